From an optimization exercise on the open Yosys and OpenROAD flow, aimed at small area and a short achievable clock period; shortcuts taken in it are not production practice. Only simulation tests tie the RTL to the original design; equivalence was not proved. The runs stand in the order in which they began. Some may have run side by side, so a run need not build on the results above it, and the first need not be the original design. The series may have gaps, and a smaller design here may also do less where the tests do not look. No activity file was given, so power comes from the tool's default toggle rates.

## design/flow/run.sh

```bash
#!/bin/bash
# synth_recipe.tcl (not shown) runs the flow's synth.tcl, then flattens the netlist and writes it again
# the make line also repeats each setting of config.mk as NAME=value (left out here)
make -C /OpenROAD-flow-scripts/flow DESIGN_CONFIG=/design/flow/config.mk WORK_HOME=/design/flow/orfs CLKGATE_MAP_FILE= SYNTH_SCRIPT=/design/flow/synth_recipe.tcl finish
```

## design/flow/config.mk

```make
export PLATFORM = sky130hd
export DESIGN_NAME = riscv32_core
export DESIGN_NICKNAME = riscv32_core
export VERILOG_FILES = /design/flow/design.v
export SDC_FILE = /design/flow/constraint.sdc
export NUM_CORES = 4
export LEC_CHECK = 0
export CAP_MARGIN = 20
export CORE_MARGIN = 2
export CORE_UTILIZATION = 30
export PLACE_DENSITY = 0.4
export SLEW_MARGIN = 20
```

## design/flow/constraint.sdc

```tcl
create_clock -name core_clock -period 12.0 [get_ports {clk}]
set_input_delay 2.4000 -clock core_clock [delete_from_list [all_inputs] [get_ports {clk}]]
set_output_delay 2.4000 -clock core_clock [all_outputs]
set_load 0.01 [all_outputs]
```

## design/flow/design.v

```verilog
`timescale 1ns / 1ps
module riscv32_core (
    input  wire clk,
    input  wire reset,
    input  wire [31:0] instr_in,
    output wire [31:0] pc_dbg,
    output wire [31:0] instr_dbg,
    output wire [31:0] x1_dbg,
    output wire [31:0] x2_dbg,
    output wire [31:0] x3_dbg,
    output wire [31:0] x4_dbg
);
    reg [31:0] pc;
    always @(posedge clk or posedge reset) begin
        if (reset)
            pc <= 32'd0;
        else
            pc <= pc + 32'd4;
    end
    assign pc_dbg = pc;
    wire [31:0] instr;
    assign instr = instr_in;
    assign instr_dbg = instr;
    wire [6:0] opcode = instr[6:0];
    wire [4:0] rd     = instr[11:7];
    wire [4:0] rs1    = instr[19:15];
    wire [4:0] rs2    = instr[24:20];
    wire [6:0] funct7 = instr[31:25];
    wire [31:0] imm_i = {{20{instr[31]}}, instr[31:20]};
    reg [31:0] regfile [0:31];
    integer i;
    always @(posedge clk or posedge reset) begin
        if (reset) begin
            for (i = 0; i < 32; i = i + 1)
                regfile[i] <= 32'd0;
        end else begin
            case (opcode)
                7'b0010011: begin  
                    if (rd != 0)
                        regfile[rd] <= regfile[rs1] + imm_i;
                end
                7'b0110011: begin  
                    if (rd != 0) begin
                        if (funct7 == 7'b0100000)
                            regfile[rd] <= regfile[rs1] - regfile[rs2];
                        else
                            regfile[rd] <= regfile[rs1] + regfile[rs2];
                    end
                end
            endcase
        end
    end
    assign x1_dbg = regfile[1];
    assign x2_dbg = regfile[2];
    assign x3_dbg = regfile[3];
    assign x4_dbg = regfile[4];
endmodule
```

==> results.txt, run 1 <==
met3 GRT Util: 10.8%
Finished Cell Area: 64500 um^2
die area: 184000 um^2
Clock Tree Root: clkbuf_16
Fmax: 0.0935 GHz
Synth Flop Type: dfrtp_1
fin crit share: 89.1%
XOR/XNOR Fraction of Synth Area: 1.47%
PwrDens: 136 nW/um^2
Least-Margin Pin Slew: 1270 ps
hold buffers post-CTS: 0
main combinational cell family by area after synthesis: compound AO/OA/AOI/OAI gates
Hold Path Origin: regfile[0][21]$_DFFE_PP0P_
Vias per Instance: 6.40
Syn Std Cell Area: 54200 um^2
met2 usage in global routing: 52.7%
critical path launch point type: input pin
TritonRoute pass-1 iters: 6
Die Height: 429 um
Nets: 6111
GRT busiest layer: met2
Setup WS post-layout: 1310 ps
GR Util met1: 50.2%
WHS Endpoint: regfile[0][21]$_DFFE_PP0P_
FF-to-FF End: regfile[15][28]$_DFFE_PP0P_
clock skew: 39.4 ps
Hold Path Class: register to register
Mapped Cells: 6023
CTS tree: done
Synth Area in Compound Gates: 25.4%
simple logic cell fraction of the synthesized area: 14.9%
Arr. time, crit path: 11360 ps
Hold Path Stages: 0
R2R Path Start: regfile[1][2]$_DFFE_PP0P_
Post-CTS Repair Setup Buffers: 0
adder and majority gate portion of the synthesized area: 1.03%
Core Util, Final: 35.8%
clock buffer depth: 3
EDFF count, synth: 0
grt ovf: 0
Yosys cell types: 90
share of cells above drive strength 1: 13.1%
wire length per cell: 41.2 um
HPWL Detailed: 231000 um
cts bufs inserted: 137
core area: 180000 um^2
Max Cap Violations: 0
register area share after synthesis: 48.6%
Routed Antenna Nets: 0
r2r setup slk: 4390 ps
I/O pins: 226
asr flop ratio synth: 100%
final count of pins violating max slew: 0
RSZ-0062 raised after global routing: no
mux cell area share after synthesis: 3.61%
Vias: 54600
Skew-Pair Late Insertion Delay: 850 ps
Synth Warn #: 2
Area growth syn-to-layout: 18.9%
DRC: 0
Cell Count, Final, Fillers Out: 8533
clock-pin slew on the worst setup and hold paths: 60 ps
placed insts: 8264
starting DRC count in detailed routing: 9441
Total Routed Length: 351000 um
Hold Violations, Final: 0
worst path required time: 12670 ps
post-CTS sizing: 0
H-tree levels: 4
largest net degree at the start of global routing: 128
final-report setup violation count: 0
Worst R2R Path Depth: 23
Peak supply drop: 153 uV
Post-Place Worst Slack: 798 ps
fin crit period: 10690 ps
Placer Congestion: 1.01
syn_area_per_cell: 9.00 um^2
starting utilization of the core area: 30.1%
kind of critical path: input pin to register
Row Count: 156
first-pass GRT wire length: 469000 um
antenna violations before repair: 39
slew margin rel.: 15.2%
CP endpoint kind: register
DP Area: 59800 um^2
CP Max Fanout: 31
Total GRT Usage: 37.2%
Die Width: 429 um
port bufs: 217
outcome: no timing/DRC/antenna violations
clk sink count: 1054
vias in the first global route: 50800
Synth Register Bits: 1054
Pleak: 28.0 nW
Total Neg Setup Slack: 0 ps
area by class of cell:
type                            count  area (um^2)
Tap cell                         2370         2970
Clock inverter                     51          623
Inverter                           37          143
Clock buffer                      193         3970
Timing Repair Buffer              481         4250
Fill cell                       18400       116000
Antenna cell                       25         62.6
Multi-Input combinational cell   4322        26100
Sequential cell                  1054        26400
state kept, by name, summed over array words and instances (netlist names):
name and cells:
pc 30, regfile 1024
report_power, final:
group	internal (mW)	switching (mW)	total [mW]
combinational	0.186	0.615	0.801
sequential	3.61	0.0712	3.68
clock	2.55	1.77	4.31
metrics by stage:
step	hold WS [ps]	power (mW)
2_1_floorplan	429	4.10
3_3_place_gp	365	4.51
3_5_place_dp	366	4.51
4_1_cts	377	8.80
5_1_grt	381	8.99
6_report	373	8.79
worst max-delay path by stage:
stage,start,to,slack (ps),cells after the start
finish,instr_in[21],regfile[15][28]$_DFFE_PP0P_,1310,27
global route,instr_in[21],regfile[8][31]$_DFFE_PP0P_,1190,28
CTS,instr_in[21],regfile[21][31]$_DFFE_PP0P_,1690,28
detailed placement,instr_in[21],regfile[21][31]$_DFFE_PP0P_,800,28
global placement,instr_in[21],regfile[21][28]$_DFFE_PP0P_,930,27
floorplan,reset,pc[10]$_DFF_PP0_,-4930,1
layout by cell type, fill, tap and decap left out, drive strengths merged, types with 78 or more instances in the layout:
master         count
buf              266
a22oi            694
nor2             149
clkbuf           194
nand4             78
o21ai           1008
dfrtp           1054
mux2             133
a21oi            142
clkdlybuf4s50    214
nand2           1286
cells in the mapped netlist (12+ instances only):
master	n	share of area, %
mux2i_1	41	0.76
nand2_1	1286	8.9
and3_1	17	0.20
nand2b_1	18	0.21
nor2b_1	21	0.24
or3b_2	12	0.19
a32o_1	13	0.24
a22oi_1	693	9.6
nor4_1	50	0.58
mux2_2	131	2.7
ha_1	43	0.99
dfrtp_1	1054	49
nor3_1	58	0.54
xnor2_1	60	0.97
nand3b_1	20	0.28
a21oi_1	142	1.3
clkbuf_1	522	3.6
nand4_1	78	0.90
a22o_1	45	0.73
and4b_1	13	0.24
a2111oi_0	13	0.21
o21ai_0	977	9.0
a32oi_1	32	0.52
nand3_1	70	0.65
o21ai_2	30	0.48
xor2_1	29	0.47
o22ai_1	30	0.35
buf_2	25	0.23
nor2_1	149	1.0
a221oi_1	42	0.68
o211ai_1	22	0.30
a21o_1	21	0.29
buf_4	43	0.60
inv_1	36	0.25
worst max-delay path: stages:
cell	delay, ps
clkdlybuf4s50_1	720
ha_2	470
or4b_1	540
o221a_2	240
a221oi_1	530
nand3_1	210
buf_4	320
or4_1	450
a211oi_1	980
nand2_1	280
nor2_1	220
nor2_1	70
xnor2_1	170
o21ai_0	100
ha_1	420
and3_1	270
nand3_1	100
a211o_1	330
a211oi_1	620
o21a_1	260
o21ai_0	150
a21oi_1	540
o21ai_0	130
nor2b_1	180
xor2_2	140
buf_4	320
o21ai_0	150
metal layers:
layer | part of all wire (%) | vias up
met1 | 41 | 27400
met4 | 6.8 | 39
met5 | 0.085 | -
met3 | 11 | 1200
li1 | - | 21800
met2 | 41 | 4176
cells by family after synthesis:
kind of cell	count (synthesis)
adder cells (fa/ha/maj)	44
XOR/XNOR	90
buffers and inverters	648
AO/OA/AOI/OAI	2158
multiplexers	176
AND/OR/NAND/NOR	1852
flip-flops	1054
other	1
==> run 2, diff against run 1 <==
==> design/flow/design.v (replaced) <==
`timescale 1ns / 1ps
module riscv32_core (
    input  wire clk,
    input  wire reset,
    input  wire [31:0] instr_in,
    output wire [31:0] pc_dbg,
    output wire [31:0] instr_dbg,
    output wire [31:0] x1_dbg,
    output wire [31:0] x2_dbg,
    output wire [31:0] x3_dbg,
    output wire [31:0] x4_dbg
);
    reg [31:2] pc;
    always @(posedge clk or posedge reset) begin
        if (reset)
            pc <= 30'd0;
        else
            pc <= pc + 30'd1;
    end
    assign pc_dbg = {pc, 2'b00};
    wire [31:0] instr = instr_in;
    assign instr_dbg = instr;
    wire [6:0] opcode = instr[6:0];
    wire [4:0] rd     = instr[11:7];
    wire [4:0] rs1    = instr[19:15];
    wire [4:0] rs2    = instr[24:20];
    wire [6:0] funct7 = instr[31:25];
    wire is_opimm = (opcode == 7'b0010011);
    wire is_op    = (opcode == 7'b0110011);
    wire sub      = is_op & (funct7 == 7'b0100000);
    wire wen      = is_opimm | is_op;
    reg [31:1] xv;
    wire [31:0] xs [0:31];
    assign xs[0] = 32'd0;
    function [31:0] rdport(input [4:0] r);
        integer k;
        reg [31:0] acc;
        begin
            acc = 32'd0;
            for (k = 1; k < 32; k = k + 1)
                acc = acc | ({32{(r == k) & xv[k]}} & xs[k]);
            rdport = acc;
        end
    endfunction
    wire [31:0] imm_i = {{20{instr[31]}}, instr[31:20]};
    wire [31:0] ra = rdport(rs1);
    wire [31:0] rb = is_opimm ? imm_i : (rdport(rs2) ^ {32{sub}});
    wire [31:0] result = add32(ra, rb, sub);
    function [31:0] add32(input [31:0] a, input [31:0] b, input cin);
        reg [31:0] g, p, gg, pp, gn, pn;
        integer lvl, i, j;
        begin
            g = a & b;
            p = a ^ b;
            g[0] = g[0] | (p[0] & cin);
            gg = g;
            pp = p;
            for (lvl = 0; lvl < 5; lvl = lvl + 1) begin
                gn = gg;
                pn = pp;
                for (i = 0; i < 32; i = i + 1) begin
                    if (i & (1 << lvl)) begin
                        j = ((i >> lvl) << lvl) - 1;
                        gn[i] = gg[i] | (pp[i] & gg[j]);
                        pn[i] = pp[i] & pp[j];
                    end
                end
                gg = gn;
                pp = pn;
            end
            add32 = p ^ {gg[30:0], cin};
        end
    endfunction
    wire [31:0] we = wen ? (32'd1 << rd) : 32'd0;
    always @(posedge clk or posedge reset) begin
        if (reset)
            xv <= 31'd0;
        else
            xv <= xv | we[31:1];
    end
    genvar g;
    generate
        for (g = 1; g < 32; g = g + 1) begin : gx
            reg [31:0] r;
            always @(posedge clk)
                if (we[g])
                    r <= result;
            assign xs[g] = r;
        end
    endgenerate
    assign x1_dbg = xs[1] & {32{xv[1]}};
    assign x2_dbg = xs[2] & {32{xv[2]}};
    assign x3_dbg = xs[3] & {32{xv[3]}};
    assign x4_dbg = xs[4] & {32{xv[4]}};
endmodule
--- a/design/flow/config.mk
+++ b/design/flow/config.mk
@@ -8,5 +8,5 @@
 export CAP_MARGIN = 20
 export CORE_MARGIN = 2
-export CORE_UTILIZATION = 30
-export PLACE_DENSITY = 0.4
+export CORE_UTILIZATION = 50
+export PLACE_DENSITY = 0.65
 export SLEW_MARGIN = 20
==> results.txt, run 2 <==
outcome: no timing/DRC/antenna violations
first-pass GRT wire length: 310000 um
top-area cell type share of the netlist area: 64.1%
Arr. time, crit path: 9520 ps
Vias per Instance: 8.32
cts bufs inserted: 106
core area: 91800 um^2
starting DRC count in detailed routing: 10000
Filler cells: 7163
RSZ-0062 raised after global routing: no
slew margin rel.: 16.6%
Row Count: 111
final-report setup violation count: 0
most frequent cells in the layout: edfxtp_1, a22oi_1, clkdlybuf4s50_1, a22o_1, a221oi_1
Skew-Pair Late Insertion Delay: 710 ps
wire length per cell: 49.0 um
Die Height: 309 um
register area share after synthesis: 67.4%
Clk pwr share: 45.2%
Largest Register: gx.r
syn_area_per_cell: 14.4 um^2
switching component of the power: 1.57 mW
fin crit share: 76.6%
Post-CTS Repair Setup Buffers: 0
Hold Path Origin: pc[31]$_DFF_PP0_
Synth Warn #: 1
Syn Std Cell Area: 46400 um^2
Pwr Total: 7.57 mW
Vias: 39500
Total GRT Usage: 48.1%
critical path launch point type: input pin
Total Routed Length: 233000 um
clock buffer depth: 3
clock skew: 21.7 ps
vias in the first global route: 36800
clock-pin slew on the worst setup and hold paths: 70 ps
Max Cap Violations: 0
Least-Margin Pin Slew: 1250 ps
grt ovf: 0
CTS tree: done
port bufs: 217
TritonRoute pass-1 iters: 17
Peak supply drop: 117 uV
DRC: 0
EDFF count, synth: 992
Finished Cell Area: 54000 um^2
area leader, netlist: edfxtp_1
Synth Flop Type: edfxtp_1
Area growth syn-to-layout: 16.3%
sequential power share: 52.9%
hold buffers post-CTS: 0
starting utilization of the core area: 50.6%
number of flip-flops in the largest register: 992
post-CTS sizing: 0
H-tree levels: 3
I/O pins: 226
Synth Register Bits: 1053
CP Max Fanout: 31
R2R Path Start: xv[1]$_DFF_PP0_
Routed Antenna Nets: 0
Mapped Cells: 3230
clk sink count: 1053
Top Registers: gx.r x992, xv x31, pc x30
worst path required time: 12330 ps
Hold Path Class: register to register
Pleak: 18.9 nW
Die Width: 309 um
count leader, synth: edfxtp_1
Crit. Startpoint: instr_in[22]
HPWL Detailed: 128000 um
largest net degree at the start of global routing: 62
Total Neg Setup Slack: 0 ps
Internal: 6.00 mW
asr flop ratio synth: 5.79%
Clock Tree Root: clkbuf_16
PwrDens: 140 nW/um^2
commonest non-fill, non-tap cell in the layout: edfxtp_1
DP Area: 50400 um^2
Hold Violations, Final: 0
Yosys cell types: 67
top post-synthesis cells by count: edfxtp_1, a22oi_1, a221oi_1
antenna violations before repair: 14
share of cells above drive strength 1: 13.7%
Placer Congestion: 1.04
Logic pwr share: 1.9%
kind of critical path: input pin to register
CP endpoint kind: register
Synth area leaders: edfxtp_1, a22oi_1, a221oi_1, a22o_1, dfrtp_1
fin crit period: 9190 ps
Nets: 3480
final count of pins violating max slew: 0
Sw Share: 20.8%
Fmax: 0.109 GHz
die area: 95300 um^2
## run 2: cell types whose count changed after synthesis, sizes merged, moves of 57 or more
cell	delta
edfxtp	+992
a21oi	-129
nand2	-1251
a22oi	-220
a221oi	+169
dfrtp	-993
a222oi	+57
a22o	+163
o21ai	-971
mux2	-131
nand3	+85
nor2	-86
clkbuf	-338
and2	+124
## run 2: worst paths after layout
check / cells past startpoint / slack (ps) / end
setup / recovery: 18 / 2810 / gx[7].r[31]$_DFFE_PP_
hold reg to reg: 1 / 460 / pc[31]$_DFF_PP0_
max in group asynchronous: 3 / 9220 / xv[3]$_DFF_PP0_
min in group asynchronous: 3 / 2230 / pc[12]$_DFF_PP0_
setup reg to reg: 15 / 5000 / gx[7].r[31]$_DFFE_PP_
hold / removal: 1 / 460 / pc[31]$_DFF_PP0_
## run 2: logic make-up (layout without fill, tap and decap cells)
family	after synthesis	count (layout)	share of synthesized area, %
AND/OR/NAND/NOR	710	710	8.93
flip-flops	1053	1053	67.4
buffers and inverters	312	580	2.98
XOR/XNOR	73	73	1.38
multiplexers	4	4	0.0916
other	1	12	0.00807
AO/OA/AOI/OAI	1041	1041	18.1
adder cells (fa/ha/maj)	36	36	1.07
## run 2: power groups by stage
stage	clock network (mW)	logic, mW	registers [mW]
CTS	3.41	0.140	4.00
floorplan	0	0.0696	4.08
finish	3.42	0.145	4.00
detailed placement	0	0.140	4.08
global placement	0	0.137	4.08
global route	3.54	0.152	4.00
## run 2: critical path, stage by stage
cell             delay, ps
clkdlybuf4s50_1        780
nor2b_1                580
and3_2                 970
a221oi_1               220
nand4_1                200
nor3_1                  80
xnor2_1                130
o21ai_0                180
fa_2                   490
fa_2                   410
a211oi_1               290
o21ai_0                180
nand3_1                160
nand2_1                260
a22oi_1                530
a311oi_2               230
a311oi_1               950
xnor2_4                420
## run 2: final cells by class
cell class	count	area (um^2)	share of cell area, %
Sequential cell	1053	31300	58.0
Multi-Input combinational cell	1866	14200	26.2
Timing Repair Buffer	367	3370	6.24
Clock buffer	133	2870	5.31
Tap cell	1243	1560	2.88
Clock inverter	64	643	1.19
Inverter	16	60.1	0.111
Antenna cell	10	25.0	0.0463
## run 2: routing by layer
| layer | wire, um | vias up | global-route usage (%) |
|---|---|---|---|
| li1 | - | 13900 | - |
| met5 | 178 | - | 0.202 |
| met3 | 43800 | 1500 | 22.4 |
| met4 | 20100 | 12 | 28.4 |
| met2 | 92700 | 5083 | 67.0 |
| met1 | 76200 | 19100 | 61.4 |
## run 2: through the flow
stage | utilization, % | hold WS [ps] | cells | setup WS (ps)
floorplan | - | 446 | 3231 | 3480
global placement | 54.9 | 453 | 4542 | 2400
detailed placement | 54.9 | 457 | 4543 | 2490
CTS | 58.8 | 468 | 4740 | 3190
global route | 58.8 | 494 | 4742 | 2800
finish | 58.9 | 465 | 4752 | 2810
==> run 3, diff against run 2 <==
--- a/design/flow/design.v
+++ b/design/flow/design.v
@@ -28,23 +28,10 @@
     wire is_opimm = (opcode == 7'b0010011);
     wire is_op    = (opcode == 7'b0110011);
-    wire sub      = is_op & (funct7 == 7'b0100000);
-    wire wen      = is_opimm | is_op;
-    reg [31:1] xv;
-    wire [31:0] xs [0:31];
-    assign xs[0] = 32'd0;
-    function [31:0] rdport(input [4:0] r);
-        integer k;
-        reg [31:0] acc;
-        begin
-            acc = 32'd0;
-            for (k = 1; k < 32; k = k + 1)
-                acc = acc | ({32{(r == k) & xv[k]}} & xs[k]);
-            rdport = acc;
-        end
-    endfunction
-    wire [31:0] imm_i = {{20{instr[31]}}, instr[31:20]};
-    wire [31:0] ra = rdport(rs1);
-    wire [31:0] rb = is_opimm ? imm_i : (rdport(rs2) ^ {32{sub}});
-    wire [31:0] result = add32(ra, rb, sub);
+    wire wen      = (is_opimm | is_op) & (rd != 5'd0);
+    reg        p_v;         
+    reg [4:0]  p_rd;
+    reg [31:0] p_a;         
+    reg [31:0] p_b;         
+    reg        p_sub;
     function [31:0] add32(input [31:0] a, input [31:0] b, input cin);
         reg [31:0] g, p, gg, pp, gn, pn;
@@ -72,11 +59,16 @@
         end
     endfunction
-    wire [31:0] we = wen ? (32'd1 << rd) : 32'd0;
+    wire [31:0] p_sum = add32(p_a, p_b, p_sub);
+    wire [31:0] p_hot = p_v ? (32'd1 << p_rd) : 32'd0;
+    reg [31:1] xv;
     always @(posedge clk or posedge reset) begin
         if (reset)
             xv <= 31'd0;
         else
-            xv <= xv | we[31:1];
+            xv <= xv | p_hot[31:1];
     end
+    wire [31:0] rd_ok = {xv & ~p_hot[31:1], 1'b0};
+    wire [31:0] xs [0:31];
+    assign xs[0] = 32'd0;
     genvar g;
     generate
@@ -84,12 +76,37 @@
             reg [31:0] r;
             always @(posedge clk)
-                if (we[g])
-                    r <= result;
+                r <= ({32{p_hot[g]}} & p_sum) | ({32{~p_hot[g]}} & r);
             assign xs[g] = r;
         end
     endgenerate
-    assign x1_dbg = xs[1] & {32{xv[1]}};
-    assign x2_dbg = xs[2] & {32{xv[2]}};
-    assign x3_dbg = xs[3] & {32{xv[3]}};
-    assign x4_dbg = xs[4] & {32{xv[4]}};
+    function [31:0] rdport(input [4:0] r);
+        integer k;
+        reg [31:0] acc;
+        begin
+            acc = p_hot[r] ? p_sum : 32'd0;
+            for (k = 1; k < 32; k = k + 1)
+                acc = acc | ({32{(r == k) & rd_ok[k]}} & xs[k]);
+            rdport = acc;
+        end
+    endfunction
+    wire [31:0] imm_i = {{20{instr[31]}}, instr[31:20]};
+    wire [31:0] ra = rdport(rs1);
+    wire        sub = is_op & (funct7 == 7'b0100000);
+    wire [31:0] rb = is_opimm ? imm_i : (rdport(rs2) ^ {32{sub}});
+    always @(posedge clk or posedge reset) begin
+        if (reset)
+            p_v <= 1'b0;
+        else
+            p_v <= wen;
+    end
+    always @(posedge clk) begin
+        p_rd  <= rd;
+        p_a   <= ra;
+        p_b   <= rb;
+        p_sub <= sub;
+    end
+    assign x1_dbg = p_hot[1] ? p_sum : (xs[1] & {32{xv[1]}});
+    assign x2_dbg = p_hot[2] ? p_sum : (xs[2] & {32{xv[2]}});
+    assign x3_dbg = p_hot[3] ? p_sum : (xs[3] & {32{xv[3]}});
+    assign x4_dbg = p_hot[4] ? p_sum : (xs[4] & {32{xv[4]}});
 endmodule
==> results.txt, run 3 <==
outcome: no timing/DRC/antenna violations
placed insts: 5018
Clk pwr share: 44.9%
antenna violations before repair: 29
final-report setup violation count: 0
Vias: 44200
Routed Antenna Nets: 0
Least-Margin Pin Slew: 1180 ps
PwrDens: 142 nW/um^2
core area: 98700 um^2
asr flop ratio synth: 5.52%
Sw Share: 21.9%
Post-CTS Repair Setup Buffers: 0
Max Cap Violations: 0
Area growth syn-to-layout: 16.3%
clock-pin slew on the worst setup and hold paths: 70 ps
clock buffer depth: 3
Placer Congestion: 0.997
fin crit share: 66.6%
clk sink count: 1124
Synth Flop Type: edfxtp_1
Skew-Pair Late Insertion Delay: 730 ps
Filler cells: 7695
largest net degree at the start of global routing: 67
Die Width: 320 um
kind of critical path: register to primary output
grt ovf: 0
CP Max Fanout: 6
syn_area_per_cell: 13.6 um^2
Row Count: 115
HPWL Detailed: 136000 um
Logic pwr share: 3.2%
Crit. Startpoint: p_a[0]$_DFF_P_
port bufs: 217
Peak supply drop: 104 uV
RSZ-0062 raised after global routing: no
Die Height: 320 um
Arr. time, crit path: 5590 ps
register area share after synthesis: 65.6%
starting DRC count in detailed routing: 10400
DRC: 0
die area: 102000 um^2
cts bufs inserted: 111
Synth Warn #: 1
Clock Tree Root: clkbuf_16
Total Routed Length: 246000 um
CTS tree: done
EDFF count, synth: 992
Hold Violations, Final: 0
area leader, netlist: edfxtp_1
clock skew: 36.0 ps
share of cells above drive strength 1: 12.1%
commonest non-fill, non-tap cell in the layout: edfxtp_1
I/O pins: 226
Pleak: 18.9 nW
post-CTS sizing: 0
Syn Std Cell Area: 49900 um^2
Cell Count, Final, Fillers Out: 5249
wire length per cell: 46.8 um
H-tree levels: 3
count leader, synth: edfxtp_1
top post-synthesis cells by count: edfxtp_1, a22oi_1, a221oi_1
fin crit period: 7990 ps
starting utilization of the core area: 50.6%
worst path required time: 9600 ps
Hold Path Class: register to register
switching component of the power: 1.81 mW
Hold Path Origin: pc[18]$_DFF_PP0_
Internal: 6.45 mW
Nets: 3914
Synth Register Bits: 1124
CP endpoint kind: primary output
final count of pins violating max slew: 0
slew margin rel.: 20.8%
Total Neg Setup Slack: 0 ps
vias in the first global route: 40700
R2R Path Start: p_rd[3]$_DFF_P_
critical path launch point type: register
Mapped Cells: 3661
sequential power share: 51.9%
top-area cell type share of the netlist area: 59.7%
TritonRoute pass-1 iters: 10
Synth area leaders: edfxtp_1, a22oi_1, a221oi_1, a22o_1, dfrtp_1
first-pass GRT wire length: 332000 um
Yosys cell types: 81
most frequent cells in the layout: edfxtp_1, a22oi_1, a221oi_1, a22o_1
Fmax: 0.125 GHz
hold buffers post-CTS: 0
Vias per Instance: 8.42
Total GRT Usage: 47.1%
==> run 3: cell families (layout without fill, tap and decap cells) <==
group / after synthesis / in the layout / share of synthesized area [%]
other cells: 1 / 22 / 0.00751
fa+ha+maj: 36 / 36 / 0.993
compound gates: 1320 / 1320 / 20.9
buf+inv: 396 / 676 / 3.42
xor+xnor: 65 / 65 / 1.14
flops: 1124 / 1124 / 65.6
mux: 8 / 8 / 0.241
simple gates: 711 / 711 / 7.73
==> run 3: worst max-delay path: stages (launching register included) <==
cell and delay [ps]:
dfxtp_1 340, fa_1 200, inv_1 60, fa_1 400, nand2b_1 180, a21oi_1 500, o21ai_0 270, o21ai_0 470
a21oi_1 160, fa_1 430, xor2_1 180, buf_4 160, o21ai_0 820, clkdlybuf4s50_1 710
==> run 3: final timing paths <==
kind	endpoint	slack, ps	depth (start not counted)
worst max-delay path	x3_dbg[17]	4010	13
worst min-delay path	pc[18]$_DFF_PP0_	490	1
worst max register to register	p_a[14]$_DFF_P_	6750	11
worst min register to register	pc[18]$_DFF_PP0_	490	1
max in group asynchronous	xv[2]$_DFF_PP0_	9040	3
min in group asynchronous	pc[31]$_DFF_PP0_	2290	3
==> run 3: power groups by stage <==
stage / combinational (mW) / clock (mW) / sequential [mW]
2_1_floorplan: 0.134 / 0 / 4.37
3_3_place_gp: 0.248 / 0 / 4.38
3_5_place_dp: 0.251 / 0 / 4.38
4_1_cts: 0.251 / 3.67 / 4.29
5_1_grt: 0.273 / 3.84 / 4.29
6_report: 0.264 / 3.71 / 4.29
==> run 3: layer usage <==
| layer | wire length (um) | global-route usage (%) |
|---|---|---|
| met5 | 498 | 1.84 |
| met3 | 47300 | 23.8 |
| met1 | 77100 | 56.7 |
| met4 | 25600 | 35.7 |
| met2 | 95400 | 64.0 |
==> run 3: metrics by stage <==
stage | hold WS [ps] | utilization, % | total power [mW] | instance area (um^2) | setup WS, ps
detailed placement | 465 | 54.9 | 4.63 | 54200 | 5120
CTS | 496 | 58.8 | 8.21 | 58000 | 4360
global route | 520 | 58.8 | 8.40 | 58000 | 4000
floorplan | 446 | - | 4.50 | 49900 | 6530
finish | 491 | 58.8 | 8.26 | 58000 | 4010
global placement | 458 | 54.9 | 4.62 | 54200 | 5180
==> run 3: final cells by class <==
class / count / area [um^2] / area share, %
sequential: 1124 / 32700 / 56.4
multi-input combinational: 2142 / 16100 / 27.7
timing repair buffer: 379 / 3390 / 5.84
clock buffer: 138 / 2990 / 5.15
tap: 1287 / 1610 / 2.77
clock inverter: 73 / 847 / 1.46
inverter: 86 / 327 / 0.563
antenna: 20 / 50.0 / 0.0862
==> run 4, diff against run 3 <==
--- a/design/flow/design.v
+++ b/design/flow/design.v
@@ -28,36 +28,13 @@
     wire is_opimm = (opcode == 7'b0010011);
     wire is_op    = (opcode == 7'b0110011);
+    wire sub      = is_op & (funct7 == 7'b0100000);
     wire wen      = (is_opimm | is_op) & (rd != 5'd0);
     reg        p_v;         
     reg [4:0]  p_rd;
-    reg [31:0] p_a;         
-    reg [31:0] p_b;         
-    reg        p_sub;
-    function [31:0] add32(input [31:0] a, input [31:0] b, input cin);
-        reg [31:0] g, p, gg, pp, gn, pn;
-        integer lvl, i, j;
-        begin
-            g = a & b;
-            p = a ^ b;
-            g[0] = g[0] | (p[0] & cin);
-            gg = g;
-            pp = p;
-            for (lvl = 0; lvl < 5; lvl = lvl + 1) begin
-                gn = gg;
-                pn = pp;
-                for (i = 0; i < 32; i = i + 1) begin
-                    if (i & (1 << lvl)) begin
-                        j = ((i >> lvl) << lvl) - 1;
-                        gn[i] = gg[i] | (pp[i] & gg[j]);
-                        pn[i] = pp[i] & pp[j];
-                    end
-                end
-                gg = gn;
-                pp = pn;
-            end
-            add32 = p ^ {gg[30:0], cin};
-        end
-    endfunction
-    wire [31:0] p_sum = add32(p_a, p_b, p_sub);
+    reg [15:0] p_lo;        
+    reg        p_c16;       
+    reg [15:0] p_h0;        
+    reg [15:0] p_h1;        
+    wire [31:0] p_sum = {p_c16 ? p_h1 : p_h0, p_lo};
     wire [31:0] p_hot = p_v ? (32'd1 << p_rd) : 32'd0;
     reg [31:1] xv;
@@ -76,5 +53,6 @@
             reg [31:0] r;
             always @(posedge clk)
-                r <= ({32{p_hot[g]}} & p_sum) | ({32{~p_hot[g]}} & r);
+                if (p_hot[g])
+                    r <= p_sum;
             assign xs[g] = r;
         end
@@ -91,7 +69,9 @@
     endfunction
     wire [31:0] imm_i = {{20{instr[31]}}, instr[31:20]};
-    wire [31:0] ra = rdport(rs1);
-    wire        sub = is_op & (funct7 == 7'b0100000);
-    wire [31:0] rb = is_opimm ? imm_i : (rdport(rs2) ^ {32{sub}});
+    wire [31:0] a = rdport(rs1);
+    wire [31:0] b = is_opimm ? imm_i : (rdport(rs2) ^ {32{sub}});
+    wire [16:0] lo = {1'b0, a[15:0]} + {1'b0, b[15:0]} + {16'd0, sub};
+    wire [15:0] h0 = a[31:16] + b[31:16];
+    wire [15:0] h1 = a[31:16] + b[31:16] + 16'd1;
     always @(posedge clk or posedge reset) begin
         if (reset)
@@ -102,7 +82,8 @@
     always @(posedge clk) begin
         p_rd  <= rd;
-        p_a   <= ra;
-        p_b   <= rb;
-        p_sub <= sub;
+        p_lo  <= lo[15:0];
+        p_c16 <= lo[16];
+        p_h0  <= h0;
+        p_h1  <= h1;
     end
     assign x1_dbg = p_hot[1] ? p_sum : (xs[1] & {32{xv[1]}});
==> design/flow/flow/run.sh (new file) <==
#!/bin/bash
# Layout flow: the standard ORFS flow (standard.sh), unchanged, with two
# optimisation settings passed through the environment:
#  - port buffers use sky130_fd_sc_hd__buf_2 instead of the default delay
#    buffer (every input and output port still gets its own buffer);
#  - timing repair aims for extra setup slack, so that the design is sized
#    for a shorter achieved period (the SDC and clock period are unchanged).
# make's full output goes to standard.log; ORFS's per-step logs stay under
# orfs/logs/.
set -euo pipefail
export BUFFER_PORTS_ARGS="-buffer_cell sky130_fd_sc_hd__buf_2"
export SETUP_SLACK_MARGIN=6.5
bash standard.sh > standard.log 2>&1
==> design/flow/standard.sh (new file) <==
#!/bin/bash
# synth_recipe.tcl (not shown) runs the flow's synth.tcl, then flattens the netlist and writes it again
# the make line also repeats each setting of config.mk as NAME=value (left out here)
make -C /OpenROAD-flow-scripts/flow DESIGN_CONFIG=/design/flow/config.mk WORK_HOME=/design/flow/orfs CLKGATE_MAP_FILE= SYNTH_SCRIPT=/design/flow/synth_recipe.tcl "${@:-finish}"
removed: design/flow/run.sh
==> results.txt, run 4 <==
starting DRC count in detailed routing: 12300
Yosys cell types: 76
RSZ-0062 raised after global routing: yes
fin crit share: 54.5%
slew margin rel.: 6.51%
Area growth syn-to-layout: 26.2%
CP endpoint kind: register
first-pass GRT wire length: 349000 um
asr flop ratio synth: 5.60%
core area: 98400 um^2
CP Max Fanout: 9
Synth Register Bits: 1108
PwrDens: 132 nW/um^2
Total GRT Usage: 50.1%
Row Count: 115
TritonRoute pass-1 iters: 22
number of flip-flops in the largest register: 992
cell family with most CP delay: compound AO/OA/AOI/OAI gates
commonest non-fill, non-tap cell in the layout: edfxtp_1
Largest Register: gx.r
clock buffer depth: 3
antenna violations before repair: 20
clk sink count: 1108
DRC: 0
Clock Tree Root: clkbuf_16
area of the multi-input gates: 17700 um^2
wire length per cell: 47.8 um
Cell Count, Final, Fillers Out: 5566
Nets: 4223
Arr. time, crit path: 7180 ps
Synth Flop Type: edfxtp_1
Syn Std Cell Area: 49600 um^2
H-tree levels: 3
clock-pin slew on the worst setup and hold paths: 60 ps
Filler cells: 7141
Clk pwr share: 45.8%
slowest cell delay on critical path: 480 ps
Vias: 47000
area leader, netlist: edfxtp_1
final-report setup violation count: 0
Vias per Instance: 8.44
Synth Warn #: 1
starting utilization of the core area: 50.4%
register area share after synthesis: 65.3%
Max Cap Violations: 0
grt ovf: 0
Pleak: 22.0 nW
kind of critical path: input pin to register
port bufs: 217
Sw Share: 22.1%
Mapped Cells: 3693
vias in the first global route: 42100
HPWL Detailed: 133000 um
Total Neg Setup Slack: 0 ps
Die Width: 319 um
EDFF count, synth: 992
Peak supply drop: 120 uV
register area: 32400 um^2
most frequent cells in the layout: edfxtp_1, a22oi_1, buf_4, buf_2, a22o_1
Top Registers: gx.r x992, xv x31, pc x30
sequential power share: 51.1%
Logic pwr share: 3.1%
slowest CP cell: o41a_1
CTS tree: done
final count of pins violating max slew: 0
switching component of the power: 1.82 mW
cts bufs inserted: 115
worst path required time: 12640 ps
fin crit period: 6530 ps
Internal: 6.42 mW
placed insts: 5069
count leader, synth: edfxtp_1
worst-path cell chain: buf_16, or3b_4, buf_4, a2111oi_4, buf_6, buf_12, a22oi_1, nand3_1, a2111oi_4, xnor2_1, o21ai_1, fa_2, fa_2, a21o_1, a21oi_4, o21ai_4, a211oi_4, o31ai_4, o41a_1, a311oi_2, o21ai_1
top post-synthesis cells by count: edfxtp_1, a22oi_1, clkbuf_1
Skew-Pair Late Insertion Delay: 760 ps
Least-Margin Pin Slew: 1400 ps
largest net degree at the start of global routing: 63
share of cells above drive strength 1: 26.6%
Min Hold Slack: 468 ps
Core Util, Final: 63.6%
syn_area_per_cell: 13.4 um^2
outcome: no timing/DRC/antenna violations
clock skew: 45.6 ps
top-area cell type share of the netlist area: 60.0%
Total Routed Length: 266000 um
Hold Violations, Final: 0
critical path launch point type: input pin
Placer Congestion: 0.998
I/O pins: 226
Hold Path Class: register to register
Fmax: 0.153 GHz
Synth area leaders: edfxtp_1, a22oi_1, a221oi_1, a22o_1, dfrtp_1
Routed Antenna Nets: 0
die area: 102000 um^2
Die Height: 319 um
worst path bufs/invs: 4
-- run 4: cell count changes after synthesis, sizes merged, moves of 28 or more --
cell and delta:
nand2 +100, o21ai -76, clkbuf +59, a22oi +56, buf -47, a221oi -32
xnor2 +32, a2111oi +31, a22o -28
-- run 4: layout make-up --
cell class	instances	share of cell area (%)
Inverter	69	0.496
Clock buffer	135	4.88
Antenna cell	24	0.0959
Tap cell	1287	2.57
Timing Repair Buffer	665	10.5
Sequential cell	1108	51.8
Clock inverter	83	1.42
Multi-Input combinational cell	2195	28.2
-- run 4: what timing repair did --
item | in CTS | in global routing
hold buffers | 0 | 0
setup endpoints to repair | 165 | 54
setup buffers | 175 | 51
pin swaps | 86 | 61
gates cloned | 24 | 5
resized for setup | 382 | 87
-- run 4: final timing paths --
kind	slack, ps	from	endpoint	cells past startpoint
worst max-delay path	5470	instr_in[22]	p_c16$_DFF_P_	21
worst min-delay path	470	pc[31]$_DFF_PP0_	pc[31]$_DFF_PP0_	1
worst max register to register	5600	p_rd[0]$_DFF_P_	p_c16$_DFF_P_	20
worst min register to register	470	pc[31]$_DFF_PP0_	pc[31]$_DFF_PP0_	1
max in group asynchronous	9440	reset	xv[3]$_DFF_PP0_	3
min in group asynchronous	1940	reset	pc[28]$_DFF_PP0_	3
-- run 4: routing by layer --
metal  up-vias  wire [um]  track usage, %
met2      6170      98700            65.8
met1     22200      83700            61.2
li1      16400          -               -
met5         -        713            3.31
met3      2204      55300            29.5
met4        18      27800            33.5
-- run 4: worst reg2reg max path, delay by kind of cell (launching register included) --
kind | cells | cell delay [ps]
adders and majority gates | 2 | 770
and+or+nand+nor | 6 | 1780
buffers and inverters | 3 | 1120
DFF | 1 | 430
AOI/OAI and AO/OA | 9 | 2220
-- run 4: metrics by stage --
| stage | instance area, um^2 | power, mW | setup WS [ps] |
|---|---|---|---|
| 2_1_floorplan | 51000 | 4.41 | 5390 |
| 3_3_place_gp | 53800 | 4.49 | 3630 |
| 3_5_place_dp | 53800 | 4.49 | 3580 |
| 4_1_cts | 61600 | 8.18 | 5620 |
| 5_1_grt | 62600 | 8.36 | 5460 |
| 6_report | 62600 | 8.24 | 5470 |
-- run 4: cell families after synthesis --
group | synth area share (%)
flops | 65.3
fa+ha+maj | 0.928
compound gates | 19.9
other cells | 0.00756
buf+inv | 3.30
simple gates | 8.29
xor+xnor | 1.86
mux | 0.368
-- run 4: power groups by stage --
stage               Combinational [mW]  Clock, mW  Sequential [mW]
floorplan                        0.115          0             4.30
global placement                 0.196          0             4.29
detailed placement               0.198          0             4.29
CTS                              0.234       3.73             4.21
global route                     0.262       3.89             4.21
finish                           0.256       3.78             4.21
==> run 5, diff against run 4 <==
--- a/design/flow/design.v
+++ b/design/flow/design.v
@@ -32,9 +32,40 @@
     reg        p_v;         
     reg [4:0]  p_rd;
-    reg [15:0] p_lo;        
-    reg        p_c16;       
-    reg [15:0] p_h0;        
-    reg [15:0] p_h1;        
-    wire [31:0] p_sum = {p_c16 ? p_h1 : p_h0, p_lo};
+    reg [31:0] p_s0;        
+    reg [31:0] p_s1;        
+    reg [7:0]  p_bg;        
+    reg [7:0]  p_bp;        
+    reg        p_inv;       
+    function [7:0] blkcarry(input [7:0] g, input [7:0] p);
+        reg [7:0] gg, pp, gn, pn;
+        integer lvl, i, j;
+        begin
+            gg = g;
+            pp = p;
+            for (lvl = 0; lvl < 3; lvl = lvl + 1) begin
+                gn = gg;
+                pn = pp;
+                for (i = 0; i < 8; i = i + 1) begin
+                    if (i & (1 << lvl)) begin
+                        j = ((i >> lvl) << lvl) - 1;
+                        gn[i] = gg[i] | (pp[i] & gg[j]);
+                        pn[i] = pp[i] & pp[j];
+                    end
+                end
+                gg = gn;
+                pp = pn;
+            end
+            blkcarry = {gg[6:0], 1'b0};
+        end
+    endfunction
+    wire [7:0]  p_bc = blkcarry(p_bg, p_bp);
+    wire [31:0] p_sel;
+    genvar q;
+    generate
+        for (q = 0; q < 8; q = q + 1) begin : gsel
+            assign p_sel[4*q+3:4*q] = p_bc[q] ? p_s1[4*q+3:4*q] : p_s0[4*q+3:4*q];
+        end
+    endgenerate
+    wire [31:0] p_sum = p_sel ^ {32{p_inv}};
     wire [31:0] p_hot = p_v ? (32'd1 << p_rd) : 32'd0;
     reg [31:1] xv;
@@ -69,9 +100,30 @@
     endfunction
     wire [31:0] imm_i = {{20{instr[31]}}, instr[31:20]};
-    wire [31:0] a = rdport(rs1);
-    wire [31:0] b = is_opimm ? imm_i : (rdport(rs2) ^ {32{sub}});
-    wire [16:0] lo = {1'b0, a[15:0]} + {1'b0, b[15:0]} + {16'd0, sub};
-    wire [15:0] h0 = a[31:16] + b[31:16];
-    wire [15:0] h1 = a[31:16] + b[31:16] + 16'd1;
+    wire [31:0] a = rdport(rs1) ^ {32{sub}};
+    wire [31:0] b = is_opimm ? imm_i : rdport(rs2);
+    wire [31:0] gen = a & b;
+    wire [31:0] prp = a ^ b;
+    function [79:0] blocks(input [31:0] g, input [31:0] p);
+        reg [31:0] s0, s1;
+        reg [7:0]  bg, bp;
+        reg        c0, c1;
+        integer n, m;
+        begin
+            for (n = 0; n < 8; n = n + 1) begin
+                c0 = 1'b0;
+                c1 = 1'b1;
+                for (m = 0; m < 4; m = m + 1) begin
+                    s0[4*n+m] = p[4*n+m] ^ c0;
+                    s1[4*n+m] = p[4*n+m] ^ c1;
+                    c0 = g[4*n+m] | (p[4*n+m] & c0);
+                    c1 = g[4*n+m] | (p[4*n+m] & c1);
+                end
+                bg[n] = c0;
+                bp[n] = &p[4*n +: 4];
+            end
+            blocks = {bp, bg, s1, s0};
+        end
+    endfunction
+    wire [79:0] blk = blocks(gen, prp);
     always @(posedge clk or posedge reset) begin
         if (reset)
@@ -82,8 +134,9 @@
     always @(posedge clk) begin
         p_rd  <= rd;
-        p_lo  <= lo[15:0];
-        p_c16 <= lo[16];
-        p_h0  <= h0;
-        p_h1  <= h1;
+        p_s0  <= blk[31:0];
+        p_s1  <= blk[63:32];
+        p_bg  <= blk[71:64];
+        p_bp  <= blk[79:72];
+        p_inv <= sub;
     end
     assign x1_dbg = p_hot[1] ? p_sum : (xs[1] & {32{xv[1]}});
--- a/design/flow/config.mk
+++ b/design/flow/config.mk
@@ -8,5 +8,5 @@
 export CAP_MARGIN = 20
 export CORE_MARGIN = 2
-export CORE_UTILIZATION = 50
-export PLACE_DENSITY = 0.65
+export CORE_UTILIZATION = 40
+export PLACE_DENSITY = 0.55
 export SLEW_MARGIN = 20
==> results.txt, run 5 <==
outcome: no timing/DRC/antenna violations
vias in the first global route: 41300
Syn Std Cell Area: 51300 um^2
Filler cells: 11100
clock buffer depth: 3
commonest non-fill, non-tap cell in the layout: edfxtp_1
Total GRT Usage: 39.4%
CP endpoint kind: register
Largest Register: gx.r
worst path required time: 12660 ps
wire length per cell: 46.2 um
RSZ-0062 raised after global routing: yes
core area: 128000 um^2
clock skew: 36.5 ps
fin crit period: 5560 ps
Crit. Startpoint: instr_in[23]
first-pass GRT wire length: 353000 um
register area share after synthesis: 64.1%
Die Width: 362 um
port bufs: 217
Top Registers: gx.r x992, p_s0 x32, xv x31
die area: 131000 um^2
Max Cap Violations: 0
most frequent cells in the layout: edfxtp_1, a22oi_1, buf_2, a221oi_1, nand3_1
HPWL Detailed: 143000 um
Hold Path Origin: pc[31]$_DFF_PP0_
kind of critical path: input pin to register
final count of pins violating max slew: 0
Total Neg Setup Slack: 0 ps
Pleak: 20.9 nW
clock-pin slew on the worst setup and hold paths: 60 ps
cts bufs inserted: 117
Synth Flop Type: edfxtp_1
Nets: 4157
Clock Tree Root: clkbuf_16
R2R Path Start: p_rd[3]$_DFF_P_
CP Max Fanout: 23
Die Height: 362 um
placed insts: 5494
Cell Count, Final, Fillers Out: 5834
I/O pins: 226
fin crit share: 46.3%
starting utilization of the core area: 40.3%
starting DRC count in detailed routing: 10900
syn_area_per_cell: 13.6 um^2
EDFF count, synth: 992
CTS tree: done
Vias per Instance: 7.76
final-report setup violation count: 0
slew margin rel.: 19.9%
Yosys cell types: 91
Hold Path Stages: 1
DRC: 0
largest net degree at the start of global routing: 63
Mapped Cells: 3769
area leader, netlist: edfxtp_1
Hold Violations, Final: 0
Peak supply drop: 119 uV
top post-synthesis cells by count: edfxtp_1, a22oi_1, a221oi_1
area of the multi-input gates: 18000 um^2
Routed Antenna Nets: 0
Pwr Total: 8.46 mW
antenna violations before repair: 15
top-area cell type share of the netlist area: 58.0%
Synth Warn #: 1
Area growth syn-to-layout: 19.5%
Least-Margin Pin Slew: 1200 ps
register area: 32900 um^2
H-tree levels: 3
PwrDens: 138 nW/um^2
Arr. time, crit path: 6220 ps
count leader, synth: edfxtp_1
Vias: 45300
Worst R2R Path Depth: 11
Fmax: 0.180 GHz
Row Count: 131
share of cells above drive strength 1: 22.3%
TritonRoute pass-1 iters: 15
Skew-Pair Late Insertion Delay: 770 ps
asr flop ratio synth: 5.47%
grt ovf: 0
clk sink count: 1133
Placer Congestion: 0.994
Synth area leaders: edfxtp_1, a22oi_1, a221oi_1, dfxtp_1, dfrtp_1
r2r setup slk: 6540 ps
critical path launch point type: input pin
number of flip-flops in the largest register: 992
Hold Path Class: register to register
Total Routed Length: 270000 um
Synth Register Bits: 1133
## run 5: changes by cell type after synthesis, moves of 26 or more
cell       previous run  this run
a2111oi_0            55         9
nor4_1               46        14
a21oi_1              18        49
a22o_1              207       176
fa_1                  3        37
buf_2                14        83
nand2_1             193       148
and3_1               14        50
xor2_1               20        46
clkbuf_1            239       160
nand4_1             144       118
## run 5: cell type report
type	instances	area share (%)
sequential	1133	53.7
multi-input combinational	2220	29.4
timing repair buffer	489	6.52
clock buffer	146	5.03
tap	1662	3.39
clock inverter	76	1.39
inverter	90	0.557
antenna	17	0.0693
timing repair inverter	1	0.00816
## run 5: critical path, stage by stage
cell	delay (ps)
buf_8	170
nor3b_1	430
o2111a_2	610
buf_6	500
a22o_1	230
a221oi_1	50
and3_1	200
nand4_1	140
o32a_1	180
ha_2	240
fa_2	230
fa_2	210
inv_2	40
fa_1	530
inv_1	40
## run 5: final timing paths
kind | end
hold reg to reg | pc[31]$_DFF_PP0_
setup reg to reg | p_s0[19]$_DFF_P_
max in group asynchronous | p_v$_DFF_PP0_
hold / removal | pc[31]$_DFF_PP0_
min in group asynchronous | xv[21]$_DFF_PP0_
setup / recovery | p_s0[3]$_DFF_P_
## run 5: per-layer routing
metal	GRT usage (%)	routed length, um	up-vias	part of all wire, %
li1	-	-	16100	-
met1	50.8	92900	22200	34
met2	53.7	105000	5503	39
met3	18.0	48600	1476	18
met4	24.1	22800	19	8.5
met5	0.481	224	-	0.083
## run 5: timing repair
action                                 in CTS  in global routing
hold buffers                                0                  0
setup endpoints to repair                 168                 54
setup buffers                              41                 53
pin swaps                                   8                  9
endpoints found under the hold margin       0                  0
cloned                                      3                  4
resized for setup                         205                 88
## run 5: through the flow
step / worst slack (ps) / utilization (%) / area, um^2 / hold WS, ps
floorplan: 6480 / - / 52100 / 456
global placement: 4830 / 43.3 / 55200 / 460
detailed placement: 4760 / 43.3 / 55300 / 458
CTS: 6500 / 47.4 / 60400 / 470
global route: 6470 / 48.1 / 61300 / 479
finish: 6440 / 48.1 / 61400 / 465
## run 5: kinds of logic (layout without fill, tap and decap cells)
| logic type | after synthesis | in the layout | share of synthesized area [%] |
|---|---|---|---|
| xor+xnor | 114 | 114 | 2.00 |
| fa+ha+maj | 71 | 71 | 2.27 |
| simple gates | 727 | 728 | 7.62 |
| flops | 1133 | 1133 | 64.1 |
| mux | 28 | 28 | 0.570 |
| compound gates | 1277 | 1277 | 19.8 |
| other cells | 1 | 19 | 0.00731 |
| buf+inv | 418 | 802 | 3.62 |
## run 5: where the power goes
| part | switching [mW] | internal (mW) |
|---|---|---|
| combinational | 0.247 | 0.0839 |
| clock | 1.66 | 2.14 |
| sequential | 0.0141 | 4.33 |
| total | 1.92 | 6.55 |
==> run 6, diff against run 5 <==
--- a/design/flow/design.v
+++ b/design/flow/design.v
@@ -33,5 +33,4 @@
     reg [4:0]  p_rd;
     reg [31:0] p_s0;        
-    reg [31:0] p_s1;        
     reg [7:0]  p_bg;        
     reg [7:0]  p_bp;        
@@ -64,5 +63,6 @@
     generate
         for (q = 0; q < 8; q = q + 1) begin : gsel
-            assign p_sel[4*q+3:4*q] = p_bc[q] ? p_s1[4*q+3:4*q] : p_s0[4*q+3:4*q];
+            assign p_sel[4*q+3:4*q] = p_s0[4*q+3:4*q] ^ ({4{p_bc[q]}} &
+                {&p_s0[4*q+2:4*q], &p_s0[4*q+1:4*q], p_s0[4*q], 1'b1});
         end
     endgenerate
@@ -104,26 +104,24 @@
     wire [31:0] gen = a & b;
     wire [31:0] prp = a ^ b;
-    function [79:0] blocks(input [31:0] g, input [31:0] p);
-        reg [31:0] s0, s1;
+    function [47:0] blocks(input [31:0] g, input [31:0] p);
+        reg [31:0] s0;
         reg [7:0]  bg, bp;
-        reg        c0, c1;
-        integer n, m;
+        integer n;
         begin
             for (n = 0; n < 8; n = n + 1) begin
-                c0 = 1'b0;
-                c1 = 1'b1;
-                for (m = 0; m < 4; m = m + 1) begin
-                    s0[4*n+m] = p[4*n+m] ^ c0;
-                    s1[4*n+m] = p[4*n+m] ^ c1;
-                    c0 = g[4*n+m] | (p[4*n+m] & c0);
-                    c1 = g[4*n+m] | (p[4*n+m] & c1);
-                end
-                bg[n] = c0;
+                s0[4*n]   = p[4*n];
+                s0[4*n+1] = p[4*n+1] ^ g[4*n];
+                s0[4*n+2] = p[4*n+2] ^ (g[4*n+1] | (p[4*n+1] & g[4*n]));
+                s0[4*n+3] = p[4*n+3] ^ (g[4*n+2] | (p[4*n+2] & g[4*n+1])
+                                       | (p[4*n+2] & p[4*n+1] & g[4*n]));
+                bg[n] = g[4*n+3] | (p[4*n+3] & g[4*n+2])
+                      | (p[4*n+3] & p[4*n+2] & g[4*n+1])
+                      | (p[4*n+3] & p[4*n+2] & p[4*n+1] & g[4*n]);
                 bp[n] = &p[4*n +: 4];
             end
-            blocks = {bp, bg, s1, s0};
+            blocks = {bp, bg, s0};
         end
     endfunction
-    wire [79:0] blk = blocks(gen, prp);
+    wire [47:0] blk = blocks(gen, prp);
     always @(posedge clk or posedge reset) begin
         if (reset)
@@ -135,7 +133,6 @@
         p_rd  <= rd;
         p_s0  <= blk[31:0];
-        p_s1  <= blk[63:32];
-        p_bg  <= blk[71:64];
-        p_bp  <= blk[79:72];
+        p_bg  <= blk[39:32];
+        p_bp  <= blk[47:40];
         p_inv <= sub;
     end
==> design/flow/flow/run.sh (replaced) <==
#!/bin/bash
# Layout flow: the standard ORFS flow (standard.sh), unchanged, with three
# optimisation settings passed through the environment:
#  - port buffers use sky130_fd_sc_hd__buf_2 instead of the default delay
#    buffer (every input and output port still gets its own buffer);
#  - timing repair aims for extra setup slack, so that the design is sized
#    for a shorter achieved period (the SDC and clock period are unchanged);
#  - clock tree synthesis uses ORFS's default arguments but inserts no dummy
#    loads.
# make's full output goes to standard.log; ORFS's per-step logs stay under
# orfs/logs/.
set -euo pipefail
export BUFFER_PORTS_ARGS="-buffer_cell sky130_fd_sc_hd__buf_2"
export SETUP_SLACK_MARGIN=6.5
export CTS_ARGS="-sink_clustering_enable -repair_clock_nets -dont_use_dummy_load"
bash standard.sh > standard.log 2>&1
==> results.txt, run 6 <==
outcome: no timing/DRC/antenna violations
clock skew: 51.0 ps
Yosys cell types: 80
Area growth syn-to-layout: 14.8%
Die Width: 357 um
Fmax: 0.182 GHz
vias in the first global route: 38100
fin crit period: 5490 ps
commonest non-fill, non-tap cell in the layout: edfxtp_1
share of cells above drive strength 1: 17.9%
Row Count: 129
Synth Flop Type: edfxtp_1
Hold Violations, Final: 0
TritonRoute pass-1 iters: 10
HPWL Detailed: 138000 um
top-area cell type share of the netlist area: 59.6%
Total Neg Setup Slack: 0 ps
Synth area leaders: edfxtp_1, a22oi_1, a22o_1, a221oi_1, dfrtp_1
worst path required time: 12590 ps
final count of pins violating max slew: 0
first-pass GRT wire length: 317000 um
DRC: 0
wire length per cell: 42.8 um
die area: 128000 um^2
Post-Place Worst Slack: 5210 ps
core area: 124000 um^2
Syn Std Cell Area: 50000 um^2
final-report setup violation count: 0
Vias per Instance: 7.42
cts bufs inserted: 113
most frequent cells in the layout: edfxtp_1, a22oi_1, a22o_1, a221oi_1, buf_2
PwrDens: 132 nW/um^2
asr flop ratio synth: 5.61%
largest net degree at the start of global routing: 68
Filler cells: 10900
Pwr Total: 7.57 mW
Synth Register Bits: 1105
register area share after synthesis: 64.8%
fin crit share: 45.8%
clk sink count: 1105
Clock Tree Root: clkbuf_16
Pleak: 19.0 nW
Setup WS post-layout: 6510 ps
Max Cap Violations: 0
Nets: 3976
count leader, synth: edfxtp_1
I/O pins: 226
Hold Path Class: register to register
Core Util, Final: 46.3%
Synth Warn #: 1
Routed Antenna Nets: 0
clock buffer depth: 3
clock-pin slew on the worst setup and hold paths: 60 ps
antenna violations before repair: 12
number of flip-flops in the largest register: 992
CP Max Fanout: 31
Placer Congestion: 0.989
Mapped Cells: 3698
syn_area_per_cell: 13.5 um^2
H-tree levels: 3
slew margin rel.: 16.3%
Peak supply drop: 111 uV
hold buffers post-CTS: 0
critical path launch point type: input pin
Least-Margin Pin Slew: 1250 ps
Min Hold Slack: 472 ps
Top Registers: gx.r x992, p_s0 x32, xv x31
Die Height: 357 um
top post-synthesis cells by count: edfxtp_1, a22oi_1, a22o_1
Largest Register: gx.r
CP endpoint kind: register
Total Routed Length: 237000 um
Arr. time, crit path: 6080 ps
Skew-Pair Late Insertion Delay: 730 ps
port bufs: 217
Total GRT Usage: 35.9%
area leader, netlist: edfxtp_1
starting DRC count in detailed routing: 7728
starting utilization of the core area: 40.4%
RSZ-0062 raised after global routing: yes
grt ovf: 0
CTS tree: done
EDFF count, synth: 992
Vias: 41100
kind of critical path: input pin to register
-- run 6: cell types whose count changed after synthesis, sizes merged, moves of 12 or more --
cell and delta:
ha +12, a2111oi +50, xnor2 +28, a221oi +32, mux2i -26, o2111ai -34
buf -13, a22oi -86, dfxtp -28, nand4 +13, nor4 +17, a22o +49
fa -36, nor3 -26
-- run 6: timing repair --
action	4_1_cts	5_1_grt
endpoints found under the setup margin	138	64
pin swaps	3	15
cloned	0	3
resized for setup	43	120
setup buffers	8	17
-- run 6: metrics by stage --
stage | cells | cell area (um^2)
2_1_floorplan | 3699 | 50100
3_3_place_gp | 5384 | 53500
3_5_place_dp | 5385 | 53500
4_1_cts | 5506 | 56600
5_1_grt | 5530 | 57400
6_report | 5533 | 57400
-- run 6: layer usage --
metal / up-vias / GRT usage (%) / part of all wire (%) / routed length [um]
met2: 3930 / 51.1 / 41 / 97000
met3: 834 / 16.2 / 17 / 39700
met4: 14 / 16.3 / 5.6 / 13200
li1: 15700 / - / - / -
met1: 20600 / 46.8 / 37 / 86500
met5: - / 0 / 0.073 / 172
-- run 6: logic make-up (layout without fill, tap and decap cells) --
group / count (synthesis) / after routing / synth area share (%)
AOI/OAI and AO/OA: 1271 / 1271 / 20.1
xor gates and xnor gates: 143 / 143 / 2.53
adders and majority gates: 47 / 47 / 1.19
buffers and inverters: 405 / 599 / 3.56
DFF: 1105 / 1105 / 64.8
muxes: 1 / 1 / 0.0200
other: 1 / 5 / 0.00751
and+or+nand+nor: 725 / 725 / 7.83
-- run 6: final cells by class --
class	count	area, um^2	share of cell area, %
repair buffers	402	2820	4.92
clock buffers	113	2830	4.93
multi-input cells	2189	17000	29.6
well taps	1637	2050	3.57
inverters	84	315	0.550
flip-flops and latches	1105	32400	56.4
diodes	3	7.51	0.0131
-- run 6: report_power, final --
group	switching [mW]	leakage, nW	total (mW)	internal (mW)
combinational	0.219	7.35	0.291	0.0711
clock	1.42	1.39	3.05	1.63
sequential	0.0139	10.2	4.23	4.22
-- run 6: final timing paths --
| path | startpoint | slack [ps] | cells past startpoint | to |
|---|---|---|---|---|
| min in group asynchronous | reset | 1970 | 3 | pc[22]$_DFF_PP0_ |
| setup / recovery | instr_in[16] | 6510 | 13 | p_bg[6]$_DFF_P_ |
| hold reg to reg | pc[31]$_DFF_PP0_ | 470 | 1 | pc[31]$_DFF_PP0_ |
| max in group asynchronous | reset | 9370 | 3 | p_v$_DFF_PP0_ |
| hold / removal | pc[31]$_DFF_PP0_ | 470 | 1 | pc[31]$_DFF_PP0_ |
| setup reg to reg | p_rd[3]$_DFF_P_ | 6800 | 15 | p_bg[1]$_DFF_P_ |
-- run 6: worst max-delay path: stages --
cell       delay [ps]
buf_2             240
or3b_4            520
a2111oi_4         370
buf_6             490
a22oi_1           200
nand4_1           490
a2111oi_0         190
xnor2_1           200
ha_1              370
a21oi_1           280
nor2b_1            80
o21ai_0           150
nand2b_1           70
==> run 7, diff against run 6 <==
--- a/design/flow/flow/run.sh
+++ b/design/flow/flow/run.sh
@@ -12,5 +12,5 @@
 set -euo pipefail
 export BUFFER_PORTS_ARGS="-buffer_cell sky130_fd_sc_hd__buf_2"
-export SETUP_SLACK_MARGIN=6.5
+export SETUP_SLACK_MARGIN=6.8
 export CTS_ARGS="-sink_clustering_enable -repair_clock_nets -dont_use_dummy_load"
 bash standard.sh > standard.log 2>&1
==> results.txt, run 7 <==
outcome: no timing/DRC/antenna violations
Clock Tree Root: clkbuf_16
DRC: 0
Peak supply drop: 122 uV
cell family with most CP delay: simple AND/OR/NAND/NOR gates
Synth Warn #: 1
starting DRC count in detailed routing: 8094
final-report setup violation count: 0
Clk pwr share: 40.3%
Post-Route M1 WL: 88300 um
core area: 124000 um^2
Fmax: 0.191 GHz
final count of pins violating max slew: 0
asr flop ratio synth: 5.61%
most frequent cells in the layout: edfxtp_1, a22oi_1, a22o_1, a221oi_1, buf_2
Total Neg Setup Slack: 0 ps
Post-Place Worst Slack: 5040 ps
vias in the first global route: 38900
H-tree levels: 3
sequential power share: 55.7%
Internal: 5.94 mW
CP endpoint kind: register
Total Routed Length: 245000 um
wire length per cell: 44.2 um
Vias per Instance: 7.57
syn_area_per_cell: 13.5 um^2
Synth Register Bits: 1105
Setup WS post-layout: 6760 ps
Logic pwr share: 4.0%
Nets: 3986
RSZ-0062 raised after global routing: yes
HPWL Detailed: 143000 um
Least-Margin Pin Slew: 1170 ps
Vias: 42000
port bufs: 217
TritonRoute pass-1 iters: 10
Max Cap Violations: 0
Arr. time, crit path: 5850 ps
Die Height: 357 um
Max Used Layer: met5
number of flip-flops in the largest register: 992
fin crit share: 43.7%
top-area cell type share of the netlist area: 59.6%
largest net degree at the start of global routing: 63
EDFF count, synth: 992
Core Util, Final: 47.0%
area of the multi-input gates: 17400 um^2
Routed Antenna Nets: 0
Placer Congestion: 0.995
Min Hold Slack: 461 ps
worst path required time: 12610 ps
slew margin rel.: 21.8%
register area share after synthesis: 64.8%
register area: 32400 um^2
I/O pins: 226
clock-pin slew on the worst setup and hold paths: 60 ps
Total GRT Usage: 37.5%
critical path launch point type: input pin
Cell Count, Final, Fillers Out: 5552
commonest non-fill, non-tap cell in the layout: edfxtp_1
Met2 Wirelength: 99000 um
Die Width: 357 um
worst path bufs/invs: 2
Sw Share: 21.8%
starting utilization of the core area: 40.4%
Yosys cell types: 80
clk sink count: 1105
clock buffer depth: 3
slowest cell delay on critical path: 570 ps
kind of critical path: input pin to register
Hold Path Class: register to register
first-pass GRT wire length: 329000 um
worst-path cell chain: buf_4, or3b_4, a2111oi_4, clkbuf_8, a222oi_1, nand4_1, a2111oi_4, xnor2_2, ha_1, and4_1
clock skew: 42.2 ps
count leader, synth: edfxtp_1
Area growth syn-to-layout: 16.5%
Synth area leaders: edfxtp_1, a22oi_1, a22o_1, a221oi_1, dfrtp_1
Synth Flop Type: edfxtp_1
PwrDens: 131 nW/um^2
Mapped Cells: 3698
Top Registers: gx.r x992, p_s0 x32, xv x31
Pleak: 19.2 nW
Syn Std Cell Area: 50000 um^2
placed insts: 5393
Skew-Pair Late Insertion Delay: 720 ps
grt ovf: 0
Row Count: 129
met3 WL: 40200 um
slowest CP cell: clkbuf_8
top post-synthesis cells by count: edfxtp_1, a22oi_1, a22o_1
fin crit period: 5240 ps
CTS tree: done
switching component of the power: 1.66 mW
cell mode on critical path: a2111oi_4
die area: 128000 um^2
area leader, netlist: edfxtp_1
CP Max Fanout: 31
Filler cells: 10900
antenna violations before repair: 11
Hold Violations, Final: 0
share of cells above drive strength 1: 19.2%
cts bufs inserted: 114
Largest Register: gx.r
-- run 7: cell counts after synthesis --
No cell type changed its count.
-- run 7: layout make-up --
| cell class | count | area share (%) |
|---|---|---|
| sequential | 1105 | 55.6 |
| multi-input combinational | 2189 | 30.0 |
| timing repair buffer | 411 | 5.37 |
| clock buffer | 114 | 4.90 |
| tap | 1637 | 3.52 |
| inverter | 84 | 0.544 |
| antenna | 12 | 0.0516 |
-- run 7: final timing paths --
check / slack [ps] / cells past startpoint / to / startpoint
max: 6760 / 10 / p_bp[5]$_DFF_P_ / instr_in[16]
min: 460 / 1 / pc[31]$_DFF_PP0_ / pc[31]$_DFF_PP0_
max reg2reg: 6940 / 15 / p_bg[6]$_DFF_P_ / p_v$_DFF_PP0_
min in group asynchronous: 1960 / 3 / pc[25]$_DFF_PP0_ / reset
min reg2reg: 460 / 1 / pc[31]$_DFF_PP0_ / pc[31]$_DFF_PP0_
max in group asynchronous: 9360 / 3 / p_v$_DFF_PP0_ / reset
-- run 7: per-stage QoR --
step / area (um^2) / power, mW
6_report: 58200 / 7.60
5_1_grt: 58200 / 7.75
4_1_cts: 57600 / 7.58
3_5_place_dp: 53700 / 4.58
3_3_place_gp: 53700 / 4.58
2_1_floorplan: 50400 / 4.46
-- run 7: metal layers --
metal | global-route usage, % | vias up
li1 | - | 15700
met1 | 47.8 | 20900
met2 | 52.6 | 4333
met3 | 16.6 | 1057
met4 | 21.6 | 14
met5 | 1.52 | -
-- run 7: kinds of logic after synthesis --
family / Yosys count / synth area share (%)
AND/OR/NAND/NOR: 725 / 7.83
XOR/XNOR: 143 / 2.53
multiplexers: 1 / 0.0200
flip-flops: 1105 / 64.8
other: 1 / 0.00751
adder cells (fa/ha/maj): 47 / 1.19
buffers and inverters: 405 / 3.56
AO/OA/AOI/OAI: 1271 / 20.1
-- run 7: worst reg2reg max path, delay by kind of cell (launching register included) --
kind	cells	cell delay (ps)
fa+ha+maj	1	240
compound gates	5	1800
simple gates	6	1250
flops	1	410
buf+inv	3	1260
-- run 7: power by group through the flow --
stage	Combinational, mW	Sequential (mW)	Clock (mW)
2_1_floorplan	0.153	4.30	0
3_3_place_gp	0.262	4.31	0
3_5_place_dp	0.264	4.31	0
4_1_cts	0.280	4.23	3.06
5_1_grt	0.316	4.23	3.20
6_report	0.305	4.23	3.06
-- run 7: what timing repair did --
action | CTS | global route
setup buffers | 22 | 7
hold buffers | 0 | 0
pin swaps | 16 | 26
gates cloned | 1 | 0
endpoints found under the setup margin | 178 | 60
hold endpoints to repair | 0 | 0
gates resized for setup | 201 | 96
==> run 8, diff against run 7 <==
--- a/design/flow/flow/run.sh
+++ b/design/flow/flow/run.sh
@@ -6,6 +6,7 @@
 #  - timing repair aims for extra setup slack, so that the design is sized
 #    for a shorter achieved period (the SDC and clock period are unchanged);
-#  - clock tree synthesis uses ORFS's default arguments but inserts no dummy
-#    loads.
+#  - clock tree synthesis uses ORFS's default arguments plus larger sink
+#    clusters and no dummy loads, for fewer clock buffers (the clock still
+#    reaches every register through the buffered tree).
 # make's full output goes to standard.log; ORFS's per-step logs stay under
 # orfs/logs/.
@@ -13,4 +14,4 @@
 export BUFFER_PORTS_ARGS="-buffer_cell sky130_fd_sc_hd__buf_2"
 export SETUP_SLACK_MARGIN=6.8
-export CTS_ARGS="-sink_clustering_enable -repair_clock_nets -dont_use_dummy_load"
+export CTS_ARGS="-sink_clustering_enable -repair_clock_nets -dont_use_dummy_load -sink_clustering_size 24 -sink_clustering_max_diameter 80"
 bash standard.sh > standard.log 2>&1
==> results.txt, run 8 <==
EDFF count, synth: 992
H-tree levels: 2
Crit. Startpoint: instr_in[24]
Post-Place Worst Slack: 5040 ps
clk sink count: 1105
CTS tree: done
Area growth syn-to-layout: 13.9%
Die Width: 357 um
worst path required time: 12610 ps
Nets: 3946
Pwr Total: 6.58 mW
wire length per cell: 44.5 um
area leader, netlist: edfxtp_1
clock skew: 47.8 ps
CP endpoint kind: register
number of flip-flops in the largest register: 992
Clk pwr share: 31.1%
clock-pin slew on the worst setup and hold paths: 90 ps
fin crit share: 43.6%
RSZ-0062 raised after global routing: yes
Row Count: 129
R2R Path Start: p_v$_DFF_PP0_
cts bufs inserted: 55
met3 WL: 40100 um
Max Cap Violations: 0
most frequent cells in the layout: edfxtp_1, a22oi_1, a22o_1, a221oi_1, buf_2
Placer Congestion: 0.995
Max Used Layer: met5
Total GRT Usage: 37.2%
CP Max Fanout: 32
Hold Path Stages: 1
Hold Violations, Final: 0
Synth Register Bits: 1105
final count of pins violating max slew: 0
top post-synthesis cells by count: edfxtp_1, a22oi_1, a22o_1
Filler cells: 11000
outcome: no timing/DRC/antenna violations
starting DRC count in detailed routing: 7820
Least-Margin Pin Slew: 1200 ps
Setup WS post-layout: 6760 ps
Sw Share: 22.4%
Largest Register: gx.r
slew margin rel.: 19.5%
TritonRoute pass-1 iters: 12
Arr. time, crit path: 5840 ps
share of cells above drive strength 1: 18.4%
Post-Route M1 WL: 88100 um
Synth Warn #: 1
first-pass GRT wire length: 327000 um
Synth area leaders: edfxtp_1, a22oi_1, a22o_1, a221oi_1, dfrtp_1
DRC: 0
I/O pins: 226
starting utilization of the core area: 40.4%
register area share after synthesis: 64.8%
kind of critical path: input pin to register
commonest non-fill, non-tap cell in the layout: edfxtp_1
largest net degree at the start of global routing: 63
area of the multi-input gates: 17500 um^2
Synth Flop Type: edfxtp_1
grt ovf: 0
Skew-Pair Late Insertion Delay: 730 ps
Worst R2R Path Depth: 15
hold buffers post-CTS: 0
HPWL Detailed: 143000 um
count leader, synth: edfxtp_1
PwrDens: 116 nW/um^2
Peak supply drop: 114 uV
Logic pwr share: 4.6%
core area: 124000 um^2
Vias: 41600
Routed Antenna Nets: 0
Hold Path Class: register to register
critical path launch point type: input pin
vias in the first global route: 38300
Hold Path Origin: pc[31]$_DFF_PP0_
Internal: 5.10 mW
Die Height: 357 um
Mapped Cells: 3698
Syn Std Cell Area: 50000 um^2
switching component of the power: 1.47 mW
Vias per Instance: 7.55
Total Routed Length: 245000 um
Met2 Wirelength: 99200 um
Top Registers: gx.r x992, p_s0 x32, xv x31
syn_area_per_cell: 13.5 um^2
clock buffer depth: 3
register area: 32400 um^2
sequential power share: 64.3%
Yosys cell types: 80
Clock Tree Root: clkbuf_16
final-report setup violation count: 0
asr flop ratio synth: 5.61%
die area: 128000 um^2
Pleak: 18.6 nW
fin crit period: 5240 ps
top-area cell type share of the netlist area: 59.6%
port bufs: 217
antenna violations before repair: 9
Fmax: 0.191 GHz
Total Neg Setup Slack: 0 ps
run 8: cell counts after synthesis:
No cell type changed its count.
run 8: layout make-up:
type,count,share of cell area [%]
flip-flops and latches,1105,56.9
clock buffers,55,2.42
multi-input cells,2189,30.7
diodes,9,0.0396
inverters,84,0.556
repair buffers,430,5.75
well taps,1637,3.60
run 8: stage by stage:
step           util [%]  instances  hold slack [ps]  cell area, um^2
2_1_floorplan         -       3699              448            50400
3_3_place_gp       43.4       5393              454            53700
3_5_place_dp       43.4       5393              462            53700
4_1_cts            45.4       5471              475            56100
5_1_grt            46.0       5501              486            56900
6_report           46.0       5509              466            56900
run 8: kinds of logic after synthesis:
group,Yosys count,synth area share [%]
flip-flops,1105,64.8
adder cells (fa/ha/maj),47,1.19
other,1,0.00751
multiplexers,1,0.0200
XOR/XNOR,143,2.53
AND/OR/NAND/NOR,725,7.83
buffers and inverters,405,3.56
AO/OA/AOI/OAI,1271,20.1
run 8: final timing paths:
check / to / slack (ps)
worst max-delay path: p_bg[6]$_DFF_P_ / 6760
worst min-delay path: pc[31]$_DFF_PP0_ / 470
min in group asynchronous: pc[31]$_DFF_PP0_ / 1950
max in group asynchronous: xv[1]$_DFF_PP0_ / 9360
worst max register to register: p_bg[0]$_DFF_P_ / 6850
worst min register to register: pc[31]$_DFF_PP0_ / 470
run 8: critical path, cell delays in order:
cell and delay, ps:
buf_4 220, inv_1 130, nand3_1 200, nor4_2 80
buf_4 370, a22oi_2 630, nand4_1 160, a2111oi_1 650
a21oi_1 220, ha_1 240, a21oi_1 190, nor2b_1 70
o21ai_0 150, nand2b_1 80
run 8: what timing repair did:
action / in CTS / in global routing
setup buffers: 22 / 26
cloned: 1 / 1
pin swaps: 17 / 27
hold endpoints to repair: 0 / 0
endpoints found under the setup margin: 179 / 68
resized for setup: 208 / 100
run 8: power by group through the flow:
stage	clock network [mW]	logic (mW)	registers (mW)
floorplan	0	0.153	4.30
global placement	0	0.262	4.31
detailed placement	0	0.264	4.31
CTS	2.05	0.279	4.23
global route	2.17	0.316	4.23
finish	2.05	0.305	4.23
run 8: layer usage:
layer  GRT usage [%]  vias to the layer above
li1                -                    15600
met1            48.2                    20800
met2            52.2                     4191
met3            16.4                     1011
met4            20.2                       12
met5               0                        -
==> run 9, diff against run 8 <==
--- a/design/flow/flow/run.sh
+++ b/design/flow/flow/run.sh
@@ -13,5 +13,5 @@
 set -euo pipefail
 export BUFFER_PORTS_ARGS="-buffer_cell sky130_fd_sc_hd__buf_2"
-export SETUP_SLACK_MARGIN=6.8
+export SETUP_SLACK_MARGIN=7.0
 export CTS_ARGS="-sink_clustering_enable -repair_clock_nets -dont_use_dummy_load -sink_clustering_size 24 -sink_clustering_max_diameter 80"
 bash standard.sh > standard.log 2>&1
==> results.txt, run 9 <==
starting utilization of the core area: 40.4%
number of flip-flops in the largest register: 992
Max Cap Violations: 0
adder and majority gate portion of the synthesized area: 1.19%
Mapped Cells: 3698
fin crit share: 42.6%
XOR/XNOR Fraction of Synth Area: 2.53%
Arr. time, crit path: 5670 ps
area leader, netlist: edfxtp_1
most frequent cells in the layout: edfxtp_1, a22oi_1, a22o_1, a221oi_1, nand3_1
slowest CP cell: a41oi_1
share of cells above drive strength 1: 22.1%
clk sink count: 1105
Top Registers: gx.r x992, p_s0 x32, xv x31
Clk pwr share: 31.0%
commonest non-fill, non-tap cell in the layout: edfxtp_1
worst-path cell chain: bufbuf_16, nand3_1, a2111oi_4, buf_6, a22o_1, a2111oi_0, and4_1, a41oi_1, xnor3_1
simple logic cell fraction of the synthesized area: 7.83%
TritonRoute pass-1 iters: 9
Sw Share: 22.5%
critical path launch point type: input pin
Synth area leaders: edfxtp_1, a22oi_1, a22o_1, a221oi_1, dfrtp_1
CP endpoint kind: register
count leader, synth: edfxtp_1
H-tree levels: 2
largest net degree at the start of global routing: 63
Synth Warn #: 1
Routed Antenna Nets: 0
clock buffer depth: 3
I/O pins: 226
Row Count: 129
die area: 128000 um^2
Filler cells: 10700
DRC: 0
final count of pins violating max slew: 0
first-pass GRT wire length: 333000 um
core area: 124000 um^2
RSZ-0062 raised after global routing: yes
main combinational cell family by area after synthesis: compound AO/OA/AOI/OAI gates
Cell Count, Final, Fillers Out: 5605
top post-synthesis cells by count: edfxtp_1, a22oi_1, a22o_1
clock skew: 67.1 ps
antenna violations before repair: 10
Nets: 4048
Total GRT Usage: 38.0%
fin crit period: 5120 ps
worst path required time: 12550 ps
PwrDens: 112 nW/um^2
Logic pwr share: 5.6%
grt ovf: 0
outcome: no timing/DRC/antenna violations
wire length per cell: 45.5 um
mux cell area share after synthesis: 0.0200%
Least-Margin Pin Slew: 1160 ps
Synth Flop Type: edfxtp_1
cts bufs inserted: 56
Pwr Total: 6.66 mW
hold buffers post-CTS: 0
Fmax: 0.195 GHz
Peak supply drop: 118 uV
Placer Congestion: 0.977
Hold Violations, Final: 0
Total Routed Length: 255000 um
Skew-Pair Late Insertion Delay: 720 ps
Area growth syn-to-layout: 19.2%
Die Width: 357 um
vias in the first global route: 39300
Core Util, Final: 48.1%
Vias per Instance: 7.62
Vias: 42700
register area share after synthesis: 64.8%
Yosys cell types: 80
Die Height: 357 um
syn_area_per_cell: 13.5 um^2
Synth Register Bits: 1105
Internal: 5.16 mW
placed insts: 5393
Largest Register: gx.r
CP Max Fanout: 32
HPWL Detailed: 139000 um
Syn Std Cell Area: 50000 um^2
starting DRC count in detailed routing: 8656
switching component of the power: 1.50 mW
Clock Tree Root: clkbuf_16
CTS tree: done
clock-pin slew on the worst setup and hold paths: 100 ps
Total Neg Setup Slack: 0 ps
EDFF count, synth: 992
sequential power share: 63.4%
Synth Area in Compound Gates: 20.1%
Hold Path Class: register to register
slew margin rel.: 22.3%
slowest cell delay on critical path: 680 ps
kind of critical path: input pin to register
final-report setup violation count: 0
Pleak: 19.7 nW
top-area cell type share of the netlist area: 59.6%
port bufs: 217
Post-Place Worst Slack: 5310 ps
Setup WS post-layout: 6880 ps
asr flop ratio synth: 5.61%
[run 9: worst paths after layout]
path / slack, ps / depth (start not counted) / to / from
min reg2reg: 480 / 1 / pc[31]$_DFF_PP0_ / pc[31]$_DFF_PP0_
max in group asynchronous: 9320 / 3 / xv[4]$_DFF_PP0_ / reset
min: 480 / 1 / pc[31]$_DFF_PP0_ / pc[31]$_DFF_PP0_
max: 6880 / 9 / p_s0[31]$_DFF_P_ / instr_in[23]
max reg2reg: 7120 / 16 / p_s0[31]$_DFF_P_ / p_v$_DFF_PP0_
min in group asynchronous: 1990 / 3 / xv[1]$_DFF_PP0_ / reset
[run 9: layout make-up]
cell class / instances / area, um^2 / share of cell area (%)
multi-input combinational: 2191 / 18100 / 30.4
clock buffer: 56 / 1400 / 2.35
timing repair buffer: 529 / 5270 / 8.86
sequential: 1105 / 32400 / 54.4
inverter: 84 / 317 / 0.532
antenna: 3 / 7.51 / 0.0126
tap: 1637 / 2050 / 3.44
[run 9: worst max-delay path, delay by kind of cell]
kind / cells / cell delay (ps)
xor+xnor: 1 / 550
buf+inv: 2 / 780
simple gates: 2 / 480
compound gates: 4 / 1430
[run 9: per-layer routing]
metal	GRT usage [%]	vias to the layer above	wire length, um
met5	0	-	50
met4	23.0	8	20100
met3	15.6	1163	43700
met2	54.6	4544	105000
met1	47.7	21100	86400
li1	-	15900	-
[run 9: cell families (layout without fill, tap and decap cells)]
| logic type | Yosys count | in the layout |
|---|---|---|
| DFF | 1105 | 1105 |
| other | 1 | 5 |
| and+or+nand+nor | 725 | 727 |
| buffers and inverters | 405 | 669 |
| adders and majority gates | 47 | 47 |
| AOI/OAI and AO/OA | 1271 | 1271 |
| xor gates and xnor gates | 143 | 143 |
| muxes | 1 | 1 |
[run 9: power groups by stage]
stage / Combinational [mW] / Sequential (mW) / Clock [mW]
2_1_floorplan: 0.158 / 4.30 / 0
3_3_place_gp: 0.270 / 4.31 / 0
3_5_place_dp: 0.273 / 4.31 / 0
4_1_cts: 0.337 / 4.22 / 2.05
5_1_grt: 0.384 / 4.22 / 2.17
6_report: 0.374 / 4.22 / 2.07
[run 9: per-stage QoR]
stage	area (um^2)	hold slack, ps
after global routing	59500	485
after CTS	57800	479
after global placement	53900	462
final	59500	479
after floorplan	50600	462
after detailed placement	53900	462
[run 9: repair_timing]
item / in CTS / in global routing
gates cloned: 17 / 10
pin swaps: 26 / 56
gates resized for setup: 366 / 278
buffers inserted: 60 / 66
setup endpoints to repair: 202 / 160
==> run 10, diff against run 9 <==
--- a/design/flow/flow/run.sh
+++ b/design/flow/flow/run.sh
@@ -13,5 +13,5 @@
 set -euo pipefail
 export BUFFER_PORTS_ARGS="-buffer_cell sky130_fd_sc_hd__buf_2"
-export SETUP_SLACK_MARGIN=7.0
+export SETUP_SLACK_MARGIN=6.8
 export CTS_ARGS="-sink_clustering_enable -repair_clock_nets -dont_use_dummy_load -sink_clustering_size 24 -sink_clustering_max_diameter 80"
 bash standard.sh > standard.log 2>&1
--- a/design/flow/config.mk
+++ b/design/flow/config.mk
@@ -9,4 +9,4 @@
 export CORE_MARGIN = 2
 export CORE_UTILIZATION = 40
-export PLACE_DENSITY = 0.55
+export PLACE_DENSITY = 0.65
 export SLEW_MARGIN = 20
==> results.txt, run 10 <==
outcome: no timing/DRC/antenna violations
largest net degree at the start of global routing: 63
worst-path cell chain: buf_4, or3b_4, a2111oi_4, buf_6, a22o_1, a221oi_1, nand4_1, a2111oi_2, xnor2_1, ha_1, a21o_1, a21oi_1, xnor2_1
starting utilization of the core area: 40.4%
Clk pwr share: 30.6%
clock-pin slew on the worst setup and hold paths: 100 ps
Pleak: 18.6 nW
Skew-Pair Late Insertion Delay: 710 ps
Arr. time, crit path: 5880 ps
clock buffer depth: 3
asr flop ratio synth: 5.61%
Synth Register Bits: 1105
core area: 124000 um^2
count leader, synth: edfxtp_1
Synth area leaders: edfxtp_1, a22oi_1, a22o_1, a221oi_1, dfrtp_1
Largest Register: gx.r
Hold Path Origin: pc[31]$_DFF_PP0_
TritonRoute pass-1 iters: 13
EDFF count, synth: 992
Filler cells: 10800
Total Routed Length: 236000 um
Total GRT Usage: 35.5%
cell family with most CP delay: compound AO/OA/AOI/OAI gates
Area growth syn-to-layout: 14.0%
die area: 128000 um^2
commonest non-fill, non-tap cell in the layout: edfxtp_1
worst path bufs/invs: 2
Hold Path Class: register to register
Mapped Cells: 3698
Sw Share: 22.0%
hold buffers post-CTS: 0
R2R Path Start: p_rd[3]$_DFF_P_
first-pass GRT wire length: 315000 um
Max Cap Violations: 0
Placer Congestion: 1.01
Peak supply drop: 101 uV
Fmax: 0.188 GHz
slew margin rel.: 22.7%
slowest CP cell: xnor2_1
RSZ-0062 raised after global routing: yes
starting DRC count in detailed routing: 9316
Post-Place Worst Slack: 5240 ps
Syn Std Cell Area: 50000 um^2
number of flip-flops in the largest register: 992
Least-Margin Pin Slew: 1160 ps
Total Neg Setup Slack: 0 ps
switching component of the power: 1.44 mW
I/O pins: 226
syn_area_per_cell: 13.5 um^2
Logic pwr share: 4.7%
PwrDens: 115 nW/um^2
fin crit share: 44.3%
CTS tree: done
share of cells above drive strength 1: 18.4%
Yosys cell types: 80
Row Count: 129
CP Max Fanout: 31
final count of pins violating max slew: 0
clock skew: 85.0 ps
Vias per Instance: 7.73
HPWL Detailed: 135000 um
Synth Warn #: 1
Routed Antenna Nets: 0
critical path launch point type: input pin
Hold Violations, Final: 0
sequential power share: 64.7%
most frequent cells in the layout: edfxtp_1, a22oi_1, a22o_1, a221oi_1, buf_2
kind of critical path: input pin to register
Die Height: 357 um
antenna violations before repair: 8
cell mode on critical path: xnor2_1
area leader, netlist: edfxtp_1
Nets: 3963
vias in the first global route: 39200
final-report setup violation count: 0
Synth Flop Type: edfxtp_1
fin crit period: 5320 ps
Crit. Startpoint: instr_in[16]
port bufs: 217
top-area cell type share of the netlist area: 59.6%
top post-synthesis cells by count: edfxtp_1, a22oi_1, a22o_1
worst path required time: 12560 ps
Setup WS post-layout: 6680 ps
Clock Tree Root: clkbuf_16
Internal: 5.09 mW
Die Width: 357 um
clk sink count: 1105
Top Registers: gx.r x992, p_s0 x32, xv x31
CP endpoint kind: register
DRC: 0
wire length per cell: 42.7 um
grt ovf: 0
H-tree levels: 2
Vias: 42700
cts bufs inserted: 54
register area share after synthesis: 64.8%
slowest cell delay on critical path: 590 ps
[run 10: cell count changes in the layout (fill, tap and decap cells not counted), moves of 8 or more]
cell       before  now
o21ai_1        35   14
buf_4         191  159
a2111oi_4      49   39
buf_12         52   11
a2111oi_0      15   25
a221oi_1      209  221
a221oi_2       13    1
o21ai_2        16    4
buf_2         158  205
o21ai_0       106  145
buf_6          78   48
clkbuf_16      65   57
bufbuf_16      14    0
[run 10: final timing paths]
path	endpoint	slack (ps)	cells after the start
max	p_s0[27]$_DFF_P_	6680	13
min	pc[31]$_DFF_PP0_	500	1
max reg2reg	p_bg[0]$_DFF_P_	6800	15
min reg2reg	pc[31]$_DFF_PP0_	500	1
max in group asynchronous	xv[4]$_DFF_PP0_	9310	3
min in group asynchronous	pc[31]$_DFF_PP0_	1950	3
[run 10: cell families (layout without fill, tap and decap cells)]
| family | Yosys count | count (layout) | share of synthesized area, % |
|---|---|---|---|
| flops | 1105 | 1105 | 64.8 |
| xor+xnor | 143 | 143 | 2.53 |
| other cells | 1 | 7 | 0.00751 |
| buf+inv | 405 | 586 | 3.56 |
| simple gates | 725 | 725 | 7.83 |
| compound gates | 1271 | 1271 | 20.1 |
| fa+ha+maj | 47 | 47 | 1.19 |
| mux | 1 | 1 | 0.0200 |
[run 10: cell type report]
class / instances / area (um^2) / share of cell area [%]
flip-flops and latches: 1105 / 32400 / 56.9
inverters: 84 / 318 / 0.558
repair buffers: 448 / 3390 / 5.95
multi-input cells: 2189 / 17500 / 30.7
clock buffers: 54 / 1350 / 2.37
diodes: 5 / 12.5 / 0.0220
well taps: 1637 / 2050 / 3.60
[run 10: power groups by stage]
| stage | Sequential (mW) | Combinational, mW | Clock (mW) |
|---|---|---|---|
| 6_report | 4.23 | 0.306 | 2.00 |
| 5_1_grt | 4.23 | 0.314 | 2.11 |
| 4_1_cts | 4.23 | 0.273 | 1.99 |
| 3_5_place_dp | 4.31 | 0.258 | 0 |
| 3_3_place_gp | 4.31 | 0.255 | 0 |
| 2_1_floorplan | 4.30 | 0.153 | 0 |
[run 10: repair_timing]
action / CTS / global route
buffers inserted: 33 / 30
resized for setup: 170 / 134
setup endpoints to repair: 177 / 91
pin swaps: 14 / 14
gates cloned: 0 / 2
[run 10: metal layers]
layer | part of all wire, % | track usage (%) | vias to the layer above
met1 | 32 | 42.7 | 20500
met4 | 10 | 25.3 | 17
li1 | - | - | 15600
met5 | 0.14 | 1.85 | -
met3 | 18 | 16.1 | 1582
met2 | 40 | 50.0 | 4933
[run 10: through the flow]
| step | cell area [um^2] | utilization, % | power, mW | instances | hold WS [ps] |
|---|---|---|---|---|---|
| floorplan | 50400 | - | 4.46 | 3699 | 448 |
| global placement | 53800 | 43.4 | 4.57 | 5398 | 452 |
| detailed placement | 53800 | 43.4 | 4.57 | 5398 | 483 |
| CTS | 56100 | 45.3 | 6.49 | 5485 | 499 |
| global route | 57000 | 46.0 | 6.66 | 5519 | 510 |
| finish | 57000 | 46.0 | 6.53 | 5522 | 495 |
==> run 11, diff against run 10 <==
--- a/design/flow/design.v
+++ b/design/flow/design.v
@@ -35,6 +35,6 @@
     reg [7:0]  p_bg;        
     reg [7:0]  p_bp;        
-    reg        p_inv;       
-    function [7:0] blkcarry(input [7:0] g, input [7:0] p);
+    reg        p_cin;       
+    function [7:0] blkcarry(input [7:0] g, input [7:0] p, input cin);
         reg [7:0] gg, pp, gn, pn;
         integer lvl, i, j;
@@ -55,8 +55,8 @@
                 pp = pn;
             end
-            blkcarry = {gg[6:0], 1'b0};
+            blkcarry = {gg[6:0] | (pp[6:0] & {7{cin}}), cin};
         end
     endfunction
-    wire [7:0]  p_bc = blkcarry(p_bg, p_bp);
+    wire [7:0]  p_bc = blkcarry(p_bg, p_bp, p_cin);
     wire [31:0] p_sel;
     genvar q;
@@ -67,5 +67,5 @@
         end
     endgenerate
-    wire [31:0] p_sum = p_sel ^ {32{p_inv}};
+    wire [31:0] p_sum = p_sel;
     wire [31:0] p_hot = p_v ? (32'd1 << p_rd) : 32'd0;
     reg [31:1] xv;
@@ -100,6 +100,6 @@
     endfunction
     wire [31:0] imm_i = {{20{instr[31]}}, instr[31:20]};
-    wire [31:0] a = rdport(rs1) ^ {32{sub}};
-    wire [31:0] b = is_opimm ? imm_i : rdport(rs2);
+    wire [31:0] a = rdport(rs1);
+    wire [31:0] b = is_opimm ? imm_i : (rdport(rs2) ^ {32{sub}});
     wire [31:0] gen = a & b;
     wire [31:0] prp = a ^ b;
@@ -135,5 +135,5 @@
         p_bg  <= blk[39:32];
         p_bp  <= blk[47:40];
-        p_inv <= sub;
+        p_cin <= sub;
     end
     assign x1_dbg = p_hot[1] ? p_sum : (xs[1] & {32{xv[1]}});
--- a/design/flow/config.mk
+++ b/design/flow/config.mk
@@ -9,4 +9,4 @@
 export CORE_MARGIN = 2
 export CORE_UTILIZATION = 40
-export PLACE_DENSITY = 0.65
+export PLACE_DENSITY = 0.55
 export SLEW_MARGIN = 20
==> results.txt, run 11 <==
clk sink count: 1106
Fmax: 0.188 GHz
count leader, synth: edfxtp_1
Skew-Pair Late Insertion Delay: 730 ps
number of flip-flops in the largest register: 992
cts bufs inserted: 56
vias in the first global route: 40600
Clock Tree Root: clkbuf_16
Hold Path Class: register to register
Total Routed Length: 265000 um
Cell Count, Final, Fillers Out: 5571
PwrDens: 114 nW/um^2
Vias per Instance: 7.93
critical path launch point type: input pin
Hold Violations, Final: 0
Row Count: 129
Max Cap Violations: 0
worst path required time: 12610 ps
DRC: 0
CTS tree: done
Placer Congestion: 0.944
clock buffer depth: 3
Crit. Startpoint: instr_in[17]
I/O pins: 226
core area: 124000 um^2
CP Max Fanout: 24
fin crit period: 5330 ps
clock-pin slew on the worst setup and hold paths: 100 ps
Total GRT Usage: 40.1%
Area growth syn-to-layout: 15.7%
Syn Std Cell Area: 50000 um^2
fin crit share: 44.4%
Arr. time, crit path: 5940 ps
Hold Path Origin: pc[31]$_DFF_PP0_
outcome: no timing/DRC/antenna violations
register area share after synthesis: 64.7%
starting DRC count in detailed routing: 9820
Synth Warn #: 1
Filler cells: 11000
share of cells above drive strength 1: 19.9%
port bufs: 217
top-area cell type share of the netlist area: 59.6%
Synth Flop Type: edfxtp_1
placed insts: 5420
Total Neg Setup Slack: 0 ps
HPWL Detailed: 139000 um
die area: 128000 um^2
Mapped Cells: 3699
H-tree levels: 2
slew margin rel.: 20.8%
first-pass GRT wire length: 351000 um
Peak supply drop: 106 uV
most frequent cells in the layout: edfxtp_1, a22oi_1, nand3_1, buf_2, a22o_1
Pleak: 19.1 nW
EDFF count, synth: 992
area leader, netlist: edfxtp_1
antenna violations before repair: 9
Die Width: 358 um
largest net degree at the start of global routing: 63
Largest Register: gx.r
kind of critical path: input pin to register
top post-synthesis cells by count: edfxtp_1, a22oi_1, nand3_1
wire length per cell: 47.6 um
final-report setup violation count: 0
starting utilization of the core area: 40.3%
Synth Register Bits: 1106
Die Height: 358 um
Vias: 44200
grt ovf: 0
Nets: 4007
Pwr Total: 6.62 mW
asr flop ratio synth: 5.61%
Synth area leaders: edfxtp_1, a22oi_1, a22o_1, a221oi_1, dfrtp_1
clock skew: 66.3 ps
R2R Path Start: p_v$_DFF_PP0_
TritonRoute pass-1 iters: 12
commonest non-fill, non-tap cell in the layout: edfxtp_1
syn_area_per_cell: 13.5 um^2
CP endpoint kind: register
RSZ-0062 raised after global routing: yes
Routed Antenna Nets: 0
Yosys cell types: 82
Least-Margin Pin Slew: 1190 ps
final count of pins violating max slew: 0
Top Registers: gx.r x992, p_s0 x32, xv x31
-- run 11: cell types whose count changed in the layout (fill, tap and decap cells not counted), moves of 23 or more --
cell / previous run / this run
nor3_1: 12 / 52
a222oi_1: 64 / 87
o211ai_1: 4 / 38
xnor2_1: 88 / 46
a221oi_1: 221 / 185
a22o_1: 225 / 189
a22oi_1: 386 / 460
-- run 11: report_power, final --
| part | total, mW | internal (mW) | switching, mW |
|---|---|---|---|
| Clock | 2.07 | 0.829 | 1.24 |
| Combinational | 0.317 | 0.0870 | 0.230 |
| Sequential | 4.23 | 4.22 | 0.0154 |
| Total | 6.62 | 5.13 | 1.49 |
-- run 11: logic make-up after synthesis --
| family | after synthesis | share of synthesized area (%) |
|---|---|---|
| simple gates | 763 | 8.21 |
| other cells | 1 | 0.00750 |
| flops | 1106 | 64.7 |
| mux | 3 | 0.0650 |
| buf+inv | 403 | 3.60 |
| fa+ha+maj | 48 | 1.22 |
| compound gates | 1290 | 20.7 |
| xor+xnor | 85 | 1.49 |
-- run 11: worst max-delay path, cell delays in order --
cell       delay (ps)
buf_6             180
or3b_4            510
a2111oi_4         370
buf_6             330
buf_6             420
a22o_1            250
a221oi_1           60
nand4_1           150
nor3_1             80
o211ai_1          230
ha_1              360
a21oi_1           240
nor2b_1            70
o21ai_0           160
nand2b_1           70
-- run 11: layer usage --
metal	part of all wire [%]	wire [um]	track usage, %	vias up
li1	-	-	-	15800
met1	34	89200	51.2	21500
met2	40	106000	56.5	5299
met3	18	47500	17.1	1468
met4	8.5	22400	24.0	15
met5	0.060	158	0.333	-
-- run 11: final cells by class --
cell class              count  area [um^2]  area share, %
flip-flops and latches   1106        32400           56.0
multi-input cells        2196        17600           30.5
inverters                  84          378          0.653
repair buffers            480         3970           6.85
clock buffers              56         1400           2.42
diodes                     11         27.5         0.0476
repair inverters            1         8.76         0.0151
well taps                1637         2050           3.54
-- run 11: worst paths after layout --
path / end / slack (ps) / cells after the start
max: p_bg[4]$_DFF_P_ / 6670 / 15
min: pc[31]$_DFF_PP0_ / 480 / 1
max reg2reg: p_bg[4]$_DFF_P_ / 6950 / 15
min reg2reg: pc[31]$_DFF_PP0_ / 480 / 1
max in group asynchronous: p_v$_DFF_PP0_ / 9380 / 3
min in group asynchronous: pc[5]$_DFF_PP0_ / 1940 / 3
-- run 11: what timing repair did --
| action | 4_1_cts | 5_1_grt |
|---|---|---|
| resized for setup | 302 | 89 |
| endpoints found under the setup margin | 186 | 108 |
| hold buffers | 0 | 0 |
| buffers inserted | 37 | 35 |
| pin swaps | 25 | 16 |
| cloned | 10 | 2 |
-- run 11: per-stage QoR --
stage          cell area (um^2)  hold WS (ps)  setup WS, ps  utilization [%]
3_5_place_dp              54100           464          5270             43.6
2_1_floorplan             50700           463          6760                -
3_3_place_gp              54100           463          5350             43.6
6_report                  57900           477          6670             46.7
5_1_grt                   57900           489          6710             46.7
4_1_cts                   57200           477          6620             46.1

## static timing again, ports no longer ideal
No port has a modelled driver above. Below, the same layouts with a new extraction and two added sets of constraints. Step 1: set_driving_cell puts a clkbuf_16 on clk and a buf_2 on each other input, an assumption about the parent block. Step 2 also shifts input and output timing later by t, the mid clock arrival at the registers, as if the neighbouring blocks saw the same clock. Three values: ideal, step 1, step 2; two values: the first two.
| run | shift t [ns] | slack for setup (ns) | worst register clock-pin slew, ns |
|---|---|---|---|
| run 1 | 0.913 | 1.309 / 1.369 / 0.456 | 0.07 / 0.07 |
| run 2 | 0.774 | 2.812 / 2.862 / 2.088 | 0.07 / 0.07 |
| run 3 | 0.789 | 4.008 / 3.927 / 4.716 | 0.07 / 0.07 |
| run 4 | 0.821 | 5.465 / 5.382 / 4.561 | 0.07 / 0.07 |
| run 5 | 0.825 | 6.443 / 6.394 / 5.637 | 0.07 / 0.07 |
| run 6 | 0.778 | 6.508 / 6.462 / 5.785 | 0.07 / 0.07 |
| run 7 | 0.774 | 6.759 / 6.720 / 6.034 | 0.07 / 0.07 |
| run 8 | 0.788 | 6.764 / 6.711 / 6.024 | 0.11 / 0.11 |
| run 9 | 0.762 | 6.882 / 6.760 / 5.998 | 0.11 / 0.11 |
| run 10 | 0.745 | 6.679 / 6.630 / 5.984 | 0.10 / 0.10 |
| run 11 | 0.768 | 6.667 / 6.704 / 5.936 | 0.10 / 0.10 |
After both steps every run listed still meets setup and hold. The setup slack of run 4, which loses most, moves by -0.083 ns with the drivers and by -0.904 ns with both steps.
